This is an optimization exercise on Yosys and OpenROAD, whose aim is small area, not a production implementation. In this exercise RTL edits were held to simulation tests only and were not proved equivalent to the original. Order is by start time. A run may have started before the one above it ended, and the first run may already hold edits. The series may have gaps, and a smaller design here may also do less where the tests do not look. No driver is modelled on the clock port, so clocking that relies on it looks cheaper here than on a real chip. Power is estimated from default activity; no workload was simulated.

File: design/flow/constraint.sdc
create_clock -name core_clock -period 10.0 [get_ports {TCK}]
set_input_delay 2.0000 -clock core_clock [delete_from_list [all_inputs] [get_ports {TCK}]]
set_output_delay 2.0000 -clock core_clock [all_outputs]
set_load 0.01 [all_outputs]
File: design/flow/config.mk
export PLATFORM = sky130hd
export DESIGN_NAME = gate_sip_soc
export DESIGN_NICKNAME = gate_sip_soc
export VERILOG_FILES = /design/flow/design.v
export SDC_FILE = /design/flow/constraint.sdc
export NUM_CORES = 4
export LEC_CHECK = 0
export CAP_MARGIN = 20
export CORE_MARGIN = 2
export CORE_UTILIZATION = 40
export SLEW_MARGIN = 20
File: design/flow/design.v
`timescale 1ns / 1ps
module tap_controller (
    input  wire        TCK,
    input  wire        CE,
    input  wire        TMS,
    input  wire        TRST_N,
    output reg  [3:0]  tap_state
);
parameter TEST_LOGIC_RESET    = 4'd0;
parameter RUN_TEST_IDLE       = 4'd1;
parameter SELECT_DR_SCAN      = 4'd2;
parameter CAPTURE_DR          = 4'd3;
parameter SHIFT_DR            = 4'd4;
parameter EXIT1_DR            = 4'd5;
parameter PAUSE_DR            = 4'd6;
parameter EXIT2_DR            = 4'd7;
parameter UPDATE_DR           = 4'd8;
parameter SELECT_IR_SCAN      = 4'd9;
parameter CAPTURE_IR          = 4'd10;
parameter SHIFT_IR            = 4'd11;
parameter EXIT1_IR            = 4'd12;
parameter PAUSE_IR            = 4'd13;
parameter EXIT2_IR            = 4'd14;
parameter UPDATE_IR           = 4'd15;
always @(posedge TCK or negedge TRST_N) begin
    if (!TRST_N) begin
        tap_state <= TEST_LOGIC_RESET;
    end else if (CE) begin
        case (tap_state)
            TEST_LOGIC_RESET: tap_state <= (TMS) ? TEST_LOGIC_RESET : RUN_TEST_IDLE;
            RUN_TEST_IDLE:    tap_state <= (TMS) ? SELECT_DR_SCAN : RUN_TEST_IDLE;
            SELECT_DR_SCAN:   tap_state <= (TMS) ? SELECT_IR_SCAN : CAPTURE_DR;
            CAPTURE_DR:       tap_state <= (TMS) ? EXIT1_DR : SHIFT_DR;
            SHIFT_DR:         tap_state <= (TMS) ? EXIT1_DR : SHIFT_DR;
            EXIT1_DR:         tap_state <= (TMS) ? UPDATE_DR : PAUSE_DR;
            PAUSE_DR:         tap_state <= (TMS) ? EXIT2_DR : PAUSE_DR;
            EXIT2_DR:         tap_state <= (TMS) ? UPDATE_DR : SHIFT_DR;
            UPDATE_DR:        tap_state <= (TMS) ? SELECT_DR_SCAN : RUN_TEST_IDLE;
            SELECT_IR_SCAN:   tap_state <= (TMS) ? TEST_LOGIC_RESET : CAPTURE_IR;
            CAPTURE_IR:       tap_state <= (TMS) ? EXIT1_IR : SHIFT_IR;
            SHIFT_IR:         tap_state <= (TMS) ? EXIT1_IR : SHIFT_IR;
            EXIT1_IR:         tap_state <= (TMS) ? UPDATE_IR : PAUSE_IR;
            PAUSE_IR:         tap_state <= (TMS) ? EXIT2_IR : PAUSE_IR;
            EXIT2_IR:         tap_state <= (TMS) ? UPDATE_IR : SHIFT_IR;
            UPDATE_IR:        tap_state <= (TMS) ? SELECT_DR_SCAN : RUN_TEST_IDLE;
            default:          tap_state <= TEST_LOGIC_RESET;
        endcase
    end
end
endmodule
`timescale 1ns / 1ps
module instruction_register (
    input  wire        TCK,
    input  wire        CE,
    input  wire        TRST_N,
    input  wire        TDI,
    input  wire [3:0]  tap_state,
    output reg  [3:0]  IR,
    output wire        IR_tdo
);
parameter SHIFT_IR = 4'd11;
parameter CAPTURE_IR = 4'd10;
parameter UPDATE_IR = 4'd15;
reg [3:0] ir_shift;
always @(posedge TCK or negedge TRST_N) begin
    if (!TRST_N) begin
        IR <= 4'hF;
        ir_shift <= 4'hF;
    end else if (CE) begin
        case (tap_state)
            CAPTURE_IR: ir_shift <= {2'b01, IR[3:2]};
            SHIFT_IR: ir_shift <= {TDI, ir_shift[3:1]};
            UPDATE_IR: IR <= ir_shift;
        endcase
    end
end
assign IR_tdo = ir_shift[0];
endmodule
`timescale 1ns / 1ps
module config_3d_register (
    input  wire        TCK,
    input  wire        CE,
    input  wire        TRST_N,
    input  wire        TDI,
    input  wire [3:0]  tap_state,
    input  wire [3:0]  IR,
    output reg  [7:0]  config_reg,
    output wire        config_tdo
);
parameter SHIFT_DR = 4'd4;
parameter CAPTURE_DR = 4'd3;
parameter UPDATE_DR = 4'd8;
parameter CONFIG_3D = 4'h3;
reg [7:0] config_shift;
always @(posedge TCK or negedge TRST_N) begin
    if (!TRST_N) begin
        config_reg <= 8'h00;
        config_shift <= 8'h00;
    end else if (CE) begin
        if (IR == CONFIG_3D) begin
            case (tap_state)
                CAPTURE_DR: config_shift <= config_reg;
                SHIFT_DR: config_shift <= {TDI, config_shift[7:1]};
                UPDATE_DR: config_reg <= config_shift;
            endcase
        end
    end
end
assign config_tdo = config_shift[0];
endmodule
`timescale 1ns / 1ps
module die_wrapper_register (
    input  wire        TCK,
    input  wire        CE,
    input  wire        TRST_N,
    input  wire        TDI,
    input  wire [3:0]  tap_state,
    input  wire [3:0]  IR,
    input  wire [7:0]  func_in,
    output reg  [7:0]  wrapper_out,
    output wire        wrapper_tdo
);
parameter SHIFT_DR = 4'd4;
parameter CAPTURE_DR = 4'd3;
parameter UPDATE_DR = 4'd8;
parameter EXTEST = 4'h0;
reg [7:0] wrapper_shift;
always @(posedge TCK or negedge TRST_N) begin
    if (!TRST_N) begin
        wrapper_out <= 8'h00;
        wrapper_shift <= 8'h00;
    end else if (CE) begin
        if (IR == EXTEST) begin
            case (tap_state)
                CAPTURE_DR: wrapper_shift <= func_in;
                SHIFT_DR: wrapper_shift <= {TDI, wrapper_shift[7:1]};
                UPDATE_DR: wrapper_out <= wrapper_shift;
            endcase
        end
    end
end
assign wrapper_tdo = wrapper_shift[0];
endmodule
`timescale 1ns / 1ps
module idcode_register (
    input  wire        TCK,
    input  wire        CE,
    input  wire        TRST_N,
    input  wire        TDI,
    input  wire [3:0]  tap_state,
    input  wire [3:0]  IR,
    input  wire [31:0] die_id,
    output wire        idcode_tdo
);
parameter SHIFT_DR = 4'd4;
parameter CAPTURE_DR = 4'd3;
parameter IDCODE = 4'h1;
reg [31:0] idcode_shift;
always @(posedge TCK or negedge TRST_N) begin
    if (!TRST_N) begin
        idcode_shift <= 32'hDEADBEEF;
    end else if (CE) begin
        if (IR == IDCODE) begin
            case (tap_state)
                CAPTURE_DR: idcode_shift <= die_id;
                SHIFT_DR: idcode_shift <= {TDI, idcode_shift[31:1]};
            endcase
        end
    end
end
assign idcode_tdo = idcode_shift[0];
endmodule
`timescale 1ns / 1ps
module bypass_register (
    input  wire        TCK,
    input  wire        CE,
    input  wire        TRST_N,
    input  wire        TDI,
    input  wire [3:0]  tap_state,
    input  wire [3:0]  IR,
    output wire        bypass_tdo
);
parameter SHIFT_DR = 4'd4;
parameter BYPASS = 4'hF;
reg bypass_ff;
always @(posedge TCK or negedge TRST_N) begin
    if (!TRST_N) begin
        bypass_ff <= 1'b0;
    end else if (CE) begin
        if (IR == BYPASS && tap_state == SHIFT_DR) begin
            bypass_ff <= TDI;
        end
    end
end
assign bypass_tdo = bypass_ff;
endmodule
`timescale 1ns / 1ps
module stap_interface (
    input  wire        CE,
    input  wire        TMS,
    input  wire        TDI,
    input  wire [7:0]  config_reg,
    output wire        SCE,
    output wire        STMS,
    output wire        STDI
);
assign SCE  = CE & config_reg[0];
assign STMS = TMS;
assign STDI = TDI;
endmodule
`timescale 1ns / 1ps
module tamper_detection_controller (
    input  wire        clk,
    input  wire        CE,
    input  wire        rst_n,
    input  wire        auth_success,
    input  wire        struct_test_fail,
    input  wire        embedded_auth_fail,
    output reg         tamper_flag,
    output reg  [3:0]  attack_type,
    output reg         stop_test,
    output wire        send_dummy_patterns,
    output reg  [7:0]  security_status
);
parameter ATTACK_NONE = 4'd0;
parameter ATTACK_MITM = 4'd1;
parameter ATTACK_TAMPER = 4'd2;
reg [2:0] tamper_state;
reg [7:0] dummy_counter;
parameter IDLE = 3'd0;
parameter CHECK_AUTH = 3'd1;
parameter DETECT_ATTACK = 3'd2;
parameter SEND_DUMMIES = 3'd3;
parameter REPORT = 3'd4;
always @(posedge clk or negedge rst_n) begin
    if (!rst_n) begin
        tamper_state <= IDLE;
        tamper_flag <= 1'b0;
        attack_type <= ATTACK_NONE;
        stop_test <= 1'b0;
        security_status <= 8'hAA;
        dummy_counter <= 8'h0;
    end else if (CE) begin
        case (tamper_state)
            IDLE: begin
                tamper_flag <= 1'b0;
                attack_type <= ATTACK_NONE;
                stop_test <= 1'b0;
                security_status <= 8'hAA;
                if (!auth_success) begin
                    tamper_state <= DETECT_ATTACK;
                    attack_type <= ATTACK_MITM;
                    security_status <= 8'h55;
                end else if (struct_test_fail && embedded_auth_fail) begin
                    tamper_state <= DETECT_ATTACK;
                    attack_type <= ATTACK_TAMPER;
                    security_status <= 8'hCC;
                end
            end
            DETECT_ATTACK: begin
                tamper_flag <= 1'b1;
                tamper_state <= SEND_DUMMIES;
                dummy_counter <= 8'h0;
            end
            SEND_DUMMIES: begin
                dummy_counter <= dummy_counter + 1'b1;
                if (dummy_counter >= 8'd20) begin
                    tamper_state <= REPORT;
                end
            end
            REPORT: begin
                stop_test <= 1'b1;
                tamper_state <= IDLE;
            end
        endcase
    end
end
assign send_dummy_patterns = (tamper_state == SEND_DUMMIES);
endmodule
`timescale 1ns / 1ps
module tdo_mux_secure (
    input  wire [3:0]  tap_state,
    input  wire [3:0]  IR,
    input  wire        ir_tdo,
    input  wire        bypass_tdo,
    input  wire        idcode_tdo,
    input  wire        config_tdo,
    input  wire        wrapper_tdo,
    input  wire        puf_tdo,
    input  wire        sec_cfg_tdo,
    input  wire        stdo,
    output wire        TDO
);
parameter SHIFT_IR = 4'd11;
parameter SHIFT_DR = 4'd4;
parameter IDCODE = 4'h1;
parameter EXTEST = 4'h0;
parameter CONFIG_3D = 4'h3;
parameter PUF_CHALLENGE = 4'h6;
parameter SEC_CONFIG_ENC = 4'h7;
parameter BYPASS = 4'hF;
assign TDO = (tap_state == SHIFT_IR) ? ir_tdo :
             (tap_state == SHIFT_DR && IR == IDCODE) ? idcode_tdo :
             (tap_state == SHIFT_DR && IR == EXTEST) ? wrapper_tdo :
             (tap_state == SHIFT_DR && IR == CONFIG_3D) ? config_tdo :
             (tap_state == SHIFT_DR && IR == PUF_CHALLENGE) ? puf_tdo :
             (tap_state == SHIFT_DR && IR == SEC_CONFIG_ENC) ? sec_cfg_tdo :
             (tap_state == SHIFT_DR && IR == BYPASS) ? bypass_tdo : stdo;
endmodule
`timescale 1ns / 1ps
module gate_sip_chiplet (
    input  wire        TCK,
    input  wire        CE,
    input  wire        TMS,
    input  wire        TDI,
    input  wire        TRST_N,
    output wire        TDO,
    output wire        SCE,
    output wire        STMS,
    output wire        STDI,
    input  wire        STDO,
    input  wire [7:0]  func_in,
    output wire [7:0]  func_out,
    input  wire        scan_in,
    output wire        scan_out,
    input  wire [31:0] die_id,
    output wire [7:0]  security_status,
    output wire        tamper_detected
);
wire [3:0] tap_state;
tap_controller tap_ctrl (.TCK(TCK), .CE(CE), .TMS(TMS), .TRST_N(TRST_N), .tap_state(tap_state));
wire [3:0] IR;
wire ir_tdo;
instruction_register ir_reg (.TCK(TCK), .CE(CE), .TRST_N(TRST_N), .TDI(TDI), .tap_state(tap_state), .IR(IR), .IR_tdo(ir_tdo));
wire [7:0] config_reg;
wire config_tdo;
config_3d_register config_3d (.TCK(TCK), .CE(CE), .TRST_N(TRST_N), .TDI(TDI), .tap_state(tap_state), .IR(IR), .config_reg(config_reg), .config_tdo(config_tdo));
wire [7:0] wrapper_out;
wire wrapper_tdo;
die_wrapper_register dwr (.TCK(TCK), .CE(CE), .TRST_N(TRST_N), .TDI(TDI), .tap_state(tap_state), .IR(IR), .func_in(func_in), .wrapper_out(wrapper_out), .wrapper_tdo(wrapper_tdo));
wire idcode_tdo;
idcode_register idcode (.TCK(TCK), .CE(CE), .TRST_N(TRST_N), .TDI(TDI), .tap_state(tap_state), .IR(IR), .die_id(die_id), .idcode_tdo(idcode_tdo));
wire bypass_tdo;
bypass_register bypass (.TCK(TCK), .CE(CE), .TRST_N(TRST_N), .TDI(TDI), .tap_state(tap_state), .IR(IR), .bypass_tdo(bypass_tdo));
stap_interface stap (.CE(CE), .TMS(TMS), .TDI(TDI), .config_reg(config_reg), .SCE(SCE), .STMS(STMS), .STDI(STDI));
wire tamper_flag, tamper_stop;
tamper_detection_controller tamper_ctrl (.clk(TCK), .CE(CE), .rst_n(TRST_N), .auth_success(1'b0), .struct_test_fail(1'b0), .embedded_auth_fail(1'b0), .tamper_flag(tamper_flag), .attack_type(), .stop_test(tamper_stop), .send_dummy_patterns(), .security_status(security_status));
tdo_mux_secure tdo_mux (.tap_state(tap_state), .IR(IR), .ir_tdo(ir_tdo), .bypass_tdo(bypass_tdo), .idcode_tdo(idcode_tdo), .config_tdo(config_tdo), .wrapper_tdo(wrapper_tdo), .puf_tdo(1'b0), .sec_cfg_tdo(1'b0), .stdo(STDO), .TDO(TDO));
wire [7:0] internal_logic_out;
assign internal_logic_out = func_in + 8'd1;
assign func_out = (IR == 4'h0) ? wrapper_out : internal_logic_out;
assign scan_out = scan_in;
assign tamper_detected = tamper_flag;
endmodule
`timescale 1ns / 1ps
module gate_sip_soc (
    input  wire        TCK,
    input  wire        TMS,
    input  wire        TDI,
    input  wire        TRST_N,
    output wire        TDO,
    input  wire [7:0]  func_in_die0,
    output wire [7:0]  func_out_die0,
    input  wire [7:0]  func_in_die1,
    output wire [7:0]  func_out_die1,
    input  wire [7:0]  func_in_die2,
    output wire [7:0]  func_out_die2,
    input  wire        scan_in,
    output wire        scan_out_die0,
    output wire        scan_out_die1,
    output wire        scan_out_die2,
    output wire [7:0]  security_status_die0,
    output wire [7:0]  security_status_die1,
    output wire [7:0]  security_status_die2,
    output wire [2:0]  tamper_detected
);
parameter DIE0_ID = 32'h00001000;
parameter DIE1_ID = 32'h00002000;
parameter DIE2_ID = 32'h00003000;
wire sce_die0, stms_die0, stdi_die0, stdo_die0;
wire sce_die1, stms_die1, stdi_die1, stdo_die1;
gate_sip_chiplet die0 (.TCK(TCK), .CE(1'b1), .TMS(TMS), .TDI(TDI), .TRST_N(TRST_N), .TDO(TDO), .SCE(sce_die0), .STMS(stms_die0), .STDI(stdi_die0), .STDO(stdo_die0), .func_in(func_in_die0), .func_out(func_out_die0), .scan_in(scan_in), .scan_out(scan_out_die0), .die_id(DIE0_ID), .security_status(security_status_die0), .tamper_detected(tamper_detected[0]));
gate_sip_chiplet die1 (.TCK(TCK), .CE(sce_die0), .TMS(stms_die0), .TDI(stdi_die0), .TRST_N(TRST_N), .TDO(stdo_die0), .SCE(sce_die1), .STMS(stms_die1), .STDI(stdi_die1), .STDO(stdo_die1), .func_in(func_in_die1), .func_out(func_out_die1), .scan_in(scan_out_die0), .scan_out(scan_out_die1), .die_id(DIE1_ID), .security_status(security_status_die1), .tamper_detected(tamper_detected[1]));
gate_sip_chiplet die2 (.TCK(TCK), .CE(sce_die1), .TMS(stms_die1), .TDI(stdi_die1), .TRST_N(TRST_N), .TDO(stdo_die1), .SCE(), .STMS(), .STDI(), .STDO(1'b0), .func_in(func_in_die2), .func_out(func_out_die2), .scan_in(scan_out_die1), .scan_out(scan_out_die2), .die_id(DIE2_ID), .security_status(security_status_die2), .tamper_detected(tamper_detected[2]));
endmodule
File: design/flow/run.sh
#!/bin/bash
# synth_recipe.tcl (not shown) runs the flow's synth.tcl, then flattens the netlist and writes it again
# the make line also repeats each setting of config.mk as NAME=value (left out here)
make -C /OpenROAD-flow-scripts/flow DESIGN_CONFIG=/design/flow/config.mk WORK_HOME=/design/flow/orfs CLKGATE_MAP_FILE= SYNTH_SCRIPT=/design/flow/synth_recipe.tcl finish
==> flow_metrics.py, run 1 <==
metrics = {
    "setup_path": {
        "reg2reg_from": "die2.tap_ctrl.tap_state[1]",
        "startpoint_type": "primary input",
        "cp.required_ns": 8.00,
        "path_class": "primary input to output port",
        "r2r-end": "die2.idcode.idcode_shift[31]",
        "reg2regPathDepth": 5,
        "critical_path.max_fanout": 5,
        "arrival_ns": 3.90,
        "cp-startpoint": "func_in_die0[2]",
        "rrSetupSlack_ns": 7.27,
        "worst_setup_path_end_kind": "output port",
    },
    "grt": {
        "grt_pass1_wl_um": 41400,
        "grt_overflow_total": 0,
        "antenna_found_initial": 0,
        "grt_max_degree": 125,
        "grtUsageTotal_pct": 14.4,
        "grt_pass1_vias": 8641,
    },
    "placement": {
        "gp_congestion": 0.772,
        "port_buffers": 79,
        "dp_hpwl_um": 15000,
    },
    "synthesis": {
        "yosysMostFrequentCell": "nand2_1",
        "async_flop_share_pct": 100,
        "synth_area_sq_um": 12900,
        "synth_top_area_share_pct": 33.9,
        "synth_top_family_by_area": "compound AO/OA/AOI/OAI gates",
        "yosys_warnings": 7,
        "muxShareOfSynthArea_pct": 9.29,
        "synthAdderAreaFrac_pct": 0.876,
        "synth_cell_types": 64,
        "synth_top_area_cell": "dfrtp_1",
        "syn_nets": 1275,
        "ys.flop_type": "dfrtp_1",
        "yosysSeqAreaShare_pct": 54.1,
        "avgSynthCellArea_sq_um": 10.4,
        "synthTopCellsByCount": "nand2_1 (178), dfrtp_1 (174), dfstp_2 (99)",
        "synth_edf_count": 0,
        "yosys-top-cells-area": "dfrtp_1 (34%), dfstp_2 (20%), mux2_2 (6.1%), nand2_1 (5.2%), a22o_1 (4.5%)",
        "synth_xor_xnor_area_share_pct": 1.84,
        "synth_simple_gate_area_share_pct": 14.1,
        "synth_seq_cells": 273,
        "netlist_instances": 1237,
        "synth-compound-area-share_pct": 14.8,
    },
    "timing": {
        "slew_headroom_pct": 32.5,
        "final.period_utilization_pct": 59.0,
        "max_freq_mhz": 169,
        "finalSetupViolations": 0,
        "fin_skew_ns": 0.00790,
        "finalCriticalPeriod_ns": 5.90,
        "hold_viol": 0,
        "worst_pin_slew_ns": 1.01,
        "final-max-slew-violation-count": 0,
        "setup-tns-final_ns": 0,
        "rsz0062_at_grt": "no",
    },
    "pwr": {
        "p_comb_share_pct": 13.1,
        "p_seq_share_pct": 45.5,
        "max-vdd-ir-drop_uv": 153,
        "netSwitchingPower_mw": 0.682,
        "p_int_mw": 2.02,
        "p_sw_share_pct": 25.2,
        "power_leakage_nw": 6.19,
        "clkPwrFrac_pct": 41.4,
        "power.total_mw": 2.71,
        "powerDensity_nw_per_um2": 184,
    },
    "route": {
        "wl_met2_um": 10800,
        "drcViolationCount": 0,
        "detail_route.first_pass.iterations": 4,
        "ant_nets": 0,
        "drt_iter0_drc": 463,
        "wirelength_um": 23800,
        "via_per_inst": 5.24,
        "wl_met3_um": 855,
        "post_drt_wl_per_cell_um": 14.1,
        "dr.max_layer_used": "met4",
        "vias": 8826,
        "drt-met1-wl_um": 11700,
    },
    "floorplan": {
        "start_util_pct": 40.6,
        "ios": 84,
        "coreArea_sq_um": 31600,
        "rows": 65,
        "die_y_um": 183,
        "die_x_um": 183,
        "die_area_sq_um": 33600,
    },
    "hold_path": {
        "whs_path_depth": 2,
        "min_to": "die2.idcode.idcode_shift[27]",
        "min_path_type": "register to register",
        "hp-start": "die2.idcode.idcode_shift[27]",
    },
    "cts": {
        "cts_root_buf": "clkbuf_16",
        "cts_max_path_buffers": 3,
        "postCtsHoldBufs": 0,
        "clk_latency_ns": 0.54,
        "numCtsBuffers": 31,
        "cts_resized": 0,
        "cts_tree": "yes",
        "clkSinkCount": 273,
        "clk_pin_slew_ns": 0.05,
        "cts-htree-levels": 1,
        "post_cts_buffers": 0,
    },
    "final_layout": {
        "n_fill_cell": 2904,
        "fin_util_pct": 46.5,
        "drive_above_1_share_pct": 19.2,
        "largestRegisters": "die0.idcode.idcode_shift x32, die1.idcode.idcode_shift x32, die2.idcode.idcode_shift x32",
        "diodes": 0,
        "multi_input_comb_area_sq_um": 5280,
        "ff_latch_area_sq_um": 6960,
        "nNetsFinal": 1297,
        "area_growth_pct": 14.6,
    },
    "run_status": {
        "outcome": "no timing/DRC/antenna violations",
    },
    "flow_run": {
        "cap_violations": 0,
    },
}
routing by layer:
metal	track usage, %	vias to the layer above
li1	-	4382
met1	20.6	4300
met2	23.3	116
met3	2.40	28
met4	3.01	0
met5	0	-
through the flow:
stage / cells / area, sq um / hold WS (ns) / worst slack (ns)
2_1_floorplan: 1237 / 12900 / 0.440 / 5.16
6_report: 1685 / 14700 / 0.460 / 4.10
3_3_place_gp: 1628 / 13700 / 0.450 / 4.10
3_5_place_dp: 1628 / 13700 / 0.454 / 4.10
5_1_grt: 1685 / 14700 / 0.475 / 3.91
4_1_cts: 1685 / 14700 / 0.463 / 4.09
cells by family after synthesis:
kind of cell / count (synthesis)
buf+inv: 127
flops: 273
compound gates: 303
mux: 110
xor+xnor: 27
fa+ha+maj: 9
simple gates: 388
cell usage in the layout, fill, tap and decap left out, types with 3 or more instances in the layout:
master | netlist | routed
o21a_1 | 7 | 7
clkbuf_1 | 39 | 11
nand3_1 | 38 | 38
o21ai_0 | 92 | 92
clkbuf_16 | 0 | 32
a21oi_1 | 56 | 56
bufinv_16 | 0 | 3
o22ai_1 | 3 | 3
mux2i_1 | 39 | 39
clkdlybuf4s50_1 | 0 | 77
and3_1 | 14 | 14
a31oi_1 | 21 | 21
dfrtp_1 | 174 | 174
nor3_1 | 19 | 18
nand2_1 | 178 | 178
ha_1 | 9 | 9
xor2_1 | 21 | 21
dfstp_2 | 99 | 99
xnor2_1 | 6 | 6
inv_1 | 27 | 27
a22o_1 | 66 | 66
nor2b_1 | 13 | 12
buf_4 | 30 | 10
nor2_1 | 68 | 68
o21ai_1 | 31 | 31
o21bai_1 | 3 | 3
clkinv_2 | 0 | 5
mux2_2 | 70 | 70
nor3b_1 | 4 | 3
nand2b_1 | 3 | 3
or3_1 | 10 | 9
nor3_2 | 4 | 4
clkbuf_8 | 0 | 3
or2_2 | 3 | 3
nand4_1 | 15 | 15
and2_1 | 4 | 4
power by group through the flow:
stage | Sequential [mW] | Clock, mW | Combinational (mW)
4_1_cts | 1.23 | 1.16 | 0.363
5_1_grt | 1.24 | 1.21 | 0.398
6_report | 1.23 | 1.12 | 0.354
2_1_floorplan | 1.21 | 0 | 0.235
3_3_place_gp | 1.25 | 0 | 0.360
3_5_place_dp | 1.25 | 0 | 0.359
cell type report:
class / instances / area share (%)
Sequential cell: 273 / 47.2
Multi-Input combinational cell: 837 / 35.8
Clock buffer: 46 / 6.00
Timing Repair Buffer: 89 / 5.88
Tap cell: 402 / 3.42
Clock inverter: 11 / 0.943
Inverter: 27 / 0.688
worst max path at each step:
stage / to / slack (ns) / cells past startpoint
after global routing: func_out_die0[7] / 3.91 / 7
after global placement: func_out_die0[7] / 4.10 / 7
after detailed placement: func_out_die2[7] / 4.10 / 7
final: func_out_die0[7] / 4.10 / 7
after floorplan: func_out_die0[7] / 5.16 / 5
after CTS: func_out_die0[7] / 4.09 / 7
critical path: stages:
cell and delay [ns]:
clkdlybuf4s50_1 0.55, and3_1 0.19, and3_1 0.19, nand3_1 0.10, xor2_1 0.14, o21ai_0 0.16
clkdlybuf4s50_1 0.57
==> run 2: changes to the inputs <==
==> design/flow/design.v (replaced) <==
`timescale 1ns / 1ps
module tap_controller (
    input  wire        TCK,
    input  wire        CE,
    input  wire        TMS,
    input  wire        TRST_N,
    output reg  [3:0]  tap_state
);
localparam TLR = 4'h0, RTI = 4'h3, SDR = 4'h8, CDR = 4'h9, SHDR = 4'hD,
           E1DR = 4'hE, PDR = 4'hC, E2DR = 4'hF, UDR = 4'hA,
           SIR = 4'hB, CIR = 4'h1, SHIR = 4'h5, E1IR = 4'h6, PIR = 4'h4,
           E2IR = 4'h7, UIR = 4'h2;
reg [3:0] nxt;
always @(*) begin
    case (tap_state)
        TLR:  nxt = TMS ? TLR  : RTI;
        RTI:  nxt = TMS ? SDR  : RTI;
        SDR:  nxt = TMS ? SIR  : CDR;
        CDR:  nxt = TMS ? E1DR : SHDR;
        SHDR: nxt = TMS ? E1DR : SHDR;
        E1DR: nxt = TMS ? UDR  : PDR;
        PDR:  nxt = TMS ? E2DR : PDR;
        E2DR: nxt = TMS ? UDR  : SHDR;
        UDR:  nxt = TMS ? SDR  : RTI;
        SIR:  nxt = TMS ? TLR  : CIR;
        CIR:  nxt = TMS ? E1IR : SHIR;
        SHIR: nxt = TMS ? E1IR : SHIR;
        E1IR: nxt = TMS ? UIR  : PIR;
        PIR:  nxt = TMS ? E2IR : PIR;
        E2IR: nxt = TMS ? UIR  : SHIR;
        default: nxt = TMS ? SDR : RTI;  
    endcase
end
always @(posedge TCK or negedge TRST_N) begin
    if (!TRST_N)
        tap_state <= TLR;
    else if (CE)
        tap_state <= nxt;
end
endmodule
`timescale 1ns / 1ps
module gate_sip_chiplet (
    input  wire        TCK,
    input  wire        CE,
    input  wire        TMS,
    input  wire        TDI,
    input  wire        TRST_N,
    output wire        TDO,
    output wire        SCE,
    output wire        STMS,
    output wire        STDI,
    input  wire        STDO,
    input  wire [7:0]  func_in,
    output wire [7:0]  func_out,
    input  wire        scan_in,
    output wire        scan_out,
    input  wire [31:0] die_id,
    output wire [7:0]  security_status,
    output wire        tamper_detected
);
localparam CDR = 4'h9, SHDR = 4'hD, UDR = 4'hA, CIR = 4'h1, SHIR = 4'h5, UIR = 4'h2;
wire [3:0] st;
tap_controller tap_ctrl (.TCK(TCK), .CE(CE), .TMS(TMS), .TRST_N(TRST_N), .tap_state(st));
wire sh_dr = (st == SHDR);
wire sh_ir = (st == SHIR);
wire up_dr = (st == UDR);
wire up_ir = (st == UIR);
wire sr_load  = ~st[2];
wire sr_shift = st[2] & ~st[1] & st[0];
wire ir_col   = ~st[3];
reg  [3:0] ir_n;
wire [3:0] IR = ~ir_n;
wire ir_extest = (IR == 4'h0);
wire ir_idcode = (IR == 4'h1);
wire ir_config = (IR == 4'h3);
wire ir_bypass = (IR == 4'hF);
wire ir_zero   = (IR == 4'h6) | (IR == 4'h7);
reg [7:0]  config_reg;
reg [7:0]  wrapper_out;
reg        bypass_ff;
reg [31:0] sr;
wire [31:0] dr_cap = IR[1] ? {die_id[31:8], config_reg} :
                     IR[0] ? die_id : {die_id[31:8], func_in};
wire [31:0] cap = ir_col ? {dr_cap[31:4], 2'b01, IR[3:2]} : dr_cap;
wire        in8 = ~(IR[0] & ~IR[1]);
wire [31:0] shf = {TDI, sr[31:9], in8 ? TDI : sr[8], sr[7:5], ir_col ? TDI : sr[4], sr[3:1]};
wire sr_ld = CE & sr_load;
wire sr_sh = CE & sr_shift;
wire sr_hd = ~(sr_ld | sr_sh);
always @(posedge TCK)
    sr <= ({32{sr_ld}} & cap) | ({32{sr_sh}} & shf) | ({32{sr_hd}} & sr);
always @(posedge TCK or negedge TRST_N) begin
    if (!TRST_N) begin
        ir_n        <= 4'h0;
        config_reg  <= 8'h00;
        wrapper_out <= 8'h00;
        bypass_ff   <= 1'b0;
    end else if (CE) begin
        if (up_ir)
            ir_n <= ~sr[3:0];
        if (up_dr && ir_config)
            config_reg <= sr[7:0];
        if (up_dr && ir_extest)
            wrapper_out <= sr[7:0];
        if (sh_dr && ir_bypass)
            bypass_ff <= TDI;
    end
end
assign SCE  = CE & config_reg[0];
assign STMS = TMS;
assign STDI = TDI;
wire own = sh_ir | (sh_dr & (ir_extest | ir_idcode | ir_config));
assign TDO = own ? sr[0] :
             (sh_dr & ir_bypass) ? bypass_ff :
             (sh_dr & ir_zero) ? 1'b0 : STDO;
reg [4:0] tcnt;
always @(posedge TCK or negedge TRST_N) begin
    if (!TRST_N)
        tcnt <= 5'd0;
    else if (CE)
        tcnt <= (tcnt == 5'd24) ? 5'd1 : tcnt + 5'd1;
end
wire started = |tcnt;
assign security_status = started ? 8'h55 : 8'hAA;
assign tamper_detected = |tcnt[4:1];
assign func_out = ir_extest ? wrapper_out : func_in + 8'd1;
assign scan_out = scan_in;
endmodule
`timescale 1ns / 1ps
module gate_sip_soc (
    input  wire        TCK,
    input  wire        TMS,
    input  wire        TDI,
    input  wire        TRST_N,
    output wire        TDO,
    input  wire [7:0]  func_in_die0,
    output wire [7:0]  func_out_die0,
    input  wire [7:0]  func_in_die1,
    output wire [7:0]  func_out_die1,
    input  wire [7:0]  func_in_die2,
    output wire [7:0]  func_out_die2,
    input  wire        scan_in,
    output wire        scan_out_die0,
    output wire        scan_out_die1,
    output wire        scan_out_die2,
    output wire [7:0]  security_status_die0,
    output wire [7:0]  security_status_die1,
    output wire [7:0]  security_status_die2,
    output wire [2:0]  tamper_detected
);
parameter DIE0_ID = 32'h00001000;
parameter DIE1_ID = 32'h00002000;
parameter DIE2_ID = 32'h00003000;
wire sce_die0, stms_die0, stdi_die0, stdo_die0;
wire sce_die1, stms_die1, stdi_die1, stdo_die1;
gate_sip_chiplet die0 (.TCK(TCK), .CE(1'b1), .TMS(TMS), .TDI(TDI), .TRST_N(TRST_N), .TDO(TDO), .SCE(sce_die0), .STMS(stms_die0), .STDI(stdi_die0), .STDO(stdo_die0), .func_in(func_in_die0), .func_out(func_out_die0), .scan_in(scan_in), .scan_out(scan_out_die0), .die_id(DIE0_ID), .security_status(security_status_die0), .tamper_detected(tamper_detected[0]));
gate_sip_chiplet die1 (.TCK(TCK), .CE(sce_die0), .TMS(stms_die0), .TDI(stdi_die0), .TRST_N(TRST_N), .TDO(stdo_die0), .SCE(sce_die1), .STMS(stms_die1), .STDI(stdi_die1), .STDO(stdo_die1), .func_in(func_in_die1), .func_out(func_out_die1), .scan_in(scan_out_die0), .scan_out(scan_out_die1), .die_id(DIE1_ID), .security_status(security_status_die1), .tamper_detected(tamper_detected[1]));
gate_sip_chiplet die2 (.TCK(TCK), .CE(sce_die1), .TMS(stms_die1), .TDI(stdi_die1), .TRST_N(TRST_N), .TDO(stdo_die1), .SCE(), .STMS(), .STDI(), .STDO(1'b0), .func_in(func_in_die2), .func_out(func_out_die2), .scan_in(scan_out_die1), .scan_out(scan_out_die2), .die_id(DIE2_ID), .security_status(security_status_die2), .tamper_detected(tamper_detected[2]));
endmodule
==> flow_metrics.py, run 2 <==
metrics = {
    "run_status": {
        "outcome": "no timing/DRC/antenna violations",
    },
    "setup_path": {
        "max_stage_delay_ns": 0.55,
        "reg2reg_from": "die1.ir_n[1]",
        "critical_path.max_fanout": 4,
        "rrSetupSlack_ns": 7.51,
        "startpoint_type": "primary input",
        "cp_cell_sequence": "clkdlybuf4s50_1, nand3_1, nor2_1, nand3_1, xor2_1, o21ai_0, clkdlybuf4s50_1",
        "path_class": "primary input to output port",
        "worst_setup_path_end_kind": "output port",
        "cp.required_ns": 8.00,
        "r2r-end": "die1.wrapper_out[2]",
        "arrival_ns": 3.92,
        "worst-path-buf-inv": 2,
        "reg2regPathDepth": 5,
        "critPathSlowestCell": "clkdlybuf4s50_1",
        "critPathTopFamily": "buffers and inverters",
        "crit_cells": 7,
    },
    "timing": {
        "max_freq_mhz": 169,
        "hold_viol": 0,
        "worst_pin_slew_ns": 0.933,
        "setup-tns-final_ns": 0,
        "fin_skew_ns": 0.0130,
        "rsz0062_at_grt": "no",
        "final.period_utilization_pct": 59.2,
        "final-max-slew-violation-count": 0,
        "finalSetupViolations": 0,
        "finalCriticalPeriod_ns": 5.92,
        "slew_headroom_pct": 37.7,
    },
    "placement": {
        "gp_congestion": 0.745,
        "dp_hpwl_um": 11200,
        "placedCellCount": 1169,
        "port_buffers": 79,
        "dpl_cell_area_sq_um": 9320,
    },
    "final_layout": {
        "largestRegisters": "die0.sr x32, die1.sr x32, die2.sr x32",
        "fin_cells": 1201,
        "nNetsFinal": 951,
        "final_common_cell": "nand2_1",
        "ff_latch_area_sq_um": 4170,
        "multi_input_comb_area_sq_um": 3880,
        "area_growth_pct": 15.9,
        "final_cell_mix": "nand2_1 (124), dfxtp_1 (96), dfrtp_1 (90)",
        "n_fill_cell": 1971,
        "diodes": 0,
        "final_area_sq_um": 9920,
        "drive_above_1_share_pct": 12.9,
    },
    "synthesis": {
        "yosys-top-cells-area": "dfrtp_1 (26%), dfxtp_1 (22%), mux2_2 (8.4%), nand2_1 (5.4%), a22o_1 (4.7%)",
        "synth_seq_cells": 186,
        "ys.flop_type": "dfxtp_1",
        "yosysSeqAreaShare_pct": 48.8,
        "synthTopCellsByCount": "nand2_1 (124), dfxtp_1 (96), dfrtp_1 (90)",
        "synth_top_area_cell": "dfrtp_1",
        "synth_edf_count": 0,
        "avgSynthCellArea_sq_um": 9.65,
        "yosysMostFrequentCell": "nand2_1",
        "yosys_warnings": 2,
        "synth_top_area_share_pct": 26.3,
        "netlist_instances": 887,
        "synth_cell_types": 57,
        "synth_area_sq_um": 8560,
        "async_flop_share_pct": 48.4,
        "syn_nets": 925,
    },
    "cts": {
        "cts-htree-levels": 4,
        "cts_tree": "yes",
        "clkSinkCount": 186,
        "cts_resized": 0,
        "post_cts_buffers": 0,
        "postCtsHoldBufs": 0,
        "clk_pin_slew_ns": 0.07,
        "clk_latency_ns": 0.43,
        "cts_root_buf": "clkbuf_16",
        "numCtsBuffers": 17,
        "cts_max_path_buffers": 2,
    },
    "pwr": {
        "power_leakage_nw": 4.17,
        "p_seq_share_pct": 45.0,
        "clkPwrFrac_pct": 33.0,
        "netSwitchingPower_mw": 0.643,
        "powerDensity_nw_per_um2": 206,
        "p_int_mw": 1.40,
        "max-vdd-ir-drop_uv": 155,
        "p_comb_share_pct": 22.1,
        "p_sw_share_pct": 31.4,
    },
    "floorplan": {
        "coreArea_sq_um": 21000,
        "die_y_um": 150,
        "die_x_um": 150,
        "ios": 84,
        "rows": 53,
        "die_area_sq_um": 22600,
        "start_util_pct": 40.7,
    },
    "grt": {
        "antenna_found_initial": 0,
        "grt_pass1_vias": 6040,
        "grt_pass1_wl_um": 29500,
        "grt_max_degree": 68,
        "grtUsageTotal_pct": 16.3,
        "grt_overflow_total": 0,
    },
    "route": {
        "wl_met3_um": 610,
        "dr.max_layer_used": "met4",
        "via_per_inst": 5.24,
        "post_drt_wl_per_cell_um": 14.5,
        "ant_nets": 0,
        "drt-met1-wl_um": 8390,
        "vias": 6295,
        "drcViolationCount": 0,
        "wirelength_um": 17400,
        "drt_iter0_drc": 352,
        "detail_route.first_pass.iterations": 4,
        "wl_met2_um": 8180,
    },
    "hold_path": {
        "whs_path_depth": 2,
        "hp-start": "die2.sr[31]",
        "min_path_type": "register to register",
        "min_to": "die2.sr[31]",
    },
    "flow_run": {
        "cap_violations": 0,
    },
}
==> run 2: cell count changes after synthesis, moves of 21 or more <==
cell and change:
dfstp_2 -99, o21ai_0 -31, o21ai_1 -30, mux2i_1 -36, a21boi_0 +21, dfrtp_1 -84
nand2_1 -54, dfxtp_1 +96, nor2_1 -26
==> run 2: cells by family (layout without fill, tap and decap cells) <==
family	count (synthesis)	after routing	share of synthesized area, %
simple gates	264	264	14.9
compound gates	240	240	18.3
fa+ha+maj	9	9	1.32
mux	67	67	8.77
flops	186	186	48.8
xor+xnor	19	19	1.94
buf+inv	102	141	5.97
==> run 2: power by group through the flow <==
stage / Sequential, mW / Combinational (mW) / Clock [mW]
floorplan: 0.898 / 0.340 / 0
global placement: 0.934 / 0.452 / 0
detailed placement: 0.935 / 0.455 / 0
CTS: 0.919 / 0.460 / 0.700
global route: 0.936 / 0.506 / 0.730
finish: 0.919 / 0.451 / 0.674
==> run 2: how the worst max path moves through the flow <==
stage / startpoint / end / slack (ns)
2_1_floorplan: func_in_die2[0] / func_out_die2[6] / 5.16
3_3_place_gp: func_in_die2[0] / func_out_die2[6] / 4.09
3_5_place_dp: func_in_die2[2] / func_out_die2[7] / 4.08
4_1_cts: func_in_die0[0] / func_out_die0[6] / 4.08
5_1_grt: func_in_die2[2] / func_out_die2[7] / 3.93
6_report: func_in_die2[2] / func_out_die2[7] / 4.08
==> run 2: area by class of cell <==
class                   instances  area share, %
multi-input cells             599           39.2
repair buffers                 85           8.40
inverters                      24          0.908
clock inverters                14           1.55
well taps                     275           3.47
clock buffers                  18           4.43
flip-flops and latches        186           42.1
==> run 2: routing by layer <==
layer | vias up | global-route usage (%)
li1 | 3160 | -
met1 | 3027 | 21.6
met2 | 93 | 25.9
met3 | 15 | 4.09
met4 | 0 | 5.71
met5 | - | 0
==> run 2: worst reg2reg max path, cell delays in order (launching register included) <==
cell,delay [ns]
dfrtp_1,0.69
and2_1,0.42
nand3_2,0.34
nor3_1,0.27
nand2_1,0.28
mux2_2,0.37
==> run 2: metrics by stage <==
step | total power, mW | hold slack [ns] | worst slack [ns] | util, %
after floorplan | 1.24 | 0.422 | 5.16 | -
after global placement | 1.39 | 0.433 | 4.09 | 44.4
after CTS | 2.08 | 0.448 | 4.08 | 47.2
after global routing | 2.17 | 0.471 | 3.93 | 47.2
final | 2.04 | 0.446 | 4.08 | 47.2
after detailed placement | 1.39 | 0.439 | 4.08 | 44.4
==> run 3: changes to the inputs <==
--- a/design/flow/design.v
+++ b/design/flow/design.v
@@ -115,12 +115,12 @@
              (sh_dr & ir_zero) ? 1'b0 : STDO;
-reg [4:0] tcnt;
+reg  [4:0] tq;
+wire       tfb = ~((tq[1] & tq[3]) | (tq[1] & tq[4]) | (tq[3] & tq[4])) | (tq[1] & tq[3] & tq[4]);
 always @(posedge TCK or negedge TRST_N) begin
     if (!TRST_N)
-        tcnt <= 5'd0;
+        tq <= 5'd0;
     else if (CE)
-        tcnt <= (tcnt == 5'd24) ? 5'd1 : tcnt + 5'd1;
+        tq <= {tq[3:0], tfb};
 end
-wire started = |tcnt;
-assign security_status = started ? 8'h55 : 8'hAA;
-assign tamper_detected = |tcnt[4:1];
+assign security_status = (|tq) ? 8'h55 : 8'hAA;
+assign tamper_detected = |tq[4:1];
 assign func_out = ir_extest ? wrapper_out : func_in + 8'd1;
==> design/flow/flow/run.sh (new file) <==
#!/bin/bash
# Own layout flow: the standard flow (standard.sh) with these changes:
#  - synthesis: ABC maps with flow/area.abc (area-oriented) instead of the speed script;
#    the rest of the synthesis script is synth_recipe.tcl unchanged;
#  - the port buffers are the smallest buffer (buf_1) instead of clkdlybuf4s50_1;
#  - the clock tree uses small clock buffers and no dummy loads.
# The make output goes to flow_make.log; each ORFS step logs under orfs/logs/.
set -euo pipefail
HERE=$(pwd)
{ head -n 1 synth_recipe.tcl
  sed "s|@ABC_SCRIPT@|$HERE/flow/area.abc|" flow/abc_override.tcl
  tail -n +2 synth_recipe.tcl; } > own_synth.tcl
sed "s|SYNTH_SCRIPT=[^ ]*|SYNTH_SCRIPT=$HERE/own_synth.tcl|" standard.sh > own_standard.sh
export BUFFER_PORTS_ARGS="-buffer_cell sky130_fd_sc_hd__buf_1"
export CTS_ARGS="-sink_clustering_enable -repair_clock_nets -dont_use_dummy_load -buf_list {sky130_fd_sc_hd__clkbuf_8} -root_buf sky130_fd_sc_hd__clkbuf_8"
bash own_standard.sh > flow_make.log 2>&1
==> design/flow/flow/abc_override.tcl (new file) <==
# Own synthesis: ABC maps the logic with an area-oriented script (flow/area.abc) in place of
# ORFS's speed script, and without the o22ai cells (amap pairs them with an inverter per
# input where an a22o does the same job in less area). Everything else is the standard
# synthesis, so the registers are the same.
proc abc {args} {
  set i [lsearch -exact $args -script]
  if {$i >= 0} { lset args [expr {$i + 1}] @ABC_SCRIPT@ }
  yosys abc {*}$args -dont_use sky130_fd_sc_hd__o22ai_1 -dont_use sky130_fd_sc_hd__o22ai_2 -dont_use sky130_fd_sc_hd__o22ai_4
}
==> design/flow/flow/area.abc (new file) <==
strash
dc2
dch -f
amap
topo
==> design/flow/standard.sh (new file) <==
#!/bin/bash
# synth_recipe.tcl (not shown) runs the flow's synth.tcl, then flattens the netlist and writes it again
# the make line also repeats each setting of config.mk as NAME=value (left out here)
make -C /OpenROAD-flow-scripts/flow DESIGN_CONFIG=/design/flow/config.mk WORK_HOME=/design/flow/orfs CLKGATE_MAP_FILE= SYNTH_SCRIPT=/design/flow/synth_recipe.tcl "${@:-finish}"
--- a/design/flow/config.mk
+++ b/design/flow/config.mk
@@ -9,3 +9,3 @@
 export CORE_MARGIN = 2
-export CORE_UTILIZATION = 40
+export CORE_UTILIZATION = 65
 export SLEW_MARGIN = 20
removed: design/flow/run.sh
==> flow_metrics.py, run 3 <==
metrics = {
    "setup_path": {
        "critPathSlowestCell": "nor3b_1",
        "max_stage_delay_ns": 0.27,
        "cp_cell_sequence": "buf_1, and3_1, nand3_1, nor3b_1, nor2_1, o32ai_1, buf_1",
        "arrival_ns": 3.24,
        "startpoint_type": "primary input",
        "cp.required_ns": 8.00,
        "crit_top_cell": "buf_1",
        "critical_path.max_fanout": 4,
        "path_class": "primary input to output port",
        "worst_setup_path_end_kind": "output port",
    },
    "synthesis": {
        "synth_edf_count": 0,
        "synthAdderAreaFrac_pct": 0.486,
        "yosysMostFrequentCell": "clkinv_1",
        "synth_top_area_share_pct": 29.1,
        "async_flop_share_pct": 48.4,
        "synth-compound-area-share_pct": 26.8,
        "ys.flop_type": "dfxtp_1",
        "synth_top_family_by_area": "compound AO/OA/AOI/OAI gates",
        "yosys-top-cells-area": "dfrtp_1 (29%), dfxtp_1 (25%), a22oi_1 (7.2%), a22o_1 (7.1%), o21ai_0 (6.1%)",
        "avgSynthCellArea_sq_um": 9.31,
        "syn_nets": 862,
        "muxShareOfSynthArea_pct": 0,
        "synth_cell_types": 36,
        "yosysSeqAreaShare_pct": 54.0,
        "synth_area_sq_um": 7730,
        "synth_simple_gate_area_share_pct": 11.2,
        "synthTopCellsByCount": "clkinv_1 (106), dfxtp_1 (96), o21ai_0 (94)",
        "yosys_warnings": 2,
        "synth_top_area_cell": "dfrtp_1",
        "synth_seq_cells": 186,
        "netlist_instances": 830,
        "synth_xor_xnor_area_share_pct": 0,
    },
    "cts": {
        "cts_max_path_buffers": 2,
        "post_cts_buffers": 0,
        "cts_tree": "yes",
        "postCtsHoldBufs": 0,
        "numCtsBuffers": 17,
        "cts_resized": 0,
        "cts-htree-levels": 4,
        "clkSinkCount": 186,
        "clk_pin_slew_ns": 0.07,
        "cts_root_buf": "clkbuf_8",
        "clk_latency_ns": 0.47,
    },
    "final_layout": {
        "ff_latch_area_sq_um": 4170,
        "area_growth_pct": 7.72,
        "drive_above_1_share_pct": 2.86,
        "largestRegisters": "die0.sr x32, die1.sr x32, die2.sr x32",
        "final_common_cell": "clkinv_1",
        "n_fill_cell": 913,
        "nNetsFinal": 944,
        "diodes": 0,
        "multi_input_comb_area_sq_um": 2980,
        "final_cell_mix": "clkinv_1 (106), dfxtp_1 (96), o21ai_0 (94)",
    },
    "grt": {
        "grt_pass1_vias": 6111,
        "grt_max_degree": 91,
        "grt_pass1_wl_um": 28000,
        "antenna_found_initial": 0,
        "grtUsageTotal_pct": 26.8,
        "grt_overflow_total": 0,
    },
    "pwr": {
        "power.total_mw": 1.66,
        "powerDensity_nw_per_um2": 199,
        "max-vdd-ir-drop_uv": 153,
        "power_leakage_nw": 3.40,
    },
    "route": {
        "detail_route.first_pass.iterations": 16,
        "vias": 6462,
        "ant_nets": 0,
        "drt_iter0_drc": 560,
        "wirelength_um": 16100,
        "via_per_inst": 6.14,
        "drcViolationCount": 0,
        "post_drt_wl_per_cell_um": 15.3,
    },
    "timing": {
        "worst_pin_slew_ns": 0.931,
        "fin_skew_ns": 0.0319,
        "rsz0062_at_grt": "no",
        "slew_headroom_pct": 37.5,
        "final.period_utilization_pct": 52.4,
        "finalSetupViolations": 0,
        "max_freq_mhz": 191,
        "hold_viol": 0,
        "setup-tns-final_ns": 0,
        "finalCriticalPeriod_ns": 5.24,
        "final-max-slew-violation-count": 0,
    },
    "placement": {
        "gp_congestion": 0.946,
        "port_buffers": 79,
        "dp_hpwl_um": 11600,
    },
    "floorplan": {
        "die_area_sq_um": 12800,
        "coreArea_sq_um": 11500,
        "ios": 84,
        "die_x_um": 113,
        "die_y_um": 113,
        "start_util_pct": 67.1,
        "rows": 39,
    },
    "flow_run": {
        "cap_violations": 0,
    },
    "hold_path": {
        "min_path_type": "register to register",
    },
    "run_status": {
        "outcome": "no timing/DRC/antenna violations",
    },
}
## run 3: power by group
| group | total (mW) | switching [mW] | internal (mW) |
|---|---|---|---|
| sequential | 0.900 | 0.0719 | 0.828 |
| clock | 0.364 | 0.213 | 0.150 |
| combinational | 0.394 | 0.266 | 0.129 |
## run 3: layout make-up
class | instances | share of cell area (%)
tap | 143 | 2.15
clock buffer | 17 | 2.81
inverter | 106 | 4.78
sequential | 186 | 50.1
multi-input combinational | 514 | 35.8
timing repair buffer | 87 | 4.37
## run 3: per-stage QoR
| stage | util [%] | setup WS [ns] | instance area (sq um) | instances | hold WS (ns) |
|---|---|---|---|---|---|
| finish | 72.3 | 4.76 | 8330 | 1053 | 0.384 |
| global route | 72.3 | 4.55 | 8330 | 1053 | 0.402 |
| CTS | 72.3 | 4.77 | 8320 | 1053 | 0.384 |
| detailed placement | 70.3 | 4.77 | 8090 | 1036 | 0.369 |
| global placement | 70.3 | 4.84 | 8090 | 1036 | 0.363 |
| floorplan | - | 5.10 | 7730 | 830 | 0.354 |
## run 3: routing by layer
layer  GRT usage [%]  vias to the layer above  share of wire [%]
met5               0                        -                  0
met4            11.1                        0                2.1
met3            5.36                       32                5.6
met2            42.0                      239                 47
met1            36.9                     3077                 45
li1                -                     3114                  -
## run 3: cells by family (layout without fill, tap and decap cells)
logic type	Yosys count	after routing
simple gates	205	205
compound gates	306	306
flops	186	186
buf+inv	130	210
fa+ha+maj	3	3
## run 3: critical path: cells and delay by family
family | cells | cell delay, ns
compound gates | 1 | 0.21
simple gates | 4 | 0.68
buf+inv | 2 | 0.34
## run 3: final timing paths
path	startpoint	end	slack (ns)	depth (start not counted)
min in group asynchronous	TRST_N	die0.tq[0]	1.73	2
worst min-delay path	die0.tq[2]	die0.tq[3]	0.38	0
max in group asynchronous	TRST_N	die0.config_reg[1]	7.72	2
worst min register to register	die0.tq[2]	die0.tq[3]	0.38	0
worst max register to register	die0.config_reg[0]	die2.config_reg[6]	5.79	8
worst max-delay path	func_in_die1[0]	func_out_die1[7]	4.76	7
==> run 4: changes to the inputs <==
--- a/design/flow/design.v
+++ b/design/flow/design.v
@@ -81,7 +81,9 @@
 reg [31:0] sr;
-wire [31:0] dr_cap = IR[1] ? {die_id[31:8], config_reg} :
-                     IR[0] ? die_id : {die_id[31:8], func_in};
+wire [31:0] dr_cap = {die_id[31:8], IR[0] ? 7'd0 : func_in[7:1],
+                      IR[1] ? config_reg[0] : (~IR[0] & func_in[0])};
 wire [31:0] cap = ir_col ? {dr_cap[31:4], 2'b01, IR[3:2]} : dr_cap;
 wire        in8 = ~(IR[0] & ~IR[1]);
-wire [31:0] shf = {TDI, sr[31:9], in8 ? TDI : sr[8], sr[7:5], ir_col ? TDI : sr[4], sr[3:1]};
+wire        cfg_sh = IR[1] & ~ir_col;
+wire [31:0] shf = {TDI, sr[31:9], in8 ? TDI : sr[8], sr[7:5], ir_col ? TDI : sr[4], sr[3:2],
+                   cfg_sh ? config_reg[1] : sr[1]};
 wire sr_ld = CE & sr_load;
@@ -100,4 +102,6 @@
             ir_n <= ~sr[3:0];
+        if (sh_dr && ir_config)
+            config_reg[7:1] <= {TDI, config_reg[7:2]};
         if (up_dr && ir_config)
-            config_reg <= sr[7:0];
+            config_reg[0] <= sr[0];
         if (up_dr && ir_extest)
==> flow_metrics.py, run 4 <==
metrics = {
    "setup_path": {
        "cp_cell_sequence": "buf_1, and3_1, nand2_1, nor2_1, nand2_1, nor2_1, nor2_1, a21oi_1, a22o_1, buf_1",
        "r2r-end": "die1.config_reg[3]",
        "cp.required_ns": 8.00,
        "reg2regPathDepth": 7,
        "worst_setup_path_end_kind": "output port",
        "startpoint_type": "primary input",
        "critPathSlowestCell": "and3_1",
        "critical_path.max_fanout": 4,
        "crit_top_cell": "nor2_1",
        "max_stage_delay_ns": 0.20,
        "cp-startpoint": "func_in_die1[0]",
        "reg2reg_from": "die0.config_reg[0]",
        "cp-endpoint": "func_out_die1[7]",
        "arrival_ns": 3.21,
        "path_class": "primary input to output port",
        "rrSetupSlack_ns": 6.78,
    },
    "synthesis": {
        "netlist_instances": 812,
        "synth_seq_cells": 186,
        "synth_xor_xnor_area_share_pct": 0,
        "synth_edf_count": 0,
        "ys.flop_type": "dfxtp_1",
        "synth_cell_types": 38,
        "synth_top_family_by_area": "compound AO/OA/AOI/OAI gates",
        "syn_nets": 844,
        "synth_top_area_share_pct": 29.6,
        "synthAdderAreaFrac_pct": 0.493,
        "yosysSeqAreaShare_pct": 54.8,
        "muxShareOfSynthArea_pct": 0,
        "synth_simple_gate_area_share_pct": 11.7,
        "yosysMostFrequentCell": "nor2_1",
        "yosys-top-cells-area": "dfrtp_1 (30%), dfxtp_1 (25%), a22o_1 (10%), o21ai_0 (6.4%), nor2_1 (4.9%)",
        "avgSynthCellArea_sq_um": 9.39,
        "async_flop_share_pct": 48.4,
        "synth_top_area_cell": "dfrtp_1",
        "synthTopCellsByCount": "nor2_1 (100), o21ai_0 (98), clkinv_1 (97)",
        "yosys_warnings": 2,
        "synth_area_sq_um": 7620,
        "synth-compound-area-share_pct": 25.9,
    },
    "floorplan": {
        "die_y_um": 112,
        "coreArea_sq_um": 11400,
        "die_x_um": 112,
        "ios": 84,
        "start_util_pct": 66.7,
        "die_area_sq_um": 12600,
        "rows": 39,
    },
    "placement": {
        "placedCellCount": 1017,
        "gp_congestion": 0.969,
        "dp_hpwl_um": 11000,
        "port_buffers": 79,
    },
    "pwr": {
        "netSwitchingPower_mw": 0.523,
        "power_leakage_nw": 3.35,
        "clkPwrFrac_pct": 22.6,
        "p_sw_share_pct": 32.3,
        "max-vdd-ir-drop_uv": 130,
        "p_int_mw": 1.10,
        "powerDensity_nw_per_um2": 197,
        "p_comb_share_pct": 21.6,
        "p_seq_share_pct": 55.8,
    },
    "timing": {
        "rsz0062_at_grt": "no",
        "finalSetupViolations": 0,
        "slew_headroom_pct": 41.3,
        "final.period_utilization_pct": 52.1,
        "hold_viol": 0,
        "worst_pin_slew_ns": 0.880,
        "max_freq_mhz": 192,
        "final-max-slew-violation-count": 0,
        "finalCriticalPeriod_ns": 5.21,
        "setup-tns-final_ns": 0,
        "fin_skew_ns": 0.0200,
    },
    "final_layout": {
        "drive_above_1_share_pct": 2.81,
        "final_cell_mix": "nor2_1 (100), o21ai_0 (98), clkinv_1 (97)",
        "area_growth_pct": 7.68,
        "largestRegisters": "die0.sr x32, die1.sr x32, die2.sr x32",
        "final_common_cell": "nor2_1",
        "fin_cells": 1034,
        "nNetsFinal": 925,
        "diodes": 0,
    },
    "cts": {
        "post_cts_buffers": 0,
        "cts-htree-levels": 4,
        "cts_tree": "yes",
        "clk_latency_ns": 0.45,
        "cts_root_buf": "clkbuf_8",
        "cts_resized": 0,
        "clk_pin_slew_ns": 0.09,
        "numCtsBuffers": 17,
        "postCtsHoldBufs": 0,
        "cts_max_path_buffers": 2,
        "clkSinkCount": 186,
    },
    "run_status": {
        "outcome": "no timing/DRC/antenna violations",
    },
    "route": {
        "vias": 6184,
        "drt_iter0_drc": 536,
        "drcViolationCount": 0,
        "ant_nets": 0,
        "post_drt_wl_per_cell_um": 14.9,
        "detail_route.first_pass.iterations": 5,
        "via_per_inst": 5.98,
        "wirelength_um": 15400,
    },
    "grt": {
        "grt_pass1_wl_um": 26200,
        "grt_max_degree": 69,
        "grt_pass1_vias": 5734,
        "grtUsageTotal_pct": 25.2,
        "grt_overflow_total": 0,
        "antenna_found_initial": 0,
    },
    "flow_run": {
        "cap_violations": 0,
    },
    "hold_path": {
        "min_path_type": "register to register",
    },
}
run 4: cell count changes after synthesis, moves of 4 or more:
cell | previous run | this run
a22oi_1 | 74 | 26
a22o_1 | 63 | 91
nor2_1 | 73 | 100
a21oi_1 | 38 | 29
clkinv_1 | 106 | 97
nand2_1 | 85 | 78
nand4_1 | 2 | 6
o21ai_0 | 94 | 98
run 4: final cells by class:
type / count / area, sq um
Fill cell: 902 / 3210
Sequential cell: 186 / 4170
Multi-Input combinational cell: 505 / 2900
Tap cell: 143 / 179
Inverter: 97 / 364
Timing Repair Buffer: 86 / 353
Clock buffer: 17 / 234
run 4: how the worst min path moves through the flow:
stage	startpoint	endpoint	cells past startpoint
6_report	die0.tq[0]	die0.tq[1]	0
5_1_grt	die0.tq[2]	die0.tq[3]	0
4_1_cts	die0.tq[0]	die0.tq[1]	0
3_5_place_dp	die0.tq[0]	die0.tq[1]	0
3_3_place_gp	die0.tq[2]	die0.tq[3]	0
2_1_floorplan	die0.tq[0]	die0.tq[1]	0
run 4: cell families after synthesis:
| kind of cell | count (synthesis) |
|---|---|
| buf+inv | 121 |
| fa+ha+maj | 3 |
| compound gates | 286 |
| flops | 186 |
| simple gates | 216 |
run 4: metrics by stage:
| step | power [mW] | hold WS [ns] | util (%) | worst slack [ns] | instance area, sq um |
|---|---|---|---|---|---|
| after floorplan | 1.16 | 0.354 | - | 5.17 | 7620 |
| after global placement | 1.25 | 0.364 | 69.8 | 4.88 | 7970 |
| after detailed placement | 1.26 | 0.371 | 69.8 | 4.82 | 7970 |
| after CTS | 1.63 | 0.393 | 71.9 | 4.81 | 8210 |
| after global routing | 1.71 | 0.404 | 71.9 | 4.63 | 8210 |
| final | 1.62 | 0.388 | 71.9 | 4.79 | 8210 |
run 4: power by group through the flow:
stage / logic [mW] / clock network [mW] / registers (mW)
floorplan: 0.269 / 0 / 0.892
global placement: 0.334 / 0 / 0.911
detailed placement: 0.349 / 0 / 0.915
CTS: 0.350 / 0.378 / 0.900
global route: 0.397 / 0.401 / 0.913
finish: 0.350 / 0.366 / 0.903
run 4: worst max-delay path: cells and delay by family:
kind                   cells  cell delay [ns]
and+or+nand+nor            6             0.65
buffers and inverters      2             0.31
AOI/OAI and AO/OA          2             0.24
run 4: metal layers:
metal | GRT usage [%] | part of all wire, % | wire length, um | up-vias
met5 | 0 | 0 | 0 | -
met3 | 4.70 | 4.9 | 758 | 23
met4 | 9.67 | 1.6 | 246 | 0
met2 | 39.8 | 46 | 7160 | 199
li1 | - | - | - | 3030
met1 | 35.0 | 47 | 7240 | 2932
==> run 5: changes to the inputs <==
--- a/design/flow/flow/run.sh
+++ b/design/flow/flow/run.sh
@@ -2,3 +2,3 @@
 # Own layout flow: the standard flow (standard.sh) with these changes:
-#  - synthesis: ABC maps with flow/area.abc (area-oriented) instead of the speed script;
+#  - synthesis: ABC maps with flow/area.abc (area-oriented: compress2rs-style resynthesis, then amap) instead of the speed script;
 #    the rest of the synthesis script is synth_recipe.tcl unchanged;
==> design/flow/flow/area.abc (replaced) <==
strash
balance -l
resub -K 6 -l
rewrite -l
resub -K 6 -N 2 -l
refactor -l
resub -K 8 -l
balance -l
resub -K 8 -N 2 -l
rewrite -l
resub -K 10 -l
rewrite -z -l
resub -K 10 -N 2 -l
balance -l
resub -K 12 -l
refactor -z -l
resub -K 12 -N 2 -l
rewrite -z -l
balance -l
dc2
dch -f
amap -E 0.01
topo
==> flow_metrics.py, run 5 <==
metrics = {
    "cts": {
        "cts_root_buf": "clkbuf_8",
        "post_cts_buffers": 0,
        "clk_pin_slew_ns": 0.07,
        "cts-htree-levels": 4,
        "cts_resized": 0,
        "numCtsBuffers": 17,
        "clkSinkCount": 186,
        "cts_max_path_buffers": 2,
        "postCtsHoldBufs": 0,
        "cts_tree": "yes",
        "clk_latency_ns": 0.45,
    },
    "pwr": {
        "max-vdd-ir-drop_uv": 161,
        "power.total_mw": 1.69,
        "power_leakage_nw": 3.31,
        "powerDensity_nw_per_um2": 207,
    },
    "placement": {
        "dp_hpwl_um": 11500,
        "port_buffers": 79,
        "placedCellCount": 927,
        "dpl_cell_area_sq_um": 7920,
        "gp_congestion": 0.911,
        "dp_slack_ns": 4.65,
    },
    "final_layout": {
        "diodes": 0,
        "area_growth_pct": 8.05,
        "largestRegisters": "die0.sr x32, die1.sr x32, die2.sr x32",
        "nNetsFinal": 835,
        "final_area_sq_um": 8160,
        "final_common_cell": "a22o_1",
        "final_cell_mix": "a22o_1 (108), dfxtp_1 (96), clkinv_1 (95)",
        "drive_above_1_share_pct": 3.62,
        "fin_cells": 944,
    },
    "setup_path": {
        "cp.required_ns": 8.00,
        "r2r-end": "die2.wrapper_out[2]",
        "worst-path-buf-inv": 3,
        "startpoint_type": "primary input",
        "rrSetupSlack_ns": 6.78,
        "critPathTopFamily": "simple AND/OR/NAND/NOR gates",
        "cp-endpoint": "func_out_die1[7]",
        "crit_cells": 9,
        "crit_top_cell": "buf_1",
        "reg2regPathDepth": 7,
        "path_class": "primary input to output port",
        "cp_cell_sequence": "buf_1, clkinv_1, nor3_1, nand2_1, nor2_1, nand3_1, xor2_1, a2bb2oi_1, buf_1",
        "max_stage_delay_ns": 0.24,
        "cp-startpoint": "func_in_die1[2]",
        "critPathSlowestCell": "nor3_1",
        "worst_setup_path_end_kind": "output port",
        "arrival_ns": 3.38,
        "critical_path.max_fanout": 4,
        "reg2reg_from": "die0.config_reg[0]",
    },
    "hold_path": {
        "min_path_type": "register to register",
    },
    "timing": {
        "setup-tns-final_ns": 0,
        "fin_skew_ns": 0.0220,
        "hold_viol": 0,
        "worst_pin_slew_ns": 0.952,
        "finalSetupViolations": 0,
        "slew_headroom_pct": 36.0,
        "final-max-slew-violation-count": 0,
        "max_freq_mhz": 186,
        "fin_ws_ns": 4.62,
        "final.period_utilization_pct": 53.8,
        "rsz0062_at_grt": "no",
        "finalCriticalPeriod_ns": 5.38,
    },
    "floorplan": {
        "start_util_pct": 66.5,
        "coreArea_sq_um": 11400,
        "die_y_um": 112,
        "die_area_sq_um": 12500,
        "die_x_um": 112,
        "rows": 39,
        "ios": 84,
    },
    "synthesis": {
        "netlist_instances": 721,
        "synth_edf_count": 0,
        "synth_top_family_by_area": "compound AO/OA/AOI/OAI gates",
        "synth_seq_cells": 186,
        "yosys_warnings": 2,
        "synthAdderAreaFrac_pct": 0.497,
        "synth-compound-area-share_pct": 29.6,
        "ys.flop_type": "dfxtp_1",
        "synth_top_area_share_pct": 29.8,
        "muxShareOfSynthArea_pct": 0,
        "yosysMostFrequentCell": "a22o_1",
        "synth_top_area_cell": "dfrtp_1",
        "yosysSeqAreaShare_pct": 55.2,
        "synth_area_sq_um": 7560,
        "syn_nets": 753,
        "async_flop_share_pct": 48.4,
        "synth_xor_xnor_area_share_pct": 0.116,
        "synth_cell_types": 42,
        "avgSynthCellArea_sq_um": 10.5,
        "synthTopCellsByCount": "a22o_1 (108), dfxtp_1 (96), clkinv_1 (95)",
        "yosys-top-cells-area": "dfrtp_1 (30%), dfxtp_1 (25%), a22o_1 (13%), clkinv_1 (4.7%), a22oi_1 (3.2%)",
        "synth_simple_gate_area_share_pct": 7.45,
    },
    "route": {
        "detail_route.first_pass.iterations": 5,
        "post_drt_wl_per_cell_um": 17.1,
        "vias": 6003,
        "ant_nets": 0,
        "drt_iter0_drc": 427,
        "drcViolationCount": 0,
        "via_per_inst": 6.36,
        "wirelength_um": 16200,
    },
    "flow_run": {
        "cap_violations": 0,
    },
    "run_status": {
        "outcome": "no timing/DRC/antenna violations",
    },
    "grt": {
        "grt_pass1_wl_um": 27900,
        "grtUsageTotal_pct": 27.5,
        "grt_pass1_vias": 5836,
        "antenna_found_initial": 0,
        "grt_overflow_total": 0,
        "grt_max_degree": 60,
    },
}
run 5: layout make-up:
| type | count | area [sq um] |
|---|---|---|
| clock buffers | 17 | 234 |
| inverters | 95 | 357 |
| fillers | 875 | 3210 |
| repair buffers | 87 | 360 |
| well taps | 143 | 179 |
| flip-flops and latches | 186 | 4170 |
| multi-input cells | 416 | 2860 |
run 5: worst min path at each step:
stage / depth (start not counted) / from / slack, ns / endpoint
detailed placement: 0 / die0.tq[2] / 0.36 / die0.tq[3]
global placement: 0 / die0.tq[2] / 0.35 / die0.tq[3]
CTS: 0 / die0.tq[2] / 0.39 / die0.tq[3]
finish: 0 / die0.tq[2] / 0.38 / die0.tq[3]
floorplan: 0 / die0.tq[2] / 0.35 / die0.tq[3]
global route: 0 / die0.tq[2] / 0.41 / die0.tq[3]
run 5: per-stage QoR:
stage          hold slack [ns]  util (%)
2_1_floorplan            0.347         -
6_report                 0.384      71.8
3_5_place_dp             0.364      69.7
3_3_place_gp             0.354      69.7
4_1_cts                  0.390      71.7
5_1_grt                  0.405      71.8
run 5: report_power, final:
part / total (mW) / internal, mW / switching (mW)
Combinational: 0.390 / 0.142 / 0.248
Sequential: 0.932 / 0.839 / 0.0931
Clock: 0.367 / 0.150 / 0.217
run 5: kinds of logic after synthesis:
| family | Yosys count |
|---|---|
| buffers and inverters | 119 |
| adder cells (fa/ha/maj) | 3 |
| AO/OA/AOI/OAI | 285 |
| XOR/XNOR | 1 |
| AND/OR/NAND/NOR | 127 |
| flip-flops | 186 |
run 5: per-layer routing:
layer,wire length [um],track usage [%]
met3,717,5.23
met1,7330,37.0
met5,0,0
met4,312,10.9
met2,7830,44.4
==> run 6: changes to the inputs <==
--- a/design/flow/flow/run.sh
+++ b/design/flow/flow/run.sh
@@ -5,3 +5,4 @@
 #  - the port buffers are the smallest buffer (buf_1) instead of clkdlybuf4s50_1;
-#  - the clock tree uses small clock buffers and no dummy loads.
+#  - the clock tree uses clkbuf_8 and no dummy loads; after CTS, leaf buffers driving at
+#    most 10 flip-flops are downsized to clkbuf_4 (flow/post_cts.tcl).
 # The make output goes to flow_make.log; each ORFS step logs under orfs/logs/.
@@ -15,2 +16,3 @@
 export CTS_ARGS="-sink_clustering_enable -repair_clock_nets -dont_use_dummy_load -buf_list {sky130_fd_sc_hd__clkbuf_8} -root_buf sky130_fd_sc_hd__clkbuf_8"
+export POST_CTS_TCL="$HERE/flow/post_cts.tcl"
 bash own_standard.sh > flow_make.log 2>&1
==> design/flow/flow/post_cts.tcl (new file) <==
set downsized 0
foreach inst [[ord::get_db_block] getInsts] {
  if {[[$inst getMaster] getName] ne "sky130_fd_sc_hd__clkbuf_8"} { continue }
  set out [$inst findITerm X]
  set net [$out getNet]
  if {$net eq "NULL"} { continue }
  set sinks 0
  set leaf 1
  foreach it [$net getITerms] {
    if {[$it isOutputSignal]} { continue }
    incr sinks
    if {![string match "sky130_fd_sc_hd__df*" [[[$it getInst] getMaster] getName]]} { set leaf 0 }
  }
  if {$leaf && $sinks > 0 && $sinks <= 10} {
    replace_cell [get_cells [$inst getName]] sky130_fd_sc_hd__clkbuf_4
    incr downsized
  }
}
puts "post_cts: downsized $downsized leaf clock buffers to clkbuf_4"
detailed_placement
check_placement -verbose
==> flow_metrics.py, run 6 <==
metrics = {
    "setup_path": {
        "crit_top_cell": "buf_1",
        "worst_setup_path_end_kind": "output port",
        "critPathSlowestCell": "nor3_1",
        "critical_path.max_fanout": 4,
        "max_stage_delay_ns": 0.24,
        "arrival_ns": 3.37,
        "cp_cell_sequence": "buf_1, clkinv_1, nor3_1, nand2_1, nor2_1, nand3_1, xor2_1, a2bb2oi_1, buf_1",
        "cp.required_ns": 8.00,
        "startpoint_type": "primary input",
        "path_class": "primary input to output port",
    },
    "floorplan": {
        "die_y_um": 112,
        "die_area_sq_um": 12500,
        "coreArea_sq_um": 11400,
        "rows": 39,
        "die_x_um": 112,
        "ios": 84,
        "start_util_pct": 66.5,
    },
    "synthesis": {
        "syn_nets": 753,
        "yosysSeqAreaShare_pct": 55.2,
        "synth_seq_cells": 186,
        "yosys-top-cells-area": "dfrtp_1 (30%), dfxtp_1 (25%), a22o_1 (13%), clkinv_1 (4.7%), a22oi_1 (3.2%)",
        "ys.flop_type": "dfxtp_1",
        "avgSynthCellArea_sq_um": 10.5,
        "synth_top_area_cell": "dfrtp_1",
        "synth_cell_types": 42,
        "synth_top_area_share_pct": 29.8,
        "synthTopCellsByCount": "a22o_1 (108), dfxtp_1 (96), clkinv_1 (95)",
        "synth_edf_count": 0,
        "netlist_instances": 721,
        "yosysMostFrequentCell": "a22o_1",
        "synth_area_sq_um": 7560,
        "yosys_warnings": 2,
        "async_flop_share_pct": 48.4,
    },
    "run_status": {
        "outcome": "no timing/DRC/antenna violations",
    },
    "final_layout": {
        "diodes": 0,
        "largestRegisters": "die0.sr x32, die1.sr x32, die2.sr x32",
        "n_fill_cell": 882,
        "final_common_cell": "a22o_1",
        "final_cell_mix": "a22o_1 (108), dfxtp_1 (96), clkinv_1 (95)",
        "nNetsFinal": 835,
        "ff_latch_area_sq_um": 4170,
        "drive_above_1_share_pct": 3.62,
        "fin_cells": 944,
        "multi_input_comb_area_sq_um": 2860,
        "area_growth_pct": 7.55,
        "final_area_sq_um": 8130,
    },
    "grt": {
        "grt_pass1_wl_um": 27900,
        "grt_overflow_total": 0,
        "antenna_found_initial": 0,
        "grt_pass1_vias": 5826,
        "grt_max_degree": 60,
        "grtUsageTotal_pct": 27.5,
    },
    "placement": {
        "dp_hpwl_um": 11500,
        "port_buffers": 79,
        "placedCellCount": 927,
        "gp_congestion": 0.911,
        "dpl_cell_area_sq_um": 7920,
    },
    "route": {
        "wirelength_um": 16100,
        "drt_iter0_drc": 440,
        "ant_nets": 0,
        "post_drt_wl_per_cell_um": 17.0,
        "detail_route.first_pass.iterations": 6,
        "via_per_inst": 6.35,
        "vias": 5998,
        "drcViolationCount": 0,
    },
    "hold_path": {
        "min_path_type": "register to register",
    },
    "timing": {
        "finalSetupViolations": 0,
        "hold_viol": 0,
        "max_freq_mhz": 186,
        "setup-tns-final_ns": 0,
        "fin_skew_ns": 0.0395,
        "worst_pin_slew_ns": 0.956,
        "finalCriticalPeriod_ns": 5.37,
        "final-max-slew-violation-count": 0,
        "rsz0062_at_grt": "no",
        "final.period_utilization_pct": 53.7,
        "slew_headroom_pct": 35.8,
    },
    "cts": {
        "clkSinkCount": 186,
        "clk_latency_ns": 0.46,
        "cts_tree": "yes",
        "clk_pin_slew_ns": 0.07,
    },
    "pwr": {
        "powerDensity_nw_per_um2": 204,
        "power_leakage_nw": 3.29,
        "max-vdd-ir-drop_uv": 161,
        "power.total_mw": 1.66,
    },
    "flow_run": {
        "cap_violations": 0,
    },
}
==> run 6: cell types whose count changed in the layout (fill, tap and decap cells not counted) <==
cell / delta
clkbuf_4: +6
clkbuf_8: -6
==> run 6: kinds of logic after synthesis <==
logic type,Yosys count,share of synthesized area [%]
flops,186,55.2
simple gates,127,7.45
fa+ha+maj,3,0.497
compound gates,285,29.6
xor+xnor,1,0.116
buf+inv,119,7.10
==> run 6: final timing paths <==
path	end	from	slack, ns	cells past startpoint
max reg2reg	die2.config_reg[2]	die0.config_reg[0]	6.73	7
max	func_out_die1[7]	func_in_die1[2]	4.63	9
min reg2reg	die0.tq[3]	die0.tq[2]	0.38	0
min	die0.tq[3]	die0.tq[2]	0.38	0
max in group asynchronous	die1.tq[2]	TRST_N	7.37	2
min in group asynchronous	die0.tap_ctrl.tap_state[0]	TRST_N	1.51	1
==> run 6: metrics by stage <==
stage | hold slack, ns | setup WS [ns] | util (%)
3_3_place_gp | 0.354 | 4.69 | 69.7
6_report | 0.384 | 4.63 | 71.5
5_1_grt | 0.405 | 4.44 | 71.5
3_5_place_dp | 0.364 | 4.65 | 69.7
2_1_floorplan | 0.347 | 5.06 | -
==> run 6: cell type report <==
class / count / area share (%)
inverter: 95 / 4.39
tap: 143 / 2.20
timing repair buffer: 87 / 4.43
clock buffer: 17 / 2.42
multi-input combinational: 416 / 35.2
sequential: 186 / 51.4
==> run 6: report_power, final <==
group	total, mW	internal [mW]	switching [mW]
sequential	0.931	0.839	0.0921
combinational	0.389	0.142	0.247
clock	0.337	0.126	0.211
total	1.66	1.11	0.551
==> run 6: worst max-delay path, delay by kind of cell <==
family,cells,cell delay (ns)
buf+inv,3,0.44
simple gates,4,0.62
compound gates,1,0.15
xor+xnor,1,0.16
==> run 6: per-layer routing <==
metal / part of all wire [%] / global-route usage, % / up-vias
met5: 0 / 0 / -
met4: 2.0 / 10.9 / 0
met3: 3.9 / 5.33 / 27
met2: 48 / 44.4 / 165
met1: 46 / 37.0 / 2930
li1: - / - / 2876

-- static timing again, ports no longer ideal --
No port has a modelled driver above. Below, the same layouts with a new extraction and two added sets of constraints.
Step 1 (the two cells are an assumption about what drives the block):
set clk [get_ports {TCK}]
set_driving_cell -lib_cell sky130_fd_sc_hd__clkbuf_16 $clk
set_driving_cell -lib_cell sky130_fd_sc_hd__buf_2 [delete_from_list [all_inputs] $clk]
Step 2 times the ports against the registers' clock, not the clock port: input delays grow and output delays shrink by t, the midpoint of the rising clock arrivals with the driver on.
Slacks: no drivers / after step 1 / after step 2; pairs: no drivers / after step 1.
run | t, ns | setup WS [ns] | latest minus earliest clock arrival (ns) | cell pins on the clock port's net
run 1 | 0.583 | 4.096 / 4.072 / 4.072 | 0.009 / 0.009 | 1
run 2 | 0.474 | 4.081 / 4.056 / 4.056 | 0.013 / 0.013 | 1
run 3 | 0.485 | 4.760 / 4.738 / 4.738 | 0.039 / 0.038 | 1
run 4 | 0.479 | 4.794 / 4.771 / 4.771 | 0.020 / 0.020 | 1
run 5 | 0.481 | 4.619 / 4.594 / 4.594 | 0.025 / 0.025 | 1
run 6 | 0.479 | 4.631 / 4.605 / 4.605 | 0.040 / 0.040 | 1
After both steps every run listed still meets setup and hold. The setup slack of run 6, which loses most, moves by -0.026 ns with the drivers and by -0.026 ns with both steps.
